From an optimization exercise on the open Yosys and OpenROAD flow, aimed at small area, a short achievable clock period and few clock cycles; shortcuts taken in it are not production practice. At most, simulation tests tie the RTL to the original design; equivalence was not proved. Runs are listed by start time; runs that overlapped did not see each other's results, and the first one shown may already differ from the original design. Some runs may be left out. An edit can pass the tests and still lose a function that they never use. Function not checked in run 2: the RTL went through the layout flow alone. Power figures rest on the tool's default switching activity, not on a simulated workload.

==> design/flow/design.v <==
module ysyx_22051086_MULTIPLIER(
    input         clk,
    input         rst,
    input         mul_valid,
    input         flush,
    input         mulw,
    input         mul_signed,
    input [63:0]  multiplicand,
    input [63:0]  multiplier,
    output        mul_ready,
    output        out_valid,
    output [63:0] result_hi,
    output [63:0] result_lo
);
parameter IDLE = 2'b00;
parameter RUN = 2'b01;
parameter RUNW = 2'b10;
parameter WAIT = 2'b11;
reg [1:0] cur_state;
reg [1:0] next_state;
always @(posedge clk) 
	if (rst || flush)
		cur_state <= IDLE;
	else
		cur_state <= next_state;
always @(*)begin
    case(cur_state)
    IDLE:
    begin
        if(mul_valid && !mulw)    
            next_state = RUN;
        else if(mul_valid && mulw)
            next_state = RUNW;
        else
            next_state = IDLE;
    end
    RUN:
    begin
        if(counter == 6'b100000)   
            next_state = WAIT;
        else
            next_state = RUN;
    end
    RUNW:
    begin
        if(wcounter == 5'b10000)  
            next_state = WAIT;
        else
            next_state = RUNW;
    end
    WAIT:
    begin
        next_state = IDLE;
    end
    endcase
end
reg [5:0] counter;
reg [4:0] wcounter;
always @(posedge clk)begin
    if(cur_state == IDLE)
        counter <= 6'b0;
    else if(cur_state == RUN)
        counter <= counter + 1;
    else
        counter <= 6'b0;
end
always @(posedge clk)begin
    if(cur_state == IDLE)
        wcounter <= 5'b0;
    else if(cur_state == RUNW)
        wcounter <= wcounter + 1;
    else
        wcounter <= 5'b0;
end
reg         reg_mulw;
reg [131:0] reg_multiplicand;
reg [65:0] reg_multiplier;
reg [67:0] reg_multiplicand_w;
reg [33:0] reg_multiplier_w;
always @(posedge clk)begin
    if(cur_state == IDLE && mul_valid && !mulw && mul_signed)begin
        reg_multiplicand <= {{68{multiplicand[63]}},multiplicand};
        reg_multiplier <= {multiplier[63],multiplier,1'b0};
    end
    else if(cur_state == IDLE && mul_valid && !mulw && !mul_signed)begin
        reg_multiplicand <= {{68{1'b0}},multiplicand};
        reg_multiplier <= {1'b0,multiplier,1'b0};
    end
    else if(cur_state == IDLE && mul_valid && mulw && mul_signed)begin
        reg_multiplicand_w <= {{36{multiplicand[31]}},multiplicand[31:0]};
        reg_multiplier_w <= {multiplier[31],multiplier[31:0],1'b0};
    end
    else if(cur_state == IDLE && mul_valid && mulw && !mul_signed)begin
        reg_multiplicand_w <= {{36{1'b0}},multiplicand[31:0]};
        reg_multiplier_w <= {1'b0,multiplier[31:0],1'b0};
    end
    else if(cur_state == RUNW)begin
        reg_multiplier_w <= reg_multiplier_w >> 2;
        reg_multiplicand_w <= reg_multiplicand_w << 2;
    end
    else if(cur_state == RUN)begin
        reg_multiplier <= reg_multiplier >> 2;
        reg_multiplicand <= reg_multiplicand << 2;
    end
end
always @ (posedge clk) begin
    if(cur_state == IDLE && mul_valid)begin
        reg_mulw <= mulw;
    end
end
reg [67:0] res_w;
always @(posedge clk)begin
    if(cur_state == IDLE)
        res_w <= 68'b0;
    else if(cur_state == RUNW)
        res_w <= res_w + p_w + c_w;
end
wire [67:0] p_w = ~(~({68{sel_negative_w}} & ~reg_multiplicand_w) & ~({68{sel_double_negative_w}} & ~(reg_multiplicand_w << 1)) 
                & ~({68{sel_positive_w}} & reg_multiplicand_w ) & ~({68{sel_double_positive_w}} & (reg_multiplicand_w<< 1)));
wire [67:0] c_w = (sel_negative_w || sel_double_negative_w) ? {67'b0,1'b1}:0;
wire y_add_w,y_w,y_sub_w;
assign {y_add_w,y_w,y_sub_w} = reg_multiplier_w[2:0];
wire sel_negative_w =  y_add_w & (y_w & ~y_sub_w | ~y_w & y_sub_w);
wire sel_positive_w = ~y_add_w & (y_w & ~y_sub_w | ~y_w & y_sub_w);
wire sel_double_negative_w =  y_add_w & ~y_w & ~y_sub_w;
wire sel_double_positive_w = ~y_add_w &  y_w &  y_sub_w;
reg [131:0] res;
always @(posedge clk)begin
    if(cur_state == IDLE)
        res <= 132'b0;
    else if(cur_state == RUN)
        res <= res + p + c;
end
wire [131:0] p = ~(~({132{sel_negative}} & ~reg_multiplicand) & ~({132{sel_double_negative}} & ~(reg_multiplicand << 1)) 
                & ~({132{sel_positive}} & reg_multiplicand) & ~({132{sel_double_positive}} & (reg_multiplicand << 1)));
wire [131:0] c = (sel_negative || sel_double_negative) ? {131'b0,1'b1}:0;
wire y_add,y,y_sub;
assign {y_add,y,y_sub} = reg_multiplier[2:0];
wire sel_negative =  y_add & (y & ~y_sub | ~y & y_sub);
wire sel_positive = ~y_add & (y & ~y_sub | ~y & y_sub);
wire sel_double_negative =  y_add & ~y & ~y_sub;
wire sel_double_positive = ~y_add &  y &  y_sub;
assign result_hi = reg_mulw ? {{32{res_w[63]}},res_w[63:32]} : res[127:64];
assign result_lo = reg_mulw ? {{32{res_w[31]}},res_w[31:0]} : res[63:0];
assign out_valid = cur_state == WAIT;
assign mul_ready = cur_state == IDLE;
endmodule
module ysyx_22051086_DIVIDER(
    input         clk,
    input         rst,
    input [63:0]  dividend,
    input [63:0]  divisor,
    input         div_valid,
    input         divw,
    input         div_signed,
    input         flush,
    output        div_ready,
    output        out_valid,
    output [63:0] quotient,
    output [63:0] remainder 
);
parameter IDLE = 2'b00;
parameter RUN = 2'b01;
parameter RUNW = 2'b10;
parameter WAIT = 2'b11;
reg [1:0] cur_state;
reg [1:0] next_state;
always @(posedge clk) 
	if (rst || flush)
		cur_state <= IDLE;
	else
		cur_state <= next_state;
always @(*)begin
    case(cur_state)
    IDLE:
    begin
        if(div_valid && !divw)    
            next_state = RUN;
        else if(div_valid && divw)
            next_state = RUNW;
        else
            next_state = IDLE;
    end
    RUN:
    begin
        if(counter == 6'b111111)
            next_state = WAIT;
        else
            next_state = RUN;
    end
    RUNW:
    begin
        if(wcounter == 5'b11111)
            next_state = WAIT;
        else
            next_state = RUNW;
    end
    WAIT:
    begin
        next_state = IDLE;
    end
    endcase
end
reg [5:0] counter;
reg [4:0] wcounter;
always @(posedge clk)begin
    if(cur_state == IDLE)
        counter <= 6'b0;
    else if(cur_state == RUN)
        counter <= counter + 1;
end
always @(posedge clk)begin
    if(cur_state == IDLE)
        wcounter <= 5'b0;
    else if(cur_state == RUNW)
        wcounter <= wcounter + 1;
end
/*verilator lint_off UNUSED*/
wire [63:0] abs_dividend = dividend[63] ? ~dividend[63:0]+1:dividend[63:0] ;
wire [63:0] abs_divisor = divisor[63] ? ~divisor[63:0]+1:divisor[63:0];
reg [127:0]  reg_dividend;
reg [63:0]   reg_divisor;
wire [31:0] abs_dividend_w = dividend[31] ? ~dividend[31:0]+1:dividend[31:0] ;
wire [31:0] abs_divisor_w = divisor[31] ? ~divisor[31:0]+1:divisor[31:0];
reg [63:0]  reg_dividend_w;
reg [31:0]   reg_divisor_w;
reg          reg_divw;
reg          reg_div_signed;
reg [63:0]   reg_quotient;
always @(posedge clk)begin
    if(cur_state == IDLE && div_valid && !divw && !div_signed)begin
        reg_dividend <= {{64{1'b0}},dividend};
        reg_divisor <= divisor;
        reg_divw <= divw;
        reg_div_signed <= div_signed;
        reg_quotient <= 64'b0;
    end
    else if(cur_state == IDLE && div_valid && !divw && div_signed)begin
        reg_dividend <= {{64{1'b0}},abs_dividend};
        reg_divisor <= abs_divisor;
        reg_divw <= divw;
        reg_div_signed <= div_signed;
        reg_quotient <= 64'b0;
    end
    else if(cur_state == IDLE && div_valid && divw && !div_signed)begin
        reg_dividend_w <= {32'b0,dividend[31:0]};
        reg_divisor_w <= divisor[31:0];
        reg_divw <= divw;
        reg_div_signed <= div_signed;
        reg_quotient <= 64'b0;
    end
    else if(cur_state == IDLE && div_valid && divw && div_signed)begin
        reg_dividend_w <= {32'b0,abs_dividend_w};
        reg_divisor_w <= abs_divisor_w[31:0];
        reg_divw <= divw;
        reg_div_signed <= div_signed;
        reg_quotient <= 64'b0;
    end
    else if(cur_state == RUN && temp[64] == 1 )begin
        reg_quotient[63-counter] <= 0; 
        reg_dividend <= reg_dividend << 1;
    end
    else if(cur_state == RUN && temp[64] == 0 )begin
        reg_quotient[63-counter] <= 1;
        reg_dividend <= {temp[63:0],reg_dividend[62:0],1'b0};
    end
    else if(cur_state == RUNW && temp_w[32] == 1 )begin
        reg_quotient[31-wcounter] <= 0; 
        reg_dividend_w <= reg_dividend_w << 1;
    end
    else if(cur_state == RUNW && temp_w[32] == 0 )begin
        reg_quotient[31-wcounter] <= 1;
        reg_dividend_w <= {temp_w[31:0],reg_dividend_w[30:0],1'b0};
    end
end
reg res_minus_w;
reg res_minus;
always @(posedge clk)begin
    if(cur_state == IDLE && div_valid && divw )
        res_minus_w <= (dividend[31]!=divisor[31]);
    else if (cur_state == IDLE && div_valid && !divw )
        res_minus <= (dividend[63]!=divisor[63]);
end 
reg dividend_minus;
reg dividend_w_minus;
always @(posedge clk)begin
    if(cur_state == IDLE && div_valid && divw)
        dividend_w_minus <= dividend[31];
    else if(cur_state == IDLE && div_valid && !divw)
        dividend_minus <= dividend[63];
end
wire [64:0] A = reg_dividend[127:63];
wire [64:0] B = ~{1'b0, reg_divisor} + 1;
wire [64:0] temp = A + B;
wire [32:0] A_w = reg_dividend_w[63: 31];
wire [32:0] B_w = ~{1'b0, reg_divisor_w[31:0]}+1;
wire [32:0] temp_w = A_w + B_w;
wire [63:0] unsigned_quotient;
wire [63:0] signed_quotient;
wire [63:0] unsigned_remainder;
wire [63:0] signed_remainder;
assign unsigned_quotient = reg_divw ? {{32{reg_quotient[31]}},reg_quotient[31:0]} : reg_quotient;
assign signed_quotient = (reg_divw && res_minus_w) ? {{32{1'b1}}, ~reg_quotient[31:0]+1}
                       : (reg_divw && !res_minus_w) ? {{32{reg_quotient[31]}},reg_quotient[31:0]}
                       : (!reg_divw && res_minus) ?  ~reg_quotient+1
                       : reg_quotient;
assign unsigned_remainder = reg_divw ? {{32{reg_dividend_w[63]}},reg_dividend_w[63:32]} : reg_dividend[127:64] ;
assign signed_remainder = (reg_divw && dividend_w_minus) ? {{32{1'b1}}, ~reg_dividend_w[63:32]+1}
                       : (reg_divw && !dividend_w_minus) ? {{32{reg_dividend_w[63]}},reg_dividend_w[63:32]}
                       : (!reg_divw && dividend_minus) ?  ~reg_dividend[127:64] +1
                       : reg_dividend[127:64] ;
assign div_ready = cur_state == IDLE;
assign out_valid = cur_state == WAIT;
assign quotient = reg_div_signed ? signed_quotient : unsigned_quotient;
assign remainder = reg_div_signed ? signed_remainder : unsigned_remainder;
endmodule
module ysyx_22051086_ALU (
    input       ex_valid,
    input       clk,
    input       rst,
    input [4:0] aluop,
    input [63:0] alu_src1,
    input [63:0] alu_src2,
    output [63:0] alu_res,
    output        alu_busy 
);
/*verilator lint_off UNUSED*/
wire [63:0] add_sub_result; 
wire [63:0] and_result;
wire [63:0] or_result;
wire [63:0] xor_result;
wire [63:0] sll_result; 
wire [63:0] sr_result; 
wire [31:0] sllw_result; 
wire [63:0] srw_result;  
wire [63:0] slt_result;
wire [63:0] sltu_result;
/*verilator lint_off WIDTH*/
wire [63:0] adder_a   = alu_src1;
wire [63:0] adder_b   = (aluop==5'b10001||aluop==5'b01011||aluop==5'b01100) ? ~alu_src2 : alu_src2;
wire adder_cin = (aluop==5'b10001||aluop==5'b01011||aluop==5'b01100) ? 1'b1      : 1'b0;
wire adder_cout;
assign {adder_cout, add_sub_result} = adder_a + adder_b + adder_cin;
assign and_result = alu_src1 & alu_src2;
assign or_result  = alu_src1 | alu_src2;
assign xor_result = alu_src1 ^ alu_src2;
assign sll_result = alu_src1 << alu_src2;
assign sr_result = {{64{~aluop[0] & alu_src1[63]}},alu_src1[63:0]} >> alu_src2;
assign sllw_result = alu_src1[31:0] << alu_src2;
assign srw_result ={{32{~aluop[4] & alu_src1[31]}} ,alu_src1[31:0]} >> alu_src2;
assign sltu_result[63:1]=63'b0;
assign sltu_result[0]=~adder_cout;
assign slt_result[63:1]=63'b0;
assign slt_result[0]=(alu_src1[63] & ~alu_src2[63]) | ((alu_src1[63] ~^ alu_src2[63]) & add_sub_result[63]);
wire mul_valid = op_mul && !mul_doing && !mul_out_valid && ex_valid && !mul_has_sent;
reg mul_doing;
reg mul_has_sent;
always @ (posedge clk)begin
    if(rst)
        mul_has_sent <= 1'b0;
    else if(mul_valid)
        mul_has_sent <= 1'b1;
    else if(!mul_doing)
        mul_has_sent <= 1'b0;
end
always @(posedge clk)begin
    if(rst)begin
        mul_doing <= 1'b0;
    end
    else if(mul_out_valid)begin
        mul_doing <= 1'b0;
    end
    else if(mul_valid && mul_ready)begin
        mul_doing <= 1'b1;
    end
end
wire op_mul = (aluop == 5'b01000 || aluop ==5'b01101);
wire op_mulw = aluop == 5'b01000;
wire op_mul_signed = (aluop == 5'b01000 || aluop ==5'b01101);
wire mul_ready;
wire mul_out_valid;
wire [63:0] mul_res_hi;
wire [63:0] mul_res_lo;
ysyx_22051086_MULTIPLIER mymultiplier(clk,rst,mul_valid,flush,op_mulw,op_mul_signed,alu_src1,alu_src2,mul_ready,mul_out_valid,mul_res_hi,mul_res_lo);
wire div_valid = op_div && !div_doing && !div_out_valid && ex_valid && !div_has_sent;
wire div_ready;
wire div_out_valid;
reg div_doing;
reg div_has_sent;
always @ (posedge clk)begin
    if(rst)
        div_has_sent <= 1'b0;
    else if(div_valid)
        div_has_sent <= 1'b1;
    else if(!div_doing)
        div_has_sent <= 1'b0;
end
always @(posedge clk)begin
    if(rst)begin
        div_doing <= 1'b0;
    end
    else if(div_out_valid)begin
        div_doing <= 1'b0;
    end
    else if(div_valid && div_ready)begin
        div_doing <= 1'b1;
    end
end
wire op_divw = (aluop == 5'b01001 || aluop == 5'b01010 || aluop == 5'b10011 || aluop == 5'b10100); 
wire op_div_signed = (aluop == 5'b01001 || aluop == 5'b01010 || aluop == 5'b10110);
wire op_div = (aluop == 5'b01001 || aluop == 5'b01010 || aluop == 5'b10010 || aluop == 5'b10011 || aluop == 5'b10100  || aluop == 5'b10101 || aluop==5'b10110);
wire flush = 0;
wire [63:0] quotient;
wire [63:0] remainder;
ysyx_22051086_DIVIDER mydivider(
    .clk(clk),
    .rst(rst),
    .dividend(alu_src1),
    .divisor(alu_src2),
    .div_valid(div_valid),
    .divw(op_divw),
    .div_signed(op_div_signed),
    .flush(flush),
    .div_ready(div_ready),
    .out_valid(div_out_valid),
    .quotient(quotient),
    .remainder(remainder)
    );
assign alu_busy = op_div ? (div_doing || div_valid)
                : op_mul ? (mul_doing || mul_valid)
                : 0;
assign alu_res = (aluop == 5'b00001 || aluop ==5'b10001)? add_sub_result
               : (aluop == 5'b00010)? and_result
               : (aluop == 5'b00011)? or_result
               : (aluop == 5'b00100)? xor_result
               : (aluop == 5'b00101)? sll_result
               : (aluop == 5'b00110 || aluop == 5'b00111)? sr_result[63:0]
               : (aluop == 5'b01000 || aluop == 5'b01101)? mul_res_lo
               : (aluop == 5'b01001 || aluop == 5'b10010 || aluop == 5'b10011 || aluop == 5'b10110)? quotient
               : (aluop == 5'b01010 || aluop == 5'b10100 || aluop == 5'b10101)? remainder
               : (aluop == 5'b01011) ? slt_result
               : (aluop == 5'b01100) ? sltu_result
               : (aluop == 5'b01110)? {32'b0,sllw_result}
               : (aluop == 5'b01111 || aluop == 5'b10000)? srw_result
               :0;
endmodule
==> design/flow/run.sh <==
#!/bin/bash
# synth_recipe.tcl (not shown) runs the flow's synth.tcl, then flattens the netlist and writes it again
# the make line also repeats each setting of config.mk as NAME=value (left out here)
make -C /OpenROAD-flow-scripts/flow DESIGN_CONFIG=/design/flow/config.mk WORK_HOME=/design/flow/orfs CLKGATE_MAP_FILE= SYNTH_SCRIPT=/design/flow/synth_recipe.tcl finish
==> design/flow/config.mk <==
export PLATFORM = sky130hd
export DESIGN_NAME = ysyx_22051086_ALU
export DESIGN_NICKNAME = ysyx_22051086_ALU
export VERILOG_FILES = /design/flow/design.v
export SDC_FILE = /design/flow/constraint.sdc
export NUM_CORES = 4
export LEC_CHECK = 0
export CAP_MARGIN = 20
export CORE_MARGIN = 2
export CORE_UTILIZATION = 40
export SETUP_SLACK_MARGIN = 0.3
export SLEW_MARGIN = 20
==> design/flow/constraint.sdc <==
create_clock -name core_clock -period 10.0 [get_ports {clk}]
set_input_delay 2.0000 -clock core_clock [delete_from_list [all_inputs] [get_ports {clk}]]
set_output_delay 2.0000 -clock core_clock [all_outputs]
set_load 0.01 [all_outputs]
==> flow_summary.toml, run 1 <==
[status]
status = "no timing/DRC/antenna violations"

[flow_run]
maxCapViolations = 0

[timing]
maxSlewHeadroom_pct = 5.24
rsz0062_at_grt = "true"
period_needed_ps = 9850
holdWs_ps = 453
maxSlewViolCount = 0
skew_ps = 54.9
tightest_slew_ps = 1420
hold_viol = 0
clock.fmax_ghz = 0.102
setup_violations = 0
finalCritPeriodShare_pct = 98.5

[worst_setup_path]
worst_setup_path_start_kind = "primary input"
crit_chain = "buf_6, buf_4, nor2_2, nand2_1, a21oi_1, o21ai_1, a211oi_1, o21ai_0, o311a_1, o21ai_0, a31oi_1, o2bb2ai_1, o2111ai_1, clkdlybuf4s50_1"
crit_required_ps = 8000
setup.worst_path.start = "alu_src2[0]"
cp_max_fo = 17
arrival_ps = 7850
critPathMostFrequentCell = "o21ai_0"
cp-end-kind = "output pin"
crit_slowest_cell = "a21oi_1"
reg2reg_from = "mydivider.reg_dividend[63]"
critPathBufInv = 3
r2r_slack_ps = 3490
cp_top_family = "compound AO/OA/AOI/OAI gates"
crit_type = "in2out"
critical_path.max_stage_delay_ps = 970
r2r_cells = 15

[finish]
drive_gt1_share_pct = 12.1
final_area_sq_um = 79900
fin_cells = 11570
layout.nets = 9691
area_growth_pct = 14.8

[global_route]
grt_max_degree = 118
grt_usage_pct = 46.9
grt_pass1_wl_microns = 587000
antenna_found_initial = 57
grt_overflow = 0
grt_pass1_vias = 72444

[route]
postRouteAntennaNets = 0
wire_per_inst_microns = 37.6
dr.pass1.iters = 9
dr_total_vias = 78276
wirelength_microns = 435000
avgViaCountPerCell = 6.77
initialDrtViolationCount = 10910
route.detailed.drc = 0

[die]
start_util_pct = 40.2
rows = 153
fp.coreArea_sq_um = 173000
io_pins = 201
fp.dieW_microns = 421
die_y_microns = 421
dieArea_sq_um = 177000

[logic_synthesis]
async_flop_share_pct = 0
seq_area_frac_synth_pct = 25.7
syn_area_sq_um = 69600
synth.ff_latch_count = 681
synth_mux_area_share_pct = 7.54
yosys.area_share.simple_pct = 18.2
synth_edf_count = 426
yosysTopAreaCell = "edfxtp_1"
netlist-cell-type-count = 103
synth_commonest_cells = "o21ai_0 (984), nand2_1 (968), nor2_1 (903), a21oi_1 (747), clkbuf_1 (547)"
postSynthCellCount = 8951
synth_xor_area_share_pct = 8.73
synth_compound_area_share_pct = 26.8
yosys-top-cells-area = "edfxtp_1 (18%), dfxtp_1 (7.3%), ha_1 (7.2%)"
synth_top_area_share_pct = 18.4
ys_warn_count = 3
yosysMostFrequentCell = "o21ai_0"
avgSynthCellArea_sq_um = 7.77
synth_adder_area_share_pct = 7.43
synth_ff_type = "edfxtp_1"
synth_top_family_by_area = "compound AO/OA/AOI/OAI gates"
syn_nets = 9495

[power]
pwr-share-seq_pct = 30.4
power.total_uw = 11300
pwr-share-comb_pct = 40.3
power.internal_uw = 6580
pwr-share-clk_pct = 29.3
power.switching_uw = 4680
power_density_nw_per_um2 = 141
p_leak_uw = 0.0311
ir_drop_v = 0.000141
switching_share_pct = 41.6

[clock_tree]
cts_buffers = 88
clock-sinks = 681
cts_hold_buffers = 0
cts_buffer_depth = 3
htree_num_levels = 3
clkLatencyLatePin_ps = 790
root_buffer = "clkbuf_16"
clkTransAtPathRegs_ps = 60
cts_tree = "done"

[worst_hold_path]
hold-path-cell-count = 2
hp-class = "reg2reg"
hold_end = "mymultiplier.res_w[0]"
hp-start = "mymultiplier.res_w[0]"

[place]
dpl-instance-area_sq_um = 76700
port_buffers = 200
dp.final_hpwl_microns = 343000
place_congestion = 1.14
placedCellCount = 11372
==> flip-flops by register name, indices dropped and copies added (netlist names), 2 cells and up, named ones only <==
signal                           flops
mymultiplier.reg_multiplicand       64
mymultiplier.res_w                  32
mymultiplier.reg_multiplier_w       34
mymultiplier.counter                 6
mymultiplier.wcounter                5
mydivider.reg_divisor               64
mydivider.counter                    6
mymultiplier.reg_multiplicand_w     32
mymultiplier.cur_state               2
mydivider.reg_divisor_w             32
mydivider.cur_state                  2
mydivider.reg_dividend_w            64
mymultiplier.reg_multiplier         66
mydivider.reg_dividend             128
mymultiplier.res                    64
mydivider.wcounter                   5
==> power groups by stage <==
| stage | clock network [uW] | logic (uW) | registers [uW] |
|---|---|---|---|
| 6_report | 3290 | 4540 | 3430 |
| 5_1_grt | 3390 | 4740 | 3450 |
| 4_1_cts | 3300 | 4330 | 3420 |
| 3_5_place_dp | 0 | 4300 | 3470 |
| 3_3_place_gp | 0 | 4290 | 3470 |
| 2_1_floorplan | 0 | 2670 | 3350 |
==> layer usage <==
layer | track usage (%) | share of wire, % | vias up
met5 | 0 | 0.053 | -
met4 | 29.9 | 7.8 | 34
met3 | 17.3 | 13 | 1256
met2 | 68.7 | 41 | 5328
met1 | 57.9 | 38 | 38428
li1 | - | - | 33230
==> timing repair <==
item / CTS / global route
pin swaps: 3 / 4
gates resized for setup: 9 / 19
endpoints found under the setup margin: 13 / 26
cloned: 0 / 0
buffers inserted: 1 / 8
==> final cells by class <==
cell class                 instances  area [sq um]
multi-input combinational       7255         48200
clock buffer                     123          2490
sequential                       681         17900
tap                             2325          2910
fill                           17195         93400
antenna                           25          62.6
clock inverter                    40           417
timing repair buffer             782          6640
inverter                         339          1280
==> worst max-delay path by stage <==
stage                        to  slack [ps]  depth (start not counted)
floorplan            alu_res[0]        1230                         20
global placement    alu_res[56]       -1090                         22
detailed placement   alu_res[0]          20                         23
CTS                  alu_res[0]         250                         23
global route         alu_res[0]         200                         23
finish              alu_res[44]         150                         14
==> metrics by stage <==
| stage | setup slack [ps] | util (%) | setup TNS, ps |
|---|---|---|---|
| final | 153 | 46.1 | 0 |
| after global routing | 197 | 46.1 | 0 |
| after CTS | 254 | 45.9 | 0 |
| after detailed placement | 22.6 | 44.2 | 0 |
| after global placement | -1090 | 44.2 | -8240 |
| after floorplan | 1230 | - | 0 |
==> worst reg2reg max path, delay by kind of cell, from the launching register on <==
family | cells | cell delay (ps)
flops | 1 | 600
simple gates | 2 | 610
buf+inv | 2 | 730
compound gates | 9 | 3800
fa+ha+maj | 2 | 630
==> cell families after synthesis <==
family	count (synthesis)
AO/OA/AOI/OAI	3007
XOR/XNOR	693
adder cells (fa/ha/maj)	409
buffers and inverters	1015
flip-flops	681
multiplexers	350
AND/OR/NAND/NOR	2796
==> cells in the final DEF (no fill, tap or decap), drive strengths merged, types with 91 or more instances in the layout <==
cell type,n
o21ai,997
nand2,971
nor2,909
a21oi,748
buf,590
xnor2,431
edfxtp,426
ha,401
inv,339
xor2,262
dfxtp,255
clkdlybuf4s50,192
nor3,191
a21o,161
a211oi,151
nand3,149
mux2i,130
mux4,129
clkbuf,123
a22oi,111
a31oi,109
mux2,91
Testbench counts, summed over its fixed seeds: cycles 364,971.
==> run 2, diff against run 1 <==
==> design/flow/design.v (replaced) <==
module ysyx_22051086_MULTIPLIER(
    input  [63:0] acc,
    input  [63:0] mcand,
    input  [3:0]  mplier,
    input         mprev,
    output [63:0] acc_next
);
wire b0 = mprev, b1 = mplier[0], b2 = mplier[1], b3 = mplier[2], b4 = mplier[3];
wire one0 = b1 ^ b0;
wire two0 = (b2 & ~b1 & ~b0) | (~b2 & b1 & b0);
wire neg0 = b2;
wire one1 = b3 ^ b2;
wire two1 = (b4 & ~b3 & ~b2) | (~b4 & b3 & b2);
wire neg1 = b4;
wire [63:0] sel0 = ({64{one0}} & mcand) | ({64{two0}} & {mcand[62:0], 1'b0});
wire [61:0] sel1 = ({62{one1}} & mcand[61:0]) | ({62{two1}} & {mcand[60:0], 1'b0});
wire [63:0] y = sel0 ^ {64{neg0}};
wire [63:0] z = {sel1 ^ {62{neg1}}, neg1, neg1};
wire [63:0] s = acc ^ y ^ z;
wire [63:0] c = {(acc[62:0] & y[62:0]) | (acc[62:0] & z[62:0]) | (y[62:0] & z[62:0]), neg0};
assign acc_next = s + c + {63'b0, neg1};
endmodule
module ysyx_22051086_LZC64(
    input  [63:0] x,
    output [5:0]  lz,
    output        nz
);
wire [15:0] v0;
wire [31:0] z0;
genvar i;
generate
for (i = 0; i < 16; i = i + 1) begin : g0
    wire [3:0] q = x[4*i+3:4*i];
    assign v0[i] = |q;
    assign z0[2*i+1:2*i] = q[3] ? 2'd0 : q[2] ? 2'd1 : q[1] ? 2'd2 : 2'd3;
end
endgenerate
wire [7:0] v1;
wire [23:0] z1;
generate
for (i = 0; i < 8; i = i + 1) begin : g1
    assign v1[i] = v0[2*i+1] | v0[2*i];
    assign z1[3*i+2:3*i] = v0[2*i+1] ? {1'b0, z0[4*i+3:4*i+2]} : {1'b1, z0[4*i+1:4*i]};
end
endgenerate
wire [3:0] v2;
wire [15:0] z2;
generate
for (i = 0; i < 4; i = i + 1) begin : g2
    assign v2[i] = v1[2*i+1] | v1[2*i];
    assign z2[4*i+3:4*i] = v1[2*i+1] ? {1'b0, z1[6*i+5:6*i+3]} : {1'b1, z1[6*i+2:6*i]};
end
endgenerate
wire [1:0] v3;
wire [9:0] z3;
generate
for (i = 0; i < 2; i = i + 1) begin : g3
    assign v3[i] = v2[2*i+1] | v2[2*i];
    assign z3[5*i+4:5*i] = v2[2*i+1] ? {1'b0, z2[8*i+7:8*i+4]} : {1'b1, z2[8*i+3:8*i]};
end
endgenerate
assign nz = v3[1] | v3[0];
assign lz = v3[1] ? {1'b0, z3[9:5]} : {1'b1, z3[4:0]};
endmodule
module ysyx_22051086_DIVIDER(
    input  [63:0] rem,
    input  [63:0] dsor,
    output [63:0] rem_next,
    output        q1,
    output        q2
);
wire [65:0] t1 = {2'b0, rem} - {1'b0, dsor, 1'b0};
assign q1 = ~t1[65];
wire [63:0] r1 = q1 ? t1[63:0] : rem;
wire [64:0] t2 = {1'b0, r1} - {1'b0, dsor};
assign q2 = ~t2[64];
assign rem_next = q2 ? t2[63:0] : r1;
endmodule
module ysyx_22051086_ALU (
    input         ex_valid,
    input         clk,
    input         rst,
    input  [4:0]  aluop,
    input  [63:0] alu_src1,
    input  [63:0] alu_src2,
    output [63:0] alu_res,
    output        alu_busy
);
localparam S_IDLE  = 3'd0;
localparam S_MUL   = 3'd1;
localparam S_ALIGN = 3'd2;
localparam S_DIV   = 3'd3;
localparam S_FIX   = 3'd4;
localparam S_DONE  = 3'd5;
reg [2:0]  state;
reg [63:0] res;      
reg [63:0] opa;      
reg [63:0] opb;      
reg [4:0]  cnt;
reg        mprev;
reg        neg_q, neg_r, is_rem;
wire [63:0] a = alu_src1;
wire [63:0] b = alu_src2;
wire op_add  = aluop == 5'b00001;
wire op_sub  = aluop == 5'b10001;
wire op_and  = aluop == 5'b00010;
wire op_or   = aluop == 5'b00011;
wire op_xor  = aluop == 5'b00100;
wire op_sll  = aluop == 5'b00101;
wire op_sra  = aluop == 5'b00110;
wire op_srl  = aluop == 5'b00111;
wire op_slt  = aluop == 5'b01011;
wire op_sltu = aluop == 5'b01100;
wire op_sllw = aluop == 5'b01110;
wire op_sraw = aluop == 5'b01111;
wire op_srlw = aluop == 5'b10000;
wire op_mul  = aluop == 5'b01101;
wire op_mulw = aluop == 5'b01000;
wire op_divu = aluop == 5'b10010;
wire op_remu = aluop == 5'b10101;
wire op_div  = aluop == 5'b10110;
wire op_divuw= aluop == 5'b10011;
wire op_remuw= aluop == 5'b10100;
wire op_divw = aluop == 5'b01001;
wire op_remw = aluop == 5'b01010;
wire is_mul  = op_mul | op_mulw;
wire is_dw   = op_divuw | op_remuw | op_divw | op_remw;
wire is_dv   = op_divu | op_remu | op_div | is_dw;
wire d_sgn   = op_div | op_divw | op_remw;
wire d_rem   = op_remu | op_remuw | op_remw;
wire        subtract = op_sub | op_slt | op_sltu;
wire [64:0] sum = {1'b0, a} + {1'b0, b ^ {64{subtract}}} + {64'b0, subtract};
wire        lt_u = ~sum[64];
wire        lt_s = (a[63] & ~b[63]) | (~(a[63] ^ b[63]) & sum[63]);
wire        in_align = state == S_ALIGN;
wire        sh_left  = in_align | op_sll | op_sllw;
wire [63:0] sh_x     = in_align ? opb
                     : (op_srlw | op_sraw) ? {{32{op_sraw & a[31]}}, a[31:0]} : a;
wire        sh_fill  = ~in_align & (op_sra | op_sraw) & sh_x[63];
wire [5:0]  lz_r, lz_d;
wire        nz_r, nz_d;
wire [6:0]  sdiff    = {1'b0, lz_d} - {1'b0, lz_r};
wire [5:0]  sh_amt   = in_align ? {sdiff[5:1], 1'b0} : b[5:0];
reg  [63:0] sh_xr, sh_out;
integer k;
always @(*) begin
    for (k = 0; k < 64; k = k + 1) sh_xr[k] = sh_left ? sh_x[63-k] : sh_x[k];
end
wire [127:0] sh_wide = {{64{sh_fill}}, sh_xr} >> sh_amt;
always @(*) begin
    for (k = 0; k < 64; k = k + 1) sh_out[k] = sh_left ? sh_wide[63-k] : sh_wide[k];
end
wire [63:0] alu_val = (op_add | op_sub) ? sum[63:0]
                    : op_and ? (a & b)
                    : op_or  ? (a | b)
                    : op_xor ? (a ^ b)
                    : op_slt ? {63'b0, lt_s}
                    : op_sltu ? {63'b0, lt_u}
                    : sh_out;
wire [63:0] mul_next;
ysyx_22051086_MULTIPLIER u_mul(.acc(res), .mcand(opa), .mplier(opb[3:0]), .mprev(mprev),
                               .acc_next(mul_next));
wire mul_last = (&opb[63:3]) | ~(|opb[63:3]);
wire        sa = op_divw | op_remw ? a[31] : a[63];
wire        sb = op_divw | op_remw ? b[31] : b[63];
wire [63:0] ax = is_dw ? {{32{a[31]}}, a[31:0]} : a;
wire [63:0] bx = is_dw ? {{32{b[31]}}, b[31:0]} : b;
wire [63:0] am = (d_sgn & sa) ? -ax : ax;
wire [63:0] bm = (d_sgn & sb) ? -bx : bx;
wire [63:0] a_mag = is_dw ? {32'b0, am[31:0]} : am;
wire [63:0] b_mag = is_dw ? {32'b0, bm[31:0]} : bm;
ysyx_22051086_LZC64 u_lzr(.x(opa), .lz(lz_r), .nz(nz_r));
ysyx_22051086_LZC64 u_lzd(.x(opb), .lz(lz_d), .nz(nz_d));
wire [63:0] rem_next;
wire        q1, q2;
ysyx_22051086_DIVIDER u_div(.rem(opa), .dsor(opb), .rem_next(rem_next), .q1(q1), .q2(q2));
wire [63:0] fix_x = is_rem ? opa : res;
wire        fix_n = is_rem ? neg_r : neg_q;
wire [63:0] fix_v = fix_n ? -fix_x : fix_x;
always @(posedge clk) begin
    if (rst) begin
        state <= S_IDLE;
    end else begin
        case (state)
        S_IDLE: if (ex_valid) state <= is_mul ? S_MUL : is_dv ? S_ALIGN : S_DONE;
        S_MUL:  if (mul_last) state <= S_DONE;
        S_ALIGN: state <= (~nz_d | sdiff[6]) ? S_FIX : S_DIV;
        S_DIV:  if (cnt == 5'd0) state <= S_FIX;
        S_FIX:  state <= S_DONE;
        default: state <= S_IDLE;
        endcase
    end
end
always @(posedge clk) begin
    case (state)
    S_IDLE: begin
        res    <= is_mul ? 64'b0 : alu_val;
        opa    <= is_mul ? a : a_mag;
        opb    <= op_mulw ? {{32{b[31]}}, b[31:0]} : is_mul ? b : b_mag;
        mprev  <= 1'b0;
        neg_q  <= d_sgn & (sa ^ sb);
        neg_r  <= d_sgn & sa;
        is_rem <= d_rem;
    end
    S_MUL: begin
        res   <= mul_next;
        opa   <= {opa[59:0], 4'b0};
        opb   <= {{4{opb[63]}}, opb[63:4]};
        mprev <= opb[3];
    end
    S_ALIGN: begin
        res <= {64{~nz_d}};
        opb <= sh_out;
        cnt <= sdiff[5:1];
    end
    S_DIV: begin
        res <= {res[61:0], q1, q2};
        opa <= rem_next;
        opb <= {2'b0, opb[63:2]};
        cnt <= cnt - 5'd1;
    end
    S_FIX: begin
        res <= fix_v;
    end
    default: ;
    endcase
end
assign alu_res  = res;
assign alu_busy = state != S_DONE;
endmodule
==> run 2 against run 1 <==
Still clean. Count of clock-buffer cells in the layout decreased by 92. Final cell count decreased by 26%. Worst hold slack improved by 200 ps. Largest cell class unchanged. Highest routed layer unchanged.
==> flow_summary.toml, run 2 <==
[logic_synthesis]
synth_ff_type = "edfxtp_1"
seq_area_frac_synth_pct = 12.1
yosysMostFrequentCell = "a21oi_1"
avgSynthCellArea_sq_um = 7.29
async_flop_share_pct = 0
ys_warn_count = 1
yosys-top-cells-area = "edfxtp_1 (12%), ha_1 (9.8%), a21oi_1 (7.8%)"
yosysTopAreaCell = "edfxtp_1"
synth_edf_count = 201
synth_top_area_share_pct = 12.0
synth_commonest_cells = "a21oi_1 (777), nor2_1 (580), nand2_1 (561), o21ai_0 (508), xnor2_1 (423)"
netlist-cell-type-count = 129
synth.ff_latch_count = 204
syn_nets = 7479
syn_area_sq_um = 50200
postSynthCellCount = 6882

[place]
dp.final_hpwl_microns = 281000
pre_cts_ws_ps = 981
place_congestion = 1.18
port_buffers = 200

[clock_tree]
cts_buffers = 30
cts_hold_buffers = 0
post_cts_resized = 0
clkTransAtPathRegs_ps = 70
htree_num_levels = 1
clock-sinks = 204
cts_buffer_depth = 3
cts_setup_buffers = 0
clkLatencyLatePin_ps = 690
cts_tree = "done"
root_buffer = "clkbuf_16"

[worst_setup_path]
worst_setup_path_start_kind = "flop"
arrival_ps = 9700
critPathBufInv = 2
cp_max_fo = 33
crit_required_ps = 10400
cp_top_family = "compound AO/OA/AOI/OAI gates"
setup.worst_path.start = "opb[27]"
critical_path.max_stage_delay_ps = 840
crit_type = "reg2reg"
reg2reg_from = "opb[27]"
crit_slowest_cell = "o21a_2"
cp-end-kind = "flop"

[route]
dr_total_vias = 61936
met3_length_microns = 52800
dr.pass1.iters = 9
avgViaCountPerCell = 7.23
wire_per_inst_microns = 41.1
wl_met1_microns = 127000
wirelength_microns = 352000
postRouteAntennaNets = 0
routed-wl-met2_microns = 135000
initialDrtViolationCount = 11393
route.detailed.drc = 0
routed.top_layer = "met5"

[finish]
layout.nets = 7469
final_cell_mix = "a21oi_1 (773), nor2_1 (570), nand2_1 (558)"
reg_top3 = "opa: 64 flops, opb: 64 flops, res: 64 flops"
area_growth_pct = 10.8
drive_gt1_share_pct = 8.58
mostFrequentLayoutCell = "a21oi_1"

[die]
rows = 129
start_util_pct = 40.4
io_pins = 201
fp.coreArea_sq_um = 124000
die_y_microns = 358
dieArea_sq_um = 128000
fp.dieW_microns = 358

[global_route]
grt_usage_pct = 52.6
grt_pass1_vias = 54962
antenna_found_initial = 45
grt_max_degree = 86
grt_pass1_wl_microns = 468000
grt_overflow = 0

[worst_hold_path]
hp-start = "cnt[0]"
hp-class = "reg2reg"

[timing]
clock.fmax_ghz = 0.107
skew_ps = 54.3
tightest_slew_ps = 1360
tns_ps = 0
period_needed_ps = 9310
setup_slack_ps = 693
hold_viol = 0
finalCritPeriodShare_pct = 93.1
holdWs_ps = 650
maxSlewViolCount = 0
rsz0062_at_grt = "false"
setup_violations = 0
maxSlewHeadroom_pct = 8.98

[flow_run]
maxCapViolations = 0

[status]
status = "no timing/DRC/antenna violations"
-- run 2: layer usage --
layer,vias up,GRT usage [%]
li1,25681,-
met1,29463,63.4
met2,5406,72.0
met3,1362,22.4
met4,24,43.1
met5,-,0
-- run 2: logic make-up (layout without fill, tap and decap cells) --
kind of cell               Yosys count  count (layout)  share of synthesized area (%)
DFF                                204             204                           12.1
xor gates and xnor gates           553             553                           9.67
adders and majority gates          461             461                           12.5
other                                0              31                              0
AOI/OAI and AO/OA                 2641            2641                           34.2
and+or+nand+nor                   1844            1844                           17.3
buffers and inverters              828             842                           6.69
muxes                              351             351                           7.41
-- run 2: final timing paths --
kind	to	slack, ps	depth (start not counted)
setup / recovery	opa[44]	690	27
hold / removal	cnt[0]	650	1
setup reg to reg	opa[44]	690	27
hold reg to reg	cnt[0]	650	1
-- run 2: stage by stage --
stage | cell area (sq um) | cells | util, %
finish | 55600 | 8564 | 44.8
global route | 55600 | 8538 | 44.8
CTS | 55500 | 8530 | 44.7
detailed placement | 54400 | 8474 | 43.8
global placement | 54400 | 8474 | 43.8
floorplan | 50200 | 6882 | -
-- run 2: cell type report --
cell class | instances | area, sq um
Clock buffer | 31 | 754
Sequential cell | 204 | 6100
Antenna cell | 31 | 77.6
Timing Repair Buffer | 492 | 4210
Inverter | 294 | 1110
Multi-Input combinational cell | 5850 | 41000
Fill cell | 12878 | 68500
Tap cell | 1637 | 2050
Clock inverter | 25 | 330
Power of run 2 is left out: the tool's default activity adds up to more than one toggle a clock period on the data nets, which glitch-free logic cannot reach.
==> run 3, diff against run 2 <==
==> design/flow/design.v (replaced) <==
module ysyx_22051086_BOOTH_DEC(
    input  [2:0] bits,       
    output [2:0] dec         
);
assign dec[0] = bits[1] ^ bits[0];
assign dec[1] = (bits[2] & ~bits[1] & ~bits[0]) | (~bits[2] & bits[1] & bits[0]);
assign dec[2] = bits[2];
endmodule
module ysyx_22051086_MULTIPLIER(
    input  [63:0] mcand,
    input  [2:0]  dec0,
    input  [2:0]  dec1,
    output [63:0] pp0,
    output [63:0] pp1
);
wire [63:0] sel0 = ({64{dec0[0]}} & mcand) | ({64{dec0[1]}} & {mcand[62:0], 1'b0});
wire [61:0] sel1 = ({62{dec1[0]}} & mcand[61:0]) | ({62{dec1[1]}} & {mcand[60:0], 1'b0});
assign pp0 = sel0 ^ {64{dec0[2]}};
assign pp1 = {sel1 ^ {62{dec1[2]}}, dec1[2], dec1[2]};
endmodule
module ysyx_22051086_LZC64(
    input  [63:0] x,
    output [5:0]  lz,
    output        nz
);
wire [15:0] v0;
wire [31:0] z0;
genvar i;
generate
for (i = 0; i < 16; i = i + 1) begin : g0
    wire [3:0] q = x[4*i+3:4*i];
    assign v0[i] = |q;
    assign z0[2*i+1:2*i] = q[3] ? 2'd0 : q[2] ? 2'd1 : q[1] ? 2'd2 : 2'd3;
end
endgenerate
wire [7:0] v1;
wire [23:0] z1;
generate
for (i = 0; i < 8; i = i + 1) begin : g1
    assign v1[i] = v0[2*i+1] | v0[2*i];
    assign z1[3*i+2:3*i] = v0[2*i+1] ? {1'b0, z0[4*i+3:4*i+2]} : {1'b1, z0[4*i+1:4*i]};
end
endgenerate
wire [3:0] v2;
wire [15:0] z2;
generate
for (i = 0; i < 4; i = i + 1) begin : g2
    assign v2[i] = v1[2*i+1] | v1[2*i];
    assign z2[4*i+3:4*i] = v1[2*i+1] ? {1'b0, z1[6*i+5:6*i+3]} : {1'b1, z1[6*i+2:6*i]};
end
endgenerate
wire [1:0] v3;
wire [9:0] z3;
generate
for (i = 0; i < 2; i = i + 1) begin : g3
    assign v3[i] = v2[2*i+1] | v2[2*i];
    assign z3[5*i+4:5*i] = v2[2*i+1] ? {1'b0, z2[8*i+7:8*i+4]} : {1'b1, z2[8*i+3:8*i]};
end
endgenerate
assign nz = v3[1] | v3[0];
assign lz = v3[1] ? {1'b0, z3[9:5]} : {1'b1, z3[4:0]};
endmodule
module ysyx_22051086_ALU (
    input         ex_valid,
    input         clk,
    input         rst,
    input  [4:0]  aluop,
    input  [63:0] alu_src1,
    input  [63:0] alu_src2,
    output [63:0] alu_res,
    output        alu_busy
);
reg st_idle, st_exec, st_mul, st_nega, st_negb, st_lz, st_align, st_div, st_corr, st_fix;
reg        done;
reg [63:0] res;      
reg [63:0] opa;      
reg        rsign;    
reg [63:0] opb;      
reg [5:0]  cnt;
reg [2:0]  bd0, bd1;     
reg f_sum, f_sub, f_and, f_or, f_xor, f_sh, f_sll, f_sra, f_slt, f_sltu;
reg neg_q, neg_r, is_rem, neg_b;
wire [63:0] a = alu_src1;
wire [63:0] b = alu_src2;
wire i_mul  = aluop == 5'b01101 || aluop == 5'b01000;
wire i_mulw = aluop == 5'b01000;
wire i_dw   = aluop == 5'b10011 || aluop == 5'b10100 || aluop == 5'b01001 || aluop == 5'b01010;
wire i_div  = i_dw || aluop == 5'b10010 || aluop == 5'b10101 || aluop == 5'b10110;
wire i_sgn  = aluop == 5'b10110 || aluop == 5'b01001 || aluop == 5'b01010;
wire i_rem  = aluop == 5'b10101 || aluop == 5'b10100 || aluop == 5'b01010;
wire i_srw  = aluop == 5'b01111 || aluop == 5'b10000;
wire [63:0] a_ext = {{32{~aluop[4] & a[31]}}, a[31:0]};
wire [63:0] b_ext = {{32{~aluop[4] & b[31]}}, b[31:0]};
wire [63:0] a_w = {{32{a[31]}}, a[31:0]};
wire [63:0] b_w = {{32{b[31]}}, b[31:0]};
wire        sa = i_sgn & (i_dw ? a[31] : a[63]);
wire        sb = i_sgn & (i_dw ? b[31] : b[63]);
wire [63:0] ma = i_mulw ? a_w : a;
wire [63:0] mb = i_mulw ? b_w : b;
wire [15:0] ea, eb;
wire [15:0] ga, gb;
genvar gi;
generate
for (gi = 0; gi < 15; gi = gi + 1) begin : g_run
    assign ea[gi] = (&ma[4*gi+4:4*gi]) | ~(|ma[4*gi+4:4*gi]);
    assign eb[gi] = (&mb[4*gi+4:4*gi]) | ~(|mb[4*gi+4:4*gi]);
    assign ga[gi] = &ea[15:gi];
    assign gb[gi] = &eb[15:gi];
end
endgenerate
assign ea[15] = 1'b1;
assign eb[15] = 1'b1;
assign ga[15] = 1'b1;
assign gb[15] = 1'b1;
wire swap = |(ga & ~gb);
wire [3:0] mpl_lo = swap ? a[3:0] : b[3:0];
wire [2:0] bd0_in, bd1_in;
ysyx_22051086_BOOTH_DEC u_bdi0(.bits({mpl_lo[1:0], 1'b0}), .dec(bd0_in));
ysyx_22051086_BOOTH_DEC u_bdi1(.bits(mpl_lo[3:1]), .dec(bd1_in));
wire [63:0] pp0, pp1;
ysyx_22051086_MULTIPLIER u_mul(.mcand(opa), .dec0(bd0), .dec1(bd1), .pp0(pp0), .pp1(pp1));
reg p_opa, p_res, q_opbr, q_opa, q_invr, c0r;
wire q_opb = q_opbr | (st_corr & rsign);
wire q_inv = q_invr | (st_div & ~rsign);
wire [64:0] p  = ({65{p_opa}} & {rsign, opa}) | ({65{p_res}} & {1'b0, res});
wire [64:0] q1 = (({65{q_opb}} & {1'b0, opb}) | ({65{q_opa}} & {1'b0, opa})
                | {1'b0, pp0}) ^ {65{q_inv}};
wire [64:0] q2 = {1'b0, pp1};
wire        c0 = bd0[2] | c0r | (st_div & ~rsign);
wire        c1 = bd1[2];
wire [64:0] cs_s = p ^ q1 ^ q2;
wire [64:0] cs_c = (p & q1) | (p & q2) | (q1 & q2);
wire [64:0] sum  = cs_s + {cs_c[63:0], c0} + {64'b0, c1};
wire lt_u = sum[64];
wire lt_s = (opa[63] & ~opb[63]) | (~(opa[63] ^ opb[63]) & sum[63]);
wire [5:0]  lz_r, lz_d;
wire        nz_r, nz_d;
ysyx_22051086_LZC64 u_lzr(.x(opa), .lz(lz_r), .nz(nz_r));
ysyx_22051086_LZC64 u_lzd(.x(opb), .lz(lz_d), .nz(nz_d));
wire        d_small = lz_d < lz_r;           
wire [5:0]  s_cnt   = lz_d - lz_r;
wire [63:0] rx = st_align ? opb : opa;
wire [5:0]  ramt = st_align ? (6'd0 - cnt) : f_sll ? (6'd0 - opb[5:0]) : opb[5:0];
wire [63:0] r1 = ramt[0] ? {rx[0],     rx[63:1]}  : rx;
wire [63:0] r2 = ramt[1] ? {r1[1:0],   r1[63:2]}  : r1;
wire [63:0] r3 = ramt[2] ? {r2[3:0],   r2[63:4]}  : r2;
wire [63:0] r4 = ramt[3] ? {r3[7:0],   r3[63:8]}  : r3;
wire [63:0] r5 = ramt[4] ? {r4[15:0],  r4[63:16]} : r4;
wire [63:0] r6 = ramt[5] ? {r5[31:0],  r5[63:32]} : r5;
wire        sh_fill = f_sra & opa[63];
reg  [63:0] sh_out;
integer k;
always @(*) begin
    for (k = 0; k < 64; k = k + 1)
        sh_out[k] = f_sll ? (opb[5:0] > k ? 1'b0 : r6[k])
                          : (opb[5:0] > 63 - k ? sh_fill : r6[k]);
end
wire [63:0] alu_val = f_sum ? sum[63:0]
                    : f_and ? cs_c[63:0]
                    : f_or  ? (cs_s[63:0] | cs_c[63:0])
                    : f_xor ? cs_s[63:0]
                    : f_slt ? {63'b0, lt_s}
                    : f_sltu ? {63'b0, lt_u}
                    : sh_out;
wire mul_last = (&opb[63:3]) | ~(|opb[63:3]);
wire q_bit    = ~sum[64];
wire cnt_z    = cnt == 6'd0;
wire start    = st_idle & ex_valid & ~done;
wire al_triv  = ~nz_d | d_small;
wire div_end  = st_div & cnt_z;
wire go_corr  = (div_end | (st_lz & al_triv)) & is_rem;
wire go_fix   = ((div_end | (st_lz & al_triv)) & ~is_rem & neg_q) | (st_corr & neg_r);
wire finish   = (st_exec) | (st_mul & mul_last) | st_fix
              | ((div_end | (st_lz & al_triv)) & ~is_rem & ~neg_q)
              | (st_corr & ~neg_r);
wire ns_exec  = start & ~i_mul & ~i_div;
wire ns_mul   = (start & i_mul) | (st_mul & ~mul_last);
wire ns_nega  = start & i_div & sa;
wire ns_negb  = (start & i_div & ~sa & sb) | (st_nega & neg_b);
wire ns_lz    = (start & i_div & ~sa & ~sb) | (st_nega & ~neg_b) | st_negb;
wire ns_align = st_lz & ~al_triv & (s_cnt != 6'd0);
wire ns_div   = st_align | (st_lz & ~al_triv & (s_cnt == 6'd0)) | (st_div & ~cnt_z);
wire ns_corr  = go_corr;
wire ns_fix   = go_fix;
wire is_rem_n = start ? i_rem : is_rem;
wire f_sub_n  = aluop == 5'b10001 || aluop == 5'b01011 || aluop == 5'b01100;
wire q_inv_n  = (ns_exec & f_sub_n) | ns_nega | ns_negb | (ns_fix & is_rem_n);
always @(posedge clk) begin
    if (rst) begin
        st_idle <= 1'b1;
        {st_exec, st_mul, st_nega, st_negb, st_lz, st_align, st_div, st_corr, st_fix} <= 9'b0;
        {p_opa, p_res, q_opbr, q_opa, q_invr, c0r} <= 6'b0;
        done <= 1'b0;
    end else begin
        done     <= finish;
        st_idle  <= finish | (st_idle & ~start);
        st_exec  <= ns_exec;
        st_mul   <= ns_mul;
        st_nega  <= ns_nega;
        st_negb  <= ns_negb;
        st_lz    <= ns_lz;
        st_align <= ns_align;
        st_div   <= ns_div;
        st_corr  <= ns_corr;
        st_fix   <= ns_fix;
        p_opa    <= ns_exec | ns_div | ns_corr;
        p_res    <= ns_mul | (ns_fix & ~is_rem_n);
        q_opbr   <= ns_exec | ns_div | ns_negb;
        q_opa    <= ns_nega | (ns_fix & is_rem_n);
        q_invr   <= q_inv_n;
        c0r      <= q_inv_n | (ns_fix & ~is_rem_n);
    end
end
always @(posedge clk) begin
    if (start) begin
        res    <= 64'b0;
        rsign  <= 1'b0;
        bd0    <= i_mul ? bd0_in : 3'b0;
        bd1    <= i_mul ? bd1_in : 3'b0;
        neg_q  <= sa ^ sb;
        neg_r  <= sa;
        neg_b  <= sb;
        is_rem <= i_rem;
        f_sum  <= aluop == 5'b00001 || aluop == 5'b10001;
        f_sub  <= f_sub_n;
        f_and  <= aluop == 5'b00010;
        f_or   <= aluop == 5'b00011;
        f_xor  <= aluop == 5'b00100;
        f_slt  <= aluop == 5'b01011;
        f_sltu <= aluop == 5'b01100;
        f_sll  <= aluop == 5'b00101 || aluop == 5'b01110;
        f_sra  <= aluop == 5'b00110 || aluop == 5'b01111;
        if (i_mul) begin
            opa <= swap ? b : a;
            opb <= swap ? ma : mb;
        end else if (i_dw) begin
            opa <= a_ext;
            opb <= b_ext;
        end else begin
            opa <= i_srw ? a_ext : a;
            opb <= b;
        end
    end
    if (st_exec) res <= alu_val;
    if (st_mul) begin
        res <= sum[63:0];
        opa <= {opa[59:0], 4'b0};
        opb <= {{4{opb[63]}}, opb[63:4]};
        bd0 <= bd0_nx;
        bd1 <= bd1_nx;
    end
    if (st_nega) opa <= sum[63:0];
    if (st_negb) opb <= sum[63:0];
    if (st_lz) begin
        res <= {64{~nz_d ^ neg_q}};
        cnt <= s_cnt;
    end
    if (st_align) opb <= r6;
    if (st_div) begin
        res   <= {res[62:0], q_bit ^ neg_q};
        opa   <= sum[63:0];
        rsign <= sum[64];
        if (~cnt_z) opb <= {1'b0, opb[63:1]};
        cnt   <= cnt - 6'd1;
    end
    if (st_corr) begin
        res <= sum[63:0];
        opa <= sum[63:0];
    end
    if (st_fix) res <= sum[63:0];
end
wire [2:0] bd0_nx, bd1_nx;
ysyx_22051086_BOOTH_DEC u_bdn0(.bits(opb[5:3]), .dec(bd0_nx));
ysyx_22051086_BOOTH_DEC u_bdn1(.bits(opb[7:5]), .dec(bd1_nx));
assign alu_res  = res;
assign alu_busy = ~done;
endmodule
--- a/design/flow/config.mk
+++ b/design/flow/config.mk
@@ -8,5 +8,6 @@
 export CAP_MARGIN = 20
 export CORE_MARGIN = 2
-export CORE_UTILIZATION = 40
-export SETUP_SLACK_MARGIN = 0.3
+export CORE_UTILIZATION = 30
+export SETUP_SLACK_MARGIN = 5
 export SLEW_MARGIN = 20
+export TNS_END_PERCENT = 5
==> run 3 against run 2 <==
Still clean on timing, DRC and antenna. Maximum frequency up 67%. Final cell count down 21%. Sequential share of layout area up 2.2 points. Highest routed layer unchanged. Largest cell class unchanged. Count of clock-buffer cells in the layout up 15. Worst hold slack worse by 180 ps. Global-route usage down 14 points.
==> flow_summary.toml, run 3 <==
[timing]
tightest_slew_ps = 1280
clock.fmax_ghz = 0.179
setup_violations = 0
finalCritPeriodShare_pct = 55.8
tns_ps = 0
maxSlewHeadroom_pct = 14.6
period_needed_ps = 5580
hold_viol = 0
maxSlewViolCount = 0
holdWs_ps = 474
setup_slack_ps = 4420
skew_ps = 34.1
rsz0062_at_grt = "true"

[place]
port_buffers = 200
dp.final_hpwl_microns = 182000
pre_cts_ws_ps = 2680
place_congestion = 1.08
dpl-instance-area_sq_um = 40700

[global_route]
grt_usage_pct = 38.4
grt_pass1_vias = 42633
antenna_found_initial = 13
grt_pass1_wl_microns = 348000
grt_max_degree = 93
grt_overflow = 0

[logic_synthesis]
syn_nets = 5291
async_flop_share_pct = 0
avgSynthCellArea_sq_um = 7.46
ys_warn_count = 1
netlist-cell-type-count = 94
seq_area_frac_synth_pct = 16.6
synth_edf_count = 152
yosysMostFrequentCell = "a21oi_1"
synth_top_area_share_pct = 12.2
synth.ff_latch_count = 234
postSynthCellCount = 5008
yosysTopAreaCell = "edfxtp_1"
yosys-top-cells-area = "edfxtp_1 (12%), mux2i_1 (11%), a21oi_1 (7.3%)"
synth_ff_type = "edfxtp_1"
synth_commonest_cells = "a21oi_1 (547), nor2_1 (412), clkbuf_1 (406), nand2_1 (399), mux2i_1 (396)"
syn_area_sq_um = 37300

[die]
fp.coreArea_sq_um = 124000
die_y_microns = 357
io_pins = 201
dieArea_sq_um = 127000
start_util_pct = 30.2
fp.dieW_microns = 357
rows = 129

[finish]
regArea_sq_um = 6230
final_cell_mix = "a21oi_1 (504), nor2_1 (395), nand2_1 (384)"
reg_top3 = "opa: 64 flops, opb: 64 flops, res: 64 flops"
area_growth_pct = 26.5
final_area_sq_um = 47200
layout.nets = 5366
drive_gt1_share_pct = 20.1
fill_cells = 12750
multiInputGateArea_sq_um = 31500
mostFrequentLayoutCell = "a21oi_1"

[worst_hold_path]
hold-path-cell-count = 1
hp-start = "st_idle"
hold_end = "st_idle"
hp-class = "reg2reg"

[clock_tree]
cts_tree = "done"
clkTransAtPathRegs_ps = 60
root_buffer = "clkbuf_16"
clkLatencyLatePin_ps = 640
htree_num_levels = 2
clock-sinks = 234
cts_buffer_depth = 3
cts_buffers = 36

[route]
dr_total_vias = 47445
dr.pass1.iters = 12
wirelength_microns = 257000
wire_per_inst_microns = 38.0
route.detailed.drc = 0
avgViaCountPerCell = 7.02
initialDrtViolationCount = 9530
postRouteAntennaNets = 0

[worst_setup_path]
reg2reg_from = "opb[52]"
arrival_ps = 5950
crit_required_ps = 10370
rr_endpoint = "res[19]"
crit_type = "reg2reg"
worst_setup_path_start_kind = "flop"
cp_max_fo = 28
setup.worst_path.start = "opb[52]"
r2r_cells = 12
cp-end-kind = "flop"
r2r_slack_ps = 4420

[flow_run]
maxCapViolations = 0

[power]
p_leak_uw = 0.0180
power_density_nw_per_um2 = 360
ir_drop_v = 0.000194

[status]
status = "no timing/DRC/antenna violations"
[run 3: cell types whose count changed after synthesis, moves of 143 or more]
cell / delta
ha_1: -312
xnor2_1: -247
a21oi_1: -230
nor2_1: -168
nand2_1: -162
a22oi_1: +151
o21ai_0: -150
mux2i_1: +143
[run 3: critical path, cell delays in order (launching register included)]
cell and delay (ps):
dfxtp_1 620, nor4_1 760, nand4_1 430, nand4b_2 390, o21ai_0 390, a211oi_4 100, buf_4 340, nor2_2 170
buf_4 440, nand2_1 400, a221oi_1 610, o211ai_1 300, and3_1 290
[run 3: cells by family (layout without fill, tap and decap cells)]
family | count (synthesis) | after routing | share of synthesized area [%]
compound gates | 1818 | 1819 | 31.3
xor+xnor | 272 | 272 | 6.42
fa+ha+maj | 147 | 147 | 6.25
buf+inv | 707 | 807 | 7.41
flops | 234 | 234 | 16.6
mux | 535 | 535 | 15.9
other cells | 0 | 9 | 0
simple gates | 1295 | 1297 | 16.1
[run 3: worst max path at each step]
stage               slack (ps)  cells past startpoint  endpoint
CTS                       4740                     21   opb[59]
global placement          2670                     14   opb[31]
floorplan                 4920                     20   res[57]
global route              4520                     24   opb[63]
finish                    4420                     12   res[19]
detailed placement        2680                     14   opb[31]
[run 3: power by group]
group	internal, uW	total (uW)	switching [uW]
Sequential	1290	1890	600
Combinational	4580	13700	9100
Clock	818	1430	612
[run 3: metal layers]
metal	wire length [microns]	track usage, %
met4	28100	30.4
met1	91200	47.4
met3	39000	14.6
met5	361	0.815
met2	98100	53.0
[run 3: final cells by class]
cell class,instances,area share [%]
antenna,9,0.0477
clock buffer,46,2.19
clock inverter,20,0.466
inverter,192,1.53
multi-input combinational,4070,66.8
sequential,234,13.2
tap,1637,4.34
timing repair buffer,549,11.5
[run 3: what timing repair did]
| item | CTS | global route |
|---|---|---|
| gates cloned | 11 | 6 |
| hold endpoints to repair | 0 | 0 |
| pin swaps | 77 | 89 |
| resized for setup | 453 | 229 |
| setup endpoints to repair | 243 | 275 |
| hold buffers | 0 | 0 |
| setup buffers | 146 | 43 |
[run 3: per-stage QoR]
step | power (uW) | utilization (%) | cells
after CTS | 15000 | 36.7 | 6696
after floorplan | 7390 | - | 5008
after detailed placement | 12300 | 32.9 | 6473
after global placement | 12300 | 32.9 | 6472
after global routing | 17000 | 38.2 | 6749
final | 17000 | 38.2 | 6757
Testbench counts for the RTL of run 3, summed over its fixed seeds: cycles 110,120.
==> run 4, diff against run 3 <==
--- a/design/flow/design.v
+++ b/design/flow/design.v
@@ -81,4 +81,5 @@
 reg f_sum, f_sub, f_and, f_or, f_xor, f_sh, f_sll, f_sra, f_slt, f_sltu;
 reg neg_q, neg_r, is_rem, neg_b;
+reg bz;          
 wire [63:0] a = alu_src1;
 wire [63:0] b = alu_src2;
@@ -166,6 +167,7 @@
 wire q_bit    = ~sum[64];
 wire cnt_z    = cnt == 6'd0;
-wire start    = st_idle & ex_valid & ~done;
-wire al_triv  = ~nz_d | d_small;
+wire cap      = st_idle & ~done;        
+wire start    = cap & ex_valid;
+wire al_triv  = bz | d_small;
 wire div_end  = st_div & cnt_z;
 wire go_corr  = (div_end | (st_lz & al_triv)) & is_rem;
@@ -183,5 +185,5 @@
 wire ns_corr  = go_corr;
 wire ns_fix   = go_fix;
-wire is_rem_n = start ? i_rem : is_rem;
+wire is_rem_n = cap ? i_rem : is_rem;
 wire f_sub_n  = aluop == 5'b10001 || aluop == 5'b01011 || aluop == 5'b01100;
 wire q_inv_n  = (ns_exec & f_sub_n) | ns_nega | ns_negb | (ns_fix & is_rem_n);
@@ -205,5 +207,5 @@
         st_fix   <= ns_fix;
         p_opa    <= ns_exec | ns_div | ns_corr;
-        p_res    <= ns_mul | (ns_fix & ~is_rem_n);
+        p_res    <= (st_mul & ~mul_last) | (ns_fix & ~is_rem_n);    
         q_opbr   <= ns_exec | ns_div | ns_negb;
         q_opa    <= ns_nega | (ns_fix & is_rem_n);
@@ -213,6 +215,5 @@
 end
 always @(posedge clk) begin
-    if (start) begin
-        res    <= 64'b0;
+    if (cap) begin
         rsign  <= 1'b0;
         bd0    <= i_mul ? bd0_in : 3'b0;
@@ -221,4 +222,5 @@
         neg_r  <= sa;
         neg_b  <= sb;
+        bz     <= i_dw ? ~(|b[31:0]) : ~(|b);
         is_rem <= i_rem;
         f_sum  <= aluop == 5'b00001 || aluop == 5'b10001;
@@ -253,5 +255,5 @@
     if (st_negb) opb <= sum[63:0];
     if (st_lz) begin
-        res <= {64{~nz_d ^ neg_q}};
+        res <= {64{bz ^ neg_q}};
         cnt <= s_cnt;
     end
--- a/design/flow/config.mk
+++ b/design/flow/config.mk
@@ -6,8 +6,8 @@
 export NUM_CORES = 4
 export LEC_CHECK = 0
-export CAP_MARGIN = 20
+export CAP_MARGIN = 35
 export CORE_MARGIN = 2
 export CORE_UTILIZATION = 30
 export SETUP_SLACK_MARGIN = 5
-export SLEW_MARGIN = 20
+export SLEW_MARGIN = 35
 export TNS_END_PERCENT = 5
==> run 4 against run 3 <==
Worst hold slack got worse by 8.7 ps. Final cell count decreased by 1.4%. Wire length shrank 4.6%. Critical endpoint is now res[40]. Largest cell class unchanged.
==> flow_summary.toml, run 4 <==
[die]
start_util_pct = 30.1
die_y_microns = 356
io_pins = 201
fp.dieW_microns = 356
fp.coreArea_sq_um = 123000
dieArea_sq_um = 127000
rows = 129

[worst_setup_path]
critPathMostFrequentCell = "buf_4"
crit_slowest_cell = "xnor2_2"
arrival_ps = 6110
worst_setup_path_start_kind = "flop"
crit_required_ps = 10440
crit_type = "reg2reg"
r2r_cells = 21
critical_path.max_stage_delay_ps = 650
cp-end-kind = "flop"
cp_max_fo = 10
crit_chain = "buf_6, buf_12, a22oi_2, xnor2_1, a221oi_4, xnor2_2, fa_1, inv_1, ha_4, nand2_2, or4_4, buf_4, buf_4, a211oi_4, o31ai_4, buf_4, xnor2_2, o221ai_1, nand2_1, o21ai_0, a41oi_1"

[route]
wirelength_microns = 245000
initialDrtViolationCount = 7302
route.detailed.drc = 0
postRouteAntennaNets = 0
dr_total_vias = 45891
avgViaCountPerCell = 6.89
wire_per_inst_microns = 36.8
dr.pass1.iters = 9

[finish]
fin_cells = 6662
mostFrequentLayoutCell = "a21oi_1"
drive_gt1_share_pct = 16.5
multiInputGateArea_sq_um = 30300
final_cell_mix = "a21oi_1 (512), nand2_1 (491), nor2_1 (326)"
layout.nets = 5274
fill_cells = 12848
area_growth_pct = 21.8
reg_top3 = "opa: 64 flops, opb: 64 flops, res: 64 flops"
regArea_sq_um = 6260

[clock_tree]
cts_hold_buffers = 0
clkTransAtPathRegs_ps = 60
htree_num_levels = 2
root_buffer = "clkbuf_16"
cts_tree = "done"
clock-sinks = 235
cts_buffers = 36
clkLatencyLatePin_ps = 640
cts_buffer_depth = 3

[power]
p_leak_uw = 0.0168
power_density_nw_per_um2 = 374
power.total_uw = 16900
ir_drop_v = 0.000228

[global_route]
grt_usage_pct = 37.1
grt_use_met1_pct = 43.8
grt_overflow = 0
grt_pass1_wl_microns = 336000
grt_max_degree = 101
top_usage_layer = "met2"
grt_pass1_vias = 41859
antenna_found_initial = 9
grt.met2_usage_pct = 56.1
met3_usage_pct = 10.3

[timing]
maxSlewHeadroom_pct = 29.0
period_needed_ps = 5660
hold_viol = 0
maxSlewViolCount = 0
skew_ps = 53.8
holdWs_ps = 465
tightest_slew_ps = 1050
finalCritPeriodShare_pct = 56.6
setup_violations = 0
tns_ps = 0
clock.fmax_ghz = 0.177
setup_slack_ps = 4340
rsz0062_at_grt = "true"

[place]
port_buffers = 200
pre_cts_ws_ps = 2450
place_congestion = 1.11
placedCellCount = 6445
dp.final_hpwl_microns = 181000

[flow_run]
maxCapViolations = 0

[logic_synthesis]
seq_area_frac_synth_pct = 16.8
netlist-cell-type-count = 92
yosysTopAreaCell = "edfxtp_1"
ys_warn_count = 1
yosysMostFrequentCell = "a21oi_1"
syn_area_sq_um = 37100
synth.ff_latch_count = 235
yosys-top-cells-area = "edfxtp_1 (12%), mux2i_1 (8.6%), a21oi_1 (7.2%)"
synth_commonest_cells = "a21oi_1 (533), nand2_1 (500), clkbuf_1 (390), nor2_1 (339), mux2i_1 (319)"
postSynthCellCount = 4975
synth_top_area_share_pct = 12.4
avgSynthCellArea_sq_um = 7.47
syn_nets = 5258
synth_ff_type = "edfxtp_1"
async_flop_share_pct = 0
synth_edf_count = 153

[worst_hold_path]
hp-class = "reg2reg"
hold-path-cell-count = 1

[status]
status = "no timing/DRC/antenna violations"
run 4: cell count changes in the layout (fill, tap and decap cells not counted), moves of 18 or more:
cell,change
a221o_1,+33
a221oi_1,+58
inv_1,+19
mux2_2,-40
mux2i_1,-70
nand2_1,+107
nor2_1,-69
o211ai_1,+21
o21ai_0,-36
o22ai_1,-18
o311ai_0,+18
o31ai_1,+24
run 4: metal layers:
layer | share of wire [%] | wire (microns)
met3 | 12 | 29000
met2 | 42 | 103000
met1 | 35 | 86300
met5 | 0.015 | 36
met4 | 11 | 26600
run 4: final cells by class:
cell class              count  area share (%)
inverters                 207            1.72
clock buffers              44            2.10
flip-flops and latches    235            13.8
diodes                      7          0.0387
repair buffers            499            10.3
well taps                1637            4.53
multi-input cells        4012            67.0
clock inverters            21           0.528
run 4: cell families after synthesis:
group                    after synthesis  share of synthesized area [%]
multiplexers                         429                           13.3
XOR/XNOR                             275                           6.48
adder cells (fa/ha/maj)              147                           6.29
AO/OA/AOI/OAI                       1903                           34.0
AND/OR/NAND/NOR                     1256                           15.2
flip-flops                           235                           16.8
buffers and inverters                730                           7.85
run 4: worst paths after layout:
path         startpoint       to  slack [ps]
max              bd0[0]  res[40]        4340
min             st_idle  st_idle         460
max reg2reg      bd0[0]  res[40]        4340
min reg2reg     st_idle  st_idle         460
run 4: power by group:
part | internal [uW] | switching, uW | total (uW)
logic | 4320 | 9330 | 13600
clock network | 764 | 610 | 1370
registers | 1340 | 550 | 1890
total | 6420 | 10500 | 16900
run 4: per-stage QoR:
step	instance area [sq um]	utilization, %
2_1_floorplan	37200	-
3_3_place_gp	40400	32.8
3_5_place_dp	40700	33.0
4_1_cts	44500	36.0
5_1_grt	45200	36.7
6_report	45200	36.7
run 4: timing repair:
item,CTS,global route
setup buffers,110,27
gates cloned,5,1
pin swaps,64,38
resized for setup,322,89
hold endpoints to repair,0,0
endpoints found under the setup margin,210,208
run 4: critical path, delay by kind of cell (launching register included):
family	cells	cell delay, ps
AO/OA/AOI/OAI	7	1580
AND/OR/NAND/NOR	3	810
XOR/XNOR	3	900
flip-flops	1	430
buffers and inverters	6	910
adder cells (fa/ha/maj)	2	830
Testbench counts for the RTL of run 4, summed over its fixed seeds: cycles 110,120.
==> run 5, diff against run 4 <==
--- a/design/flow/design.v
+++ b/design/flow/design.v
@@ -78,4 +78,5 @@
 reg [63:0] opb;      
 reg [5:0]  cnt;
+reg [5:0]  rot;      
 reg [2:0]  bd0, bd1;     
 reg f_sum, f_sub, f_and, f_or, f_xor, f_sh, f_sll, f_sra, f_slt, f_sltu;
@@ -91,4 +92,6 @@
 wire i_rem  = aluop == 5'b10101 || aluop == 5'b10100 || aluop == 5'b01010;
 wire i_srw  = aluop == 5'b01111 || aluop == 5'b10000;
+wire i_sll  = aluop == 5'b00101 || aluop == 5'b01110;
+wire i_sh   = i_sll || i_srw || aluop == 5'b00110 || aluop == 5'b00111;
 wire [63:0] a_ext = {{32{~aluop[4] & a[31]}}, a[31:0]};
 wire [63:0] b_ext = {{32{~aluop[4] & b[31]}}, b[31:0]};
@@ -141,6 +144,6 @@
 wire        d_small = lz_d < lz_r;           
 wire [5:0]  s_cnt   = lz_d - lz_r;
-wire [63:0] rx = st_align ? opb : opa;
-wire [5:0]  ramt = st_align ? (6'd0 - cnt) : f_sll ? (6'd0 - opb[5:0]) : opb[5:0];
+wire [63:0] rx = opb;
+wire [5:0]  ramt = rot;
 wire [63:0] r1 = ramt[0] ? {rx[0],     rx[63:1]}  : rx;
 wire [63:0] r2 = ramt[1] ? {r1[1:0],   r1[63:2]}  : r1;
@@ -149,11 +152,11 @@
 wire [63:0] r5 = ramt[4] ? {r4[15:0],  r4[63:16]} : r4;
 wire [63:0] r6 = ramt[5] ? {r5[31:0],  r5[63:32]} : r5;
-wire        sh_fill = f_sra & opa[63];
+wire        sh_fill = f_sra & opb[63];
 reg  [63:0] sh_out;
 integer k;
 always @(*) begin
     for (k = 0; k < 64; k = k + 1)
-        sh_out[k] = f_sll ? (opb[5:0] > k ? 1'b0 : r6[k])
-                          : (opb[5:0] > 63 - k ? sh_fill : r6[k]);
+        sh_out[k] = f_sll ? (opa[5:0] > k ? 1'b0 : r6[k])
+                          : (opa[5:0] > 63 - k ? sh_fill : r6[k]);
 end
 wire [63:0] alu_val = f_sum ? sum[63:0]
@@ -240,6 +243,7 @@
             opb <= b_ext;
         end else begin
-            opa <= i_srw ? a_ext : a;
-            opb <= b;
+            opa <= i_sh ? b : a;
+            opb <= i_sh ? (i_srw ? a_ext : a) : b;
+            rot <= i_sll ? 6'd0 - b[5:0] : b[5:0];
         end
     end
@@ -257,4 +261,5 @@
         res <= {64{bz ^ neg_q}};
         cnt <= s_cnt;
+        rot <= lz_r - lz_d;
     end
     if (st_align) opb <= r6;
==> run 5 against run 4 <==
Critical endpoint is now opb[48]. Clock power decreased by 3%. Core utilization is 0.31 points higher. Combinational power fell by 5%. Via count rose by 2.0%. Worst hold slack improved by 26 ps. Final cell count rose by 0.48%. Synthesized area increased by 3.1%. Wire length decreased by 3.3%. Still clean.
==> flow_summary.toml, run 5 <==
[status]
status = "no timing/DRC/antenna violations"

[global_route]
grt_pass1_vias = 42897
grt_pass1_wl_microns = 328000
grt_overflow = 0
antenna_found_initial = 27
grt_usage_pct = 34.5
grt_max_degree = 81

[die]
dieArea_sq_um = 130000
start_util_pct = 30.1
die_y_microns = 361
rows = 131
io_pins = 201
fp.dieW_microns = 361
fp.coreArea_sq_um = 127000

[worst_setup_path]
cp-end-kind = "flop"
crit_required_ps = 10510
cp_max_fo = 8
crit_type = "reg2reg"
worst_setup_path_start_kind = "flop"
arrival_ps = 5830
r2r_slack_ps = 4680

[finish]
drive_gt1_share_pct = 20.7
final_area_sq_um = 47000
mostFrequentLayoutCell = "a21oi_1"
reg_top3 = "opa: 64 flops, opb: 64 flops, res: 64 flops"
area_growth_pct = 22.8
final_cell_mix = "a21oi_1 (501), nand2_1 (423), o21ai_0 (352)"
layout.nets = 5279
fin_cells = 6694

[timing]
maxSlewViolCount = 0
holdWs_ps = 491
setup_slack_ps = 4680
finalCritPeriodShare_pct = 53.2
rsz0062_at_grt = "true"
skew_ps = 46.9
tightest_slew_ps = 1090
setup_violations = 0
tns_ps = 0
hold_viol = 0
period_needed_ps = 5320
maxSlewHeadroom_pct = 25.4
clock.fmax_ghz = 0.188

[logic_synthesis]
async_flop_share_pct = 0
ys_warn_count = 1
synth_ff_type = "edfxtp_1"
syn_nets = 5255
yosysMostFrequentCell = "a21oi_1"
avgSynthCellArea_sq_um = 7.71
netlist-cell-type-count = 101
yosysTopAreaCell = "edfxtp_1"
syn_area_sq_um = 38300
yosys-top-cells-area = "edfxtp_1 (12%), mux4_2 (7.2%), a21oi_1 (6.7%)"
synth.ff_latch_count = 241
synth_top_area_share_pct = 12.5
seq_area_frac_synth_pct = 16.8
postSynthCellCount = 4968
synth_commonest_cells = "a21oi_1 (514), nand2_1 (434), clkbuf_1 (412), o21ai_0 (379), nor2_1 (365)"
synth_edf_count = 159

[place]
pre_cts_ws_ps = 2780
dpl-instance-area_sq_um = 41500
port_buffers = 200
placedCellCount = 6440
dp.final_hpwl_microns = 166000
place_congestion = 1.12

[route]
met3_length_microns = 41100
avgViaCountPerCell = 6.99
initialDrtViolationCount = 8711
dr.pass1.iters = 9
wl_met1_microns = 84100
route.detailed.drc = 0
wire_per_inst_microns = 35.4
routed.top_layer = "met5"
routed-wl-met2_microns = 92700
dr_total_vias = 46819
postRouteAntennaNets = 0
wirelength_microns = 237000

[worst_hold_path]
hp-class = "reg2reg"

[clock_tree]
htree_num_levels = 2
root_buffer = "clkbuf_16"
cts_buffers = 35
clkLatencyLatePin_ps = 610
cts_buffer_depth = 3
cts_hold_buffers = 0
clkTransAtPathRegs_ps = 60
clock-sinks = 241
cts_tree = "done"

[power]
power_density_nw_per_um2 = 345
ir_drop_v = 0.000200
p_leak_uw = 0.0178

[flow_run]
maxCapViolations = 0
[run 5: cell types whose count changed after synthesis, sizes merged, moves of 25 or more]
cell and change:
a221oi -39, mux2 +57, mux2i -76, mux4 +77
nand2 -67, nor2 +25, o21ai +100
[run 5: path summary, 6_finish.rpt]
kind,to,start,cells after the start
worst max-delay path,opb[48],bd0[0],19
worst min-delay path,st_idle,st_idle,1
worst max register to register,opb[48],bd0[0],19
worst min register to register,st_idle,st_idle,1
[run 5: critical path, cell delays in order, from the launching register on]
cell and delay [ps]:
edfxtp_1 410, buf_8 180, buf_8 150, buf_16 160
a22oi_2 190, xnor2_1 100, a221oi_2 400, xnor2_1 180
fa_2 600, inv_2 50, ha_4 290, nand2_1 70
nor2_2 110, o2111a_2 320, o31a_1 380, a211oi_2 150
o31a_1 360, xnor2_1 710, a221oi_1 220, o21ai_1 180
[run 5: layer usage]
metal  global-route usage (%)  vias to the layer above
met5                     1.70                        -
met4                     20.9                       36
met3                     16.6                     1058
met2                     47.6                     4338
met1                     42.7                    22660
li1                         -                    18727
[run 5: timing repair]
item,in CTS,in global routing
endpoints found under the setup margin,208,195
buffers inserted,139,21
gates resized for setup,429,135
pin swaps,109,41
cloned,15,0
[run 5: logic make-up after synthesis]
family,synth area share (%)
and+or+nand+nor,15.1
DFF,16.8
xor gates and xnor gates,6.19
adders and majority gates,6.25
AOI/OAI and AO/OA,30.8
muxes,17.1
buffers and inverters,7.78
[run 5: metrics by stage]
step	power, uW	utilization [%]
floorplan	7530	-
finish	16200	37.0
detailed placement	11900	32.7
CTS	14600	36.3
global route	16400	37.0
global placement	11800	32.6
[run 5: power breakdown]
group | internal [uW] | total (uW) | switching, uW
Combinational | 4500 | 12900 | 8440
Sequential | 1390 | 1940 | 546
Clock | 722 | 1330 | 605
Total | 6620 | 16200 | 9590
[run 5: area by class of cell]
class	count	area [sq um]
sequential	241	6450
fill	12907	80000
tap	1662	2080
inverter	210	792
multi-input combinational	3990	31600
timing repair buffer	514	4940
antenna	13	32.5
clock inverter	17	130
clock buffer	47	983
Testbench counts for the RTL of run 5, summed over its fixed seeds: cycles 110,120.
==> run 6, diff against run 5 <==
--- a/design/flow/config.mk
+++ b/design/flow/config.mk
@@ -8,5 +8,5 @@
 export CAP_MARGIN = 35
 export CORE_MARGIN = 2
-export CORE_UTILIZATION = 30
+export CORE_UTILIZATION = 40
 export SETUP_SLACK_MARGIN = 5
 export SLEW_MARGIN = 35
==> run 6 against run 5 <==
Sequential share of layout area increased by 0.20 points. Sequential power about the same. Count of clock-buffer cells in the layout rose by 2. Sequential cell count unchanged. Clock power about the same. Combinational power barely moved. Clock skew up 1.6 ps. Maximum frequency decreased by 1.3%. Wire length decreased by 0.54%. Die area fell by 25%. Global-route usage rose by 11 points. Worst hold slack worse by 6.5 ps. Largest cell class unchanged. Largest power group unchanged.
==> flow_summary.toml, run 6 <==
[place]
place_congestion = 1.05
port_buffers = 200
placedCellCount = 6047
dp.final_hpwl_microns = 170000
dpl-instance-area_sq_um = 41100

[logic_synthesis]
synth_top_family_by_area = "compound AO/OA/AOI/OAI gates"
synth_top_area_share_pct = 12.5
postSynthCellCount = 4968
synth.ff_latch_count = 241
synth_ff_type = "edfxtp_1"
yosysMostFrequentCell = "a21oi_1"
synth_compound_area_share_pct = 30.8
syn_nets = 5255
yosys-top-cells-area = "edfxtp_1 (12%), mux4_2 (7.2%), a21oi_1 (6.7%)"
avgSynthCellArea_sq_um = 7.71
synth_edf_count = 159
async_flop_share_pct = 0
netlist-cell-type-count = 101
synth_xor_area_share_pct = 6.19
ys_warn_count = 1
seq_area_frac_synth_pct = 16.8
yosys.area_share.simple_pct = 15.1
synth_mux_area_share_pct = 17.1
syn_area_sq_um = 38300
synth_commonest_cells = "a21oi_1 (514), nand2_1 (434), clkbuf_1 (412), o21ai_0 (379), nor2_1 (365)"
synth_adder_area_share_pct = 6.25
yosysTopAreaCell = "edfxtp_1"

[timing]
skew_ps = 48.5
tightest_slew_ps = 1130
hold_viol = 0
tns_ps = 0
period_needed_ps = 5390
maxSlewViolCount = 0
setup_violations = 0
maxSlewHeadroom_pct = 22.4
clock.fmax_ghz = 0.186
holdWs_ps = 485
finalCritPeriodShare_pct = 53.9
rsz0062_at_grt = "true"

[power]
pwr-share-comb_pct = 79.5
switching_share_pct = 60.0
ir_drop_v = 0.000265
pwr-share-seq_pct = 12.1
p_leak_uw = 0.0178
power.internal_uw = 6510
power_density_nw_per_um2 = 351
pwr-share-clk_pct = 8.4
power.switching_uw = 9770

[finish]
mostFrequentLayoutCell = "a21oi_1"
multiInputGateArea_sq_um = 31600
fin_cells = 6291
final_cell_mix = "a21oi_1 (496), nand2_1 (425), o21ai_0 (359)"
fill_cells = 9220
area_growth_pct = 21.0
regArea_sq_um = 6450
drive_gt1_share_pct = 19.9
final_area_sq_um = 46300
layout.nets = 5268
reg_top3 = "opa: 64 flops, opb: 64 flops, res: 64 flops"

[route]
route.detailed.drc = 0
initialDrtViolationCount = 8028
wirelength_microns = 236000
wire_per_inst_microns = 37.4
dr_total_vias = 46069
dr.pass1.iters = 10
avgViaCountPerCell = 7.32
postRouteAntennaNets = 0

[clock_tree]
cts_buffers = 37
htree_num_levels = 2
cts_tree = "done"
cts_hold_buffers = 0
clkLatencyLatePin_ps = 650
cts_buffer_depth = 3
clkTransAtPathRegs_ps = 60
clock-sinks = 241
root_buffer = "clkbuf_16"

[global_route]
antenna_found_initial = 23
grt_overflow = 0
grt_pass1_vias = 41637
grt_pass1_wl_microns = 322000
grt_usage_pct = 45.7
grt_max_degree = 93

[worst_setup_path]
critical_path.max_stage_delay_ps = 820
cp-end-kind = "flop"
crit_cells = 19
worst_setup_path_start_kind = "flop"
crit_type = "reg2reg"
cp_top_family = "compound AO/OA/AOI/OAI gates"
critPathBufInv = 3
cp_max_fo = 8
crit_required_ps = 10340
crit_chain = "buf_6, buf_12, a22oi_2, xnor2_2, a221oi_4, xor2_2, fa_2, fa_2, a211oi_2, o21bai_2, o2111a_2, nor4_4, buf_6, o21a_1, o21ai_4, xnor2_1, nand2_1, o211ai_1, a22oi_1"
arrival_ps = 5730
r2r_cells = 19
crit_slowest_cell = "xnor2_1"

[die]
io_pins = 201
rows = 113
fp.coreArea_sq_um = 94900
die_y_microns = 313
fp.dieW_microns = 313
dieArea_sq_um = 98200
start_util_pct = 40.4

[status]
status = "no timing/DRC/antenna violations"

[worst_hold_path]
hold-path-cell-count = 1
hp-class = "reg2reg"

[flow_run]
maxCapViolations = 0
[run 6: final timing paths]
path	startpoint	to	slack, ps
worst max-delay path	bd0[0]	res[34]	4610
worst min-delay path	st_idle	st_idle	480
worst max register to register	bd0[0]	res[34]	4610
worst min register to register	st_idle	st_idle	480
[run 6: timing repair]
action                                  4_1_cts  5_1_grt
hold endpoints to repair                      0        0
endpoints found under the setup margin      208      199
pin swaps                                    47       57
resized for setup                           285      217
buffers inserted                             96       53
gates cloned                                  7        4
[run 6: power groups by stage]
stage	logic [uW]	clock network, uW	registers [uW]
global placement	10100	0	1970
detailed placement	10200	0	1970
floorplan	5980	0	1550
finish	12900	1360	1970
CTS	11300	1350	1890
global route	13200	1380	1930
[run 6: per-layer routing]
metal	global-route usage, %	part of all wire, %	wire length [microns]	up-vias
met5	1.31	0.24	570	-
met4	25.6	7.4	17500	28
met3	20.0	16	38700	932
met2	64.3	40	93900	4052
met1	57.9	36	84800	22309
li1	-	-	-	18748
[run 6: cell families after synthesis]
family / Yosys count
adder cells (fa/ha/maj): 151
XOR/XNOR: 269
buffers and inverters: 739
AND/OR/NAND/NOR: 1250
AO/OA/AOI/OAI: 1831
flip-flops: 241
multiplexers: 487
[run 6: area by class of cell]
class / count / share of cell area, %
antenna: 17 / 0.0918
multi-input combinational: 3992 / 68.1
inverter: 210 / 1.71
clock inverter: 18 / 0.308
timing repair buffer: 499 / 10.3
tap: 1265 / 3.42
sequential: 241 / 13.9
clock buffer: 49 / 2.19
[run 6: per-stage QoR]
step           worst slack (ps)  power, uW  utilization, %
3_5_place_dp               2870      12200            43.3
2_1_floorplan              5000       7530               -
5_1_grt                    4540      16500            48.8
4_1_cts                    4630      14600            47.1
6_report                   4610      16300            48.8
3_3_place_gp               2520      12100            43.1
==> run 7, diff against run 6 <==
--- a/design/flow/config.mk
+++ b/design/flow/config.mk
@@ -8,6 +8,5 @@
 export CAP_MARGIN = 35
 export CORE_MARGIN = 2
-export CORE_UTILIZATION = 40
+export CORE_UTILIZATION = 30
 export SETUP_SLACK_MARGIN = 5
 export SLEW_MARGIN = 35
-export TNS_END_PERCENT = 5
==> run 7 against run 6 <==
Still clean on timing, DRC and antenna. Critical path type unchanged. Synthesized cell count did not move. Register-to-register slack improved by 70 ps. Largest power group unchanged. First-iteration DRC count rose by 15%. Largest cell class unchanged. Count of clock-buffer cells in the layout fell by 2. Non-clock buffer count rose by 84.
==> flow_summary.toml, run 7 <==
[timing]
setup_violations = 0
hold_viol = 0
finalCritPeriodShare_pct = 53.2
rsz0062_at_grt = "true"
maxSlewViolCount = 0
maxSlewHeadroom_pct = 27.0
tns_ps = 0
tightest_slew_ps = 1090
clock.fmax_ghz = 0.188
period_needed_ps = 5320
skew_ps = 45.1

[logic_synthesis]
syn_nets = 5255
synth_ff_type = "edfxtp_1"
syn_area_sq_um = 38300
ys_warn_count = 1
yosys-top-cells-area = "edfxtp_1 (12%), mux4_2 (7.2%), a21oi_1 (6.7%)"
postSynthCellCount = 4968
synth_top_area_share_pct = 12.5
seq_area_frac_synth_pct = 16.8
synth_compound_area_share_pct = 30.8
synth_edf_count = 159
async_flop_share_pct = 0
synth_commonest_cells = "a21oi_1 (514), nand2_1 (434), clkbuf_1 (412), o21ai_0 (379), nor2_1 (365)"
yosys.area_share.simple_pct = 15.1
yosysMostFrequentCell = "a21oi_1"
synth_xor_area_share_pct = 6.19
synth_top_family_by_area = "compound AO/OA/AOI/OAI gates"
yosysTopAreaCell = "edfxtp_1"
netlist-cell-type-count = 101
synth_mux_area_share_pct = 17.1
synth_adder_area_share_pct = 6.25
avgSynthCellArea_sq_um = 7.71
synth.ff_latch_count = 241

[worst_setup_path]
crit_slowest_cell = "fa_1"
crit_required_ps = 10430
crit_chain = "buf_12, buf_16, a22oi_2, xnor2_1, a221oi_2, xnor2_1, fa_1, inv_2, ha_4, nand4_1, nor2_2, o2111a_2, o31a_1, a211oi_2, o31a_1, o31ai_4, buf_4, xnor2_2, a21oi_1, o32ai_1"
r2r_cells = 20
worst_setup_path_start_kind = "flop"
crit_type = "reg2reg"
critical_path.max_stage_delay_ps = 600
cp_max_fo = 8
cp-end-kind = "flop"
arrival_ps = 5750

[status]
status = "no timing/DRC/antenna violations"

[clock_tree]
cts_hold_buffers = 0
cts_buffers = 35
htree_num_levels = 2
clkTransAtPathRegs_ps = 70
root_buffer = "clkbuf_16"
clkLatencyLatePin_ps = 610
cts_buffer_depth = 3
cts_tree = "done"
clock-sinks = 241

[route]
avgViaCountPerCell = 7.04
route.detailed.drc = 0
dr_total_vias = 47662
wire_per_inst_microns = 35.7
postRouteAntennaNets = 0
routed-wl-met2_microns = 93600
dr.pass1.iters = 8
wirelength_microns = 242000
met3_length_microns = 42600
wl_met1_microns = 84200
routed.top_layer = "met5"
initialDrtViolationCount = 9228

[power]
power_density_nw_per_um2 = 354
p_leak_uw = 0.0186
pwr-share-clk_pct = 7.7
ir_drop_v = 0.000210
pwr-share-seq_pct = 11.2
power.internal_uw = 7230
pwr-share-comb_pct = 81.2
switching_share_pct = 58.2
power.switching_uw = 10100

[finish]
final_area_sq_um = 48800
fill_cells = 12693
layout.nets = 5348
area_growth_pct = 27.5
final_cell_mix = "a21oi_1 (478), nand2_1 (418), nor2_1 (340)"
drive_gt1_share_pct = 25.4
reg_top3 = "opa: 64 flops, opb: 64 flops, res: 64 flops"
fin_cells = 6766
mostFrequentLayoutCell = "a21oi_1"

[place]
placedCellCount = 6440
dpl-instance-area_sq_um = 41500
place_congestion = 1.12
dp.final_hpwl_microns = 166000
port_buffers = 200

[flow_run]
maxCapViolations = 0

[die]
die_y_microns = 361
dieArea_sq_um = 130000
fp.coreArea_sq_um = 127000
rows = 131
io_pins = 201
start_util_pct = 30.1
fp.dieW_microns = 361

[worst_hold_path]
hp-class = "reg2reg"
hold-path-cell-count = 1

[global_route]
grt_pass1_vias = 43051
grt_overflow = 0
grt_max_degree = 81
grt_usage_pct = 34.6
antenna_found_initial = 20
grt_pass1_wl_microns = 329000
run 7: cell counts after synthesis:
Identical to the previous run, type by type.
run 7: cells by family (layout without fill, tap and decap cells):
group           Yosys count  after routing
compound gates         1831           1833
simple gates           1250           1250
buf+inv                 739            857
mux                     487            487
xor+xnor                269            269
flops                   241            241
fa+ha+maj               151            151
other cells               0             16
run 7: worst paths after layout:
| path | startpoint | slack, ps | endpoint |
|---|---|---|---|
| setup / recovery | bd0[0] | 4680 | res[0] |
| hold / removal | st_idle | 490 | st_idle |
| setup reg to reg | bd0[0] | 4680 | res[0] |
| hold reg to reg | st_idle | 490 | st_idle |
run 7: layer usage:
layer | track usage (%) | vias up
li1 | - | 18882
met1 | 43.1 | 22927
met2 | 47.6 | 4577
met3 | 16.9 | 1240
met4 | 20.6 | 36
met5 | 0.629 | -
run 7: cell type report:
cell class	instances	area (sq um)	area share, %
Tap cell	1662	2080	4.26
Inverter	210	792	1.62
Clock buffer	47	983	2.01
Timing Repair Buffer	583	5610	11.5
Multi-Input combinational cell	3990	32700	67.1
Clock inverter	17	130	0.267
Antenna cell	16	40.0	0.0820
Sequential cell	241	6450	13.2
run 7: through the flow:
stage / setup WS (ps) / util [%] / total power (uW) / hold slack [ps]
global route: 4620 / 38.4 / 17400 / 508
global placement: 2770 / 32.6 / 11800 / 469
finish: 4680 / 38.4 / 17300 / 491
detailed placement: 2780 / 32.7 / 11900 / 481
floorplan: 5000 / - / 7530 / 435
CTS: 4850 / 36.6 / 14900 / 493
run 7: timing repair:
action / CTS / global route
pin swaps: 128 / 109
gates resized for setup: 536 / 387
setup buffers: 154 / 70
gates cloned: 15 / 6
setup endpoints to repair: 208 / 188
run 7: worst max-delay path: cells and delay by family, from the launching register on:
kind / cells / cell delay (ps)
AND/OR/NAND/NOR: 2 / 300
XOR/XNOR: 3 / 380
buffers and inverters: 4 / 590
AO/OA/AOI/OAI: 9 / 2550
flip-flops: 1 / 430
adder cells (fa/ha/maj): 2 / 900
run 7: power by group through the flow:
| stage | combinational, uW | sequential [uW] | clock (uW) |
|---|---|---|---|
| global route | 14200 | 1900 | 1340 |
| detailed placement | 9960 | 1960 | 0 |
| global placement | 9820 | 1960 | 0 |
| finish | 14000 | 1930 | 1330 |
| CTS | 11700 | 1860 | 1300 |
| floorplan | 5980 | 1550 | 0 |
==> run 8, diff against run 7 <==
--- a/design/flow/config.mk
+++ b/design/flow/config.mk
@@ -9,4 +9,6 @@
 export CORE_MARGIN = 2
 export CORE_UTILIZATION = 30
+export PLACE_DENSITY = 0.75
 export SETUP_SLACK_MARGIN = 5
 export SLEW_MARGIN = 35
+export TNS_END_PERCENT = 5
==> run 8 against run 7 <==
Largest cell class unchanged. Total power down 3.4%. Non-clock buffer count down 69. Highest routed layer unchanged. Clock power up 9%.
==> flow_summary.toml, run 8 <==
[die]
fp.dieW_microns = 361
start_util_pct = 30.1
dieArea_sq_um = 130000
io_pins = 201
die_y_microns = 361
fp.coreArea_sq_um = 127000
rows = 131

[logic_synthesis]
avgSynthCellArea_sq_um = 7.71
yosysTopAreaCell = "edfxtp_1"
async_flop_share_pct = 0
yosysMostFrequentCell = "a21oi_1"
synth.ff_latch_count = 241
netlist-cell-type-count = 101
synth_ff_type = "edfxtp_1"
yosys-top-cells-area = "edfxtp_1 (12%), mux4_2 (7.2%), a21oi_1 (6.7%)"
seq_area_frac_synth_pct = 16.8
syn_area_sq_um = 38300
synth_edf_count = 159
postSynthCellCount = 4968
syn_nets = 5255
ys_warn_count = 1
synth_commonest_cells = "a21oi_1 (514), nand2_1 (434), clkbuf_1 (412), o21ai_0 (379), nor2_1 (365)"
synth_top_area_share_pct = 12.5

[finish]
drive_gt1_share_pct = 21.2
layout.nets = 5279
reg_top3 = "opa: 64 flops, opb: 64 flops, res: 64 flops"
fin_util_pct = 37.3
final_cell_mix = "a21oi_1 (492), nand2_1 (423), o21ai_0 (359)"
fill_cells = 12756
mostFrequentLayoutCell = "a21oi_1"
final_area_sq_um = 47400
area_growth_pct = 23.7
fin_cells = 6700

[timing]
maxSlewViolCount = 0
period_needed_ps = 5460
setup_violations = 0
tns_ps = 0
maxSlewHeadroom_pct = 25.3
skew_ps = 36.1
holdWs_ps = 503
rsz0062_at_grt = "true"
hold_viol = 0
clock.fmax_ghz = 0.183
tightest_slew_ps = 1090
finalCritPeriodShare_pct = 54.6

[status]
status = "no timing/DRC/antenna violations"

[global_route]
grt_pass1_vias = 42490
grt_pass1_wl_microns = 325000
antenna_found_initial = 26
grt_max_degree = 95
grt_usage_pct = 34.2
grt_overflow = 0

[clock_tree]
clkTransAtPathRegs_ps = 60
root_buffer = "clkbuf_16"
cts_buffer_depth = 3
cts_tree = "done"
clkLatencyLatePin_ps = 630
clock-sinks = 241
cts_hold_buffers = 0
cts_buffers = 36
htree_num_levels = 2

[worst_setup_path]
cp_max_fo = 52
cp-end-kind = "flop"
crit_type = "reg2reg"
critical_path.max_stage_delay_ps = 780
worst_setup_path_start_kind = "flop"
crit_slowest_cell = "dfxtp_2"
arrival_ps = 5890
cp_top_family = "compound AO/OA/AOI/OAI gates"
crit_required_ps = 10440
critPathMostFrequentCell = "a2111o_1"
crit_chain = "buf_6, a22oi_1, fa_1, inv_2, ha_4, a211oi_2, nor2_2, a2111o_1, nor4_4, buf_4, nor3_4, or4_4, a41o_4, buf_12, xnor2_4, a2111o_1, a22oi_2"
critPathBufInv = 4

[place]
dp.final_hpwl_microns = 168000
placedCellCount = 6447
dpl-instance-area_sq_um = 41600
place_congestion = 1.13
port_buffers = 200

[route]
avgViaCountPerCell = 7.06
postRouteAntennaNets = 0
dr.pass1.iters = 9
wirelength_microns = 237000
wire_per_inst_microns = 35.3
dr_total_vias = 47319
route.detailed.drc = 0
initialDrtViolationCount = 8910

[flow_run]
maxCapViolations = 0

[power]
p_leak_uw = 0.0180
ir_drop_v = 0.000213
power_density_nw_per_um2 = 353

[worst_hold_path]
hp-class = "reg2reg"
## run 8: cell types whose count changed in the layout (fill, tap and decap cells not counted), sizes merged, moves of 3 or more
cell           previous run  this run
dlygate4sd2              49        41
bufinv                    1         4
clkdlybuf4s50           105       144
dlymetal6s2s             17        10
clkbuf                   79        48
bufbuf                    2         8
buf                     377       305
## run 8: repair_timing
item                                    4_1_cts  5_1_grt
resized for setup                           432      140
buffers inserted                            115       40
gates cloned                                 13        1
endpoints found under the setup margin      204      190
pin swaps                                   104       64
## run 8: metrics by stage
step	setup slack (ps)	total power [uW]
global placement	2840	11900
finish	4540	16700
detailed placement	2910	12100
global route	4470	16800
floorplan	5000	7530
CTS	4730	14900
## run 8: final timing paths
check / startpoint / endpoint / slack, ps / depth (start not counted)
max: p_opa / res[54] / 4540 / 17
min: st_idle / st_idle / 500 / 1
max reg2reg: p_opa / res[54] / 4540 / 17
min reg2reg: st_idle / st_idle / 500 / 1
## run 8: power breakdown
part	switching (uW)	internal, uW
Combinational	8650	4580
Sequential	626	1390
Clock	629	824
## run 8: cell type report
class                           count  area [sq um]  share of cell area [%]
Antenna cell                       18          45.0                  0.0951
Clock buffer                       43           990                    2.09
Clock inverter                     23           293                   0.618
Inverter                          210           795                    1.68
Multi-Input combinational cell   3989         31700                    67.0
Sequential cell                   241          6440                    13.6
Tap cell                         1662          2080                    4.39
Timing Repair Buffer              514          5000                    10.6
## run 8: logic make-up after synthesis
logic type      synth area share (%)
fa+ha+maj                       6.25
xor+xnor                        6.19
compound gates                  30.8
flops                           16.8
mux                             17.1
simple gates                    15.1
buf+inv                         7.78
## run 8: routing by layer
metal	GRT usage, %	vias to the layer above	wire length [microns]
met2	47.2	4769	91300
met1	41.1	22482	81300
met3	18.2	1295	43500
met5	2.33	-	577
li1	-	18751	-
met4	20.9	22	20100

## static timing again, ports no longer ideal
The results above use ideal ports. As a check the final layouts listed here were re-extracted and re-timed, cells and wires unchanged. Step 1 assumes that a clkbuf_16 drives the clock port and a buf_2 every other input. Step 2 adds t to the input delays and takes it off the output delays; t is the mean of the earliest and latest rising clock arrival at the registers after step 1. Input paths then give back, and output paths get back, about the clock's delay inside the block. Slacks: ideal ports / drivers / drivers and shift; pairs: ideal ports / drivers.
| run | shift t [ns] | setup slack, ns | worst setup path after step 2 | clock arrival spread, ns | pins driven straight from the clock port |
|---|---|---|---|---|---|
| run 1 | 0.849 | 0.153 / 0.111 / 0.111 | input to output | 0.056 / 0.055 | 1 |
| run 2 | 0.732 | 0.693 / 0.693 / 0.443 | input to register | 0.055 / 0.055 | 1 |
| run 3 | 0.700 | 4.420 / 4.420 / 3.911 | input to register | 0.034 / 0.034 | 1 |
| run 4 | 0.691 | 4.338 / 4.338 / 3.891 | input to register | 0.054 / 0.054 | 1 |
| run 5 | 0.664 | 4.683 / 4.683 / 4.080 | input to register | 0.047 / 0.046 | 1 |
| run 6 | 0.698 | 4.614 / 4.614 / 4.070 | input to register | 0.048 / 0.049 | 1 |
| run 7 | 0.661 | 4.682 / 4.682 / 4.365 | input to register | 0.045 / 0.045 | 1 |
| run 8 | 0.682 | 4.542 / 4.542 / 4.065 | input to register | 0.036 / 0.036 | 1 |
After both steps setup and hold are still met in every run listed. For run 5, which loses most, drivers alone change the setup slack by 0.000 ns; drivers and shift together by -0.603 ns.
